Context: an optimization exercise on an open-source flow, tuned for small area. The choices shown serve that exercise and are no tape-out recipe.
Where RTL was checked, it was by simulation tests only, not by an equivalence proof against the original.
Order is by start time. A run may have started before the one above it ended, and the first run may already hold edits.
Not every run is shown, and edits may drop behaviour that the tests do not exercise.
For run 3, only the layout was checked, not whether the RTL still works.
Power and IR drop assume default switching activity.

--- flow/config.mk ---
export PLATFORM = sky130hd
export DESIGN_NAME = game_engine
export DESIGN_NICKNAME = game_engine
export VERILOG_FILES = /design/flow/design.v
export SDC_FILE = /design/flow/constraint.sdc
export NUM_CORES = 4
export LEC_CHECK = 0
export CAP_MARGIN = 20
export CORE_MARGIN = 2
export CORE_UTILIZATION = 40
export PLACE_DENSITY = 0.6
export SLEW_MARGIN = 20
--- flow/constraint.sdc ---
create_clock -name core_clock -period 10.0 [get_ports {clk}]
set_input_delay 2.0000 -clock core_clock [delete_from_list [all_inputs] [get_ports {clk}]]
set_output_delay 2.0000 -clock core_clock [all_outputs]
set_load 0.01 [all_outputs]
--- flow/design.v ---
`timescale 1ns / 1ps
module timer_parameter
    #(parameter FINAL_VALUE = 255)(
    input clk,
    input rst,
    input enable,
    output done
    );
    localparam BITS = $clog2(FINAL_VALUE);
    reg [BITS - 1:0] Q_reg, Q_next;
    always @(posedge clk)
    begin
        if (rst)
            Q_reg <= 0;
        else if(enable)
            Q_reg <= Q_next;
        else
            Q_reg <= Q_reg;
    end
    assign done = Q_reg == FINAL_VALUE;
    always @(*)
        Q_next = done? 'b0: Q_reg + 1;
endmodule
`timescale 1ns / 1ps
module debouncer_delayed_fsm(
    input clk,
    input rst,
    input noisy, timer_done,
    output timer_reset, debounced
    );
    reg [1:0] state_reg, state_next;
    parameter s0 = 0, s1 = 1, s2 = 2, s3 = 3;
    always @(posedge clk)
    begin
		if (rst)
			state_reg <= s0;
		else
			state_reg <= state_next;
    end
    always @(*)
    begin
        state_next = state_reg;
        case(state_reg)
            s0: if (noisy)
                    state_next = s0;
                else if (~noisy)
                    state_next = s1;
            s1: if (noisy)
                    state_next = s0;
                else if (~noisy & ~timer_done)
                    state_next = s1;
                else if (~noisy & timer_done)
                    state_next = s2;
            s2: if (noisy)
                    state_next = s3;
                else if (~noisy)
                    state_next = s2;
            s3: if (~noisy)
                    state_next = s2;
                else if (noisy & ~timer_done)
                    state_next = s3;
                else if (noisy & timer_done)
                    state_next = s0;
            default: state_next = s0;                                             
        endcase
    end
    assign timer_reset = (state_reg == s0) | (state_reg == s2);
    assign debounced = (state_reg == s2) | (state_reg == s3);
endmodule
`timescale 1ns / 1ps
module debouncer_delayed(
    input clk,
    input rst,
    input noisy,
    output debounced
    );
    wire timer_done, timer_reset;
    debouncer_delayed_fsm FSM0(
        .clk(clk),
        .rst(rst),
        .noisy(noisy),
        .timer_done(timer_done),
        .timer_reset(timer_reset),
        .debounced(debounced)
    );
    timer_parameter #(.FINAL_VALUE(19)) T0(
        .clk(clk),
        .rst(rst),
        .enable(~timer_reset),
        .done(timer_done)
    );
endmodule
`timescale 1ns / 1ps
module edge_detector(
    input clk,
    input rst,
    input level,
    output p_edge, n_edge, _edge
    );
    reg state_reg, state_next;
    parameter s0 = 0, s1 = 1;
    always @(posedge clk)
    begin
		if (rst)
			state_reg <= s0;
		else
			state_reg <= state_next;
    end
    always @(*)
    begin
        case(state_reg)
            s0: if (level)
                    state_next = s1;
                else
                    state_next = s0;
            s1: if (level)
                    state_next = s1;
                else
                    state_next = s0;
            default: state_next = s0;                
        endcase
    end
    assign p_edge = (state_reg == s0) & level;
    assign n_edge = (state_reg == s1) & ~level;
    assign _edge = p_edge | n_edge;
endmodule
`timescale 1ns / 1ps
module button(
    input clk,
    input rst,
    input button,
    output debounced,
    output p_edge, n_edge, _edge
    );
    debouncer_delayed DD0(
        .clk(clk),
        .rst(rst),
        .noisy(button),
        .debounced(debounced)
    );
    edge_detector ED0(
        .clk(clk),
        .rst(rst),
        .level(debounced),
        .p_edge(p_edge),
        .n_edge(n_edge),
        ._edge(_edge)
    );
endmodule
module button_top( 
	input clk,
	input rst,
	input logic0_button, logic1_button, activity_button,
	output logic0, logic1, activity,
	output reg activity_reset
); 
	parameter PUSH_TIME = 511;
	integer button_timer;
	integer count_enable;
	wire act_n;
	button logic0_btn (
		.clk(clk),
		.rst(rst),
		.button(logic0_button),
		.p_edge(logic0)
	);
	button logic1_btn (
		.clk(clk),
		.rst(rst),
		.button(logic1_button),
		.p_edge(logic1)
	);
	button activity_btn (
		.clk(clk),
		.rst(rst),
		.button(activity_button),
		.n_edge(activity),
		.p_edge(act_n)
	);
	always @(posedge clk) begin 
		if (rst) begin
			count_enable <= 0;
			button_timer <= 0;
			activity_reset <= 0;
		end else begin
		if (act_n == 1) begin 
			count_enable <= 1; 
		end 
		if (activity == 1) begin 
			count_enable <= 0;
			button_timer <= 0;	
		end 
		if (count_enable == 1 && activity == 0) begin 
			button_timer <= button_timer + 1; 
		end 
		if (button_timer == PUSH_TIME) begin
			activity_reset <= 1;
			button_timer <= 0;	
		end else begin
			activity_reset <= 0;
		end
		end
	end
endmodule 
module controller(
						input clk,
						input rst,
						input logic_0_button,
						input logic_1_button,
						input activity_button,
						input activity_reset,
						input [6:0] addr,
						output reg [1:0] q_a,
						output [4:0] xout,  
						output [4:0] yout,  
						output [4:0] scoreCircOut,  
						output [4:0] scoreTrigOut,  
						output [1:0] currentTurn,  
						output [3:0] pressCounterxOut,
						output [3:0] pressCounteryOut,
						output [2:0] st_out,
						output debugOut,
						output reg winCondition,
						output reg [3:0] movTrig,
						output reg [3:0] movCirc,
						output reg [1:0] slope,
						output reg [6:0] lastMovx,
						output reg [6:0] lastMovy,
						output reg recentMovflag,
						output reg bonus1,
						output reg [3:0] rptx,
						output reg [3:0] rpty,
						output reg [3:0] rpcx,
						output reg [3:0] rpcy,
						output reg [3:0] xpre,
						output reg [3:0] ypre,
						output reg drawCon,
						output reg error
 						);
reg [1:0] board [0:127];
reg [8:0] bookKeeper[25:0];
reg [2:0] game_st;
parameter parse_inp_st = 3'b000;  
parameter invld_mv_st = 3'b001; 
parameter win_chck_st = 3'b010; 
parameter modulo_st = 3'b011;
parameter rst_st = 3'b111; 
parameter rstParam = 255;  
parameter movParam = 25;				 
parameter buttonactivehighlow = 1;  
integer movCounter;  
reg [31:0] rstCounter;  
reg [3:0] pressCounterx;  
reg [3:0] pressCountery;
integer bookKeeperrst;
integer i3;
integer j3;
reg [1:0] prevTurn;  
reg [4:0] y;  
reg [4:0] x;  
reg firstMove;  
integer scoreTrig;
integer scoreCirc;
integer dxmin, dymin, dxmax, dymax, negdiagoffset_min, negdiagoffset_max, posdiagoffset_min, posdiagoffset_max;
integer dx, dy, negdiagoffset, posdiagoffset;
integer xcounter;
integer ycounter;
integer posdiagcounter;
integer negdiagcounter;
integer checker_st;  
wire [31:0] row_idx = y*10 + x + dx;
wire [31:0] col_idx = (y + dy)*10 + x;
wire [31:0] pos_idx = (y + posdiagoffset)*10+ x + posdiagoffset;
wire [31:0] neg_idx = (y - negdiagoffset)*10 + x + negdiagoffset;
wire [31:0] mov_idx = y*10+x;
always @(posedge clk) begin
	if (rst)
		q_a <= 2'b00;
	else
		q_a <= board[addr];
end
always @(posedge clk)
begin
	if (rst) begin
		game_st <= parse_inp_st;
		movCounter <= 0;
		rstCounter <= 0;
		pressCounterx <= 0;
		pressCountery <= 0;
		prevTurn <= 0;
		x <= 0;
		y <= 0;
		firstMove <= 1;
		scoreTrig <= 0;
		scoreCirc <= 0;
		xcounter <= 0;
		ycounter <= 0;
		posdiagcounter <= 0;
		negdiagcounter <= 0;
		checker_st <= 0;
		winCondition <= 0;
		movTrig <= 0;
		movCirc <= 0;
		slope <= 0;
		lastMovx <= 0;
		lastMovy <= 0;
		recentMovflag <= 0;
		bonus1 <= 0;
		rptx <= 0;
		rpty <= 0;
		rpcx <= 0;
		rpcy <= 0;
		xpre <= 0;
		ypre <= 0;
		drawCon <= 0;
		error <= 0;
		for(i3 = 0; i3 <= 127; i3 = i3 + 1)
			board[i3] <= 2'b00;
	end else
	case (game_st)
	parse_inp_st: begin
	xcounter <= 0;
	ycounter <= 0;
	negdiagcounter <= 0;
	posdiagcounter <= 0;
	checker_st <= 0;
	if(movCounter == movParam) begin
		movCounter <= movCounter + 1;
		game_st <= modulo_st;
		pressCounterx <= 0;
		pressCountery <= 0;
	end else if(activity_reset == 1) begin 
		pressCounterx <= 0;
		pressCountery <= 0;
		x <= 0;
		y <= 0;
		game_st <= parse_inp_st;	
	end else if (firstMove == 1) begin
		prevTurn <= 'b01;
		firstMove <= 0;
	end else if(logic_0_button == buttonactivehighlow && pressCountery <= 3) begin
		y[pressCountery] <= 1'b0; 
		pressCountery <= pressCountery + 'd1;
	end else if (logic_1_button == buttonactivehighlow && pressCountery <= 3) begin
		y[pressCountery] <= 1'b1; 
		pressCountery <= pressCountery + 'd1;
	end else if ((logic_0_button == buttonactivehighlow)  && ((pressCountery == 'd4) && pressCounterx <= 3)) begin 
		x[pressCounterx] <= 1'b0; 
		pressCounterx <= pressCounterx + 'd1;
	end else if ( (logic_1_button == buttonactivehighlow) && ((pressCountery == 'd4) && (pressCounterx <= 3)) ) begin 
		x[pressCounterx] <= 1'b1; 
		pressCounterx <= pressCounterx + 'd1;
	end else if (pressCounterx == 4 && pressCountery == 4 && activity_button == buttonactivehighlow) begin
		game_st <= invld_mv_st;
		xpre <= x;
		ypre <= y;
		bonus1 <= 1;
	end else if ((pressCounterx < 4 || pressCountery < 4) && activity_button == buttonactivehighlow) begin
		pressCounterx <= 0;
		pressCountery <= 0;
		x <= 0;
		y <= 0;
		game_st <= parse_inp_st;
	end
	end  
	invld_mv_st:begin
		bonus1 <= 0;
		pressCounterx <= 0;
		pressCountery <= 0;
		if (y >= 10 || x >= 10) begin
			game_st <= parse_inp_st;
			error <= 1;
		end else if (board[mov_idx[6:0]][0] | board[mov_idx[6:0]][1]) begin
			game_st <= parse_inp_st;
			error <= 1;
		end else begin
			error <= 0;
			game_st <= modulo_st;
			board[mov_idx[6:0]] <= prevTurn;  
			bookKeeper[movCounter] <= mov_idx;
			movCounter <= movCounter + 1;
			recentMovflag <= 1;
			if (prevTurn == 'b01) begin
				movTrig <= movTrig + 1;
				rptx <= x;
				rpty <= y;
			end
			else if (prevTurn == 'b10) begin
				movCirc <= movCirc + 1;
				rpcx <= x;
				rpcy <= y;
			end
		end
	end  
	modulo_st: begin
		recentMovflag <= 0;
		case (movCounter)
			movParam + 1:  begin
								game_st <= rst_st;
								end
			11: begin
			    board[bookKeeper[0][6:0]] <= 2'b11;
				 game_st <= win_chck_st;
				 end
			12: begin
				 board[bookKeeper[1][6:0]] <= 2'b11;
				 game_st <= win_chck_st;
				 end
			23: begin
				 board[bookKeeper[2][6:0]] <= 2'b11;
				 game_st <= win_chck_st;
				 end
			24: begin
				 board[bookKeeper[3][6:0]] <= 2'b11;
				 game_st <= win_chck_st;
				 end
			default: game_st <= win_chck_st;
		endcase
		end  
	win_chck_st: begin
		case (checker_st)
			0: begin
				dxmin <= ( ( (x - (5'b00011)) > 5'b10000)) ? (-x) : -3; 
				dymin <= ( ( (y - (5'b00011)) > 5'b10000)) ? (-y) : -3;
				dxmax <= ( ( (x + (5'b00011)) >= 5'b01010)) ? (10 - x) : 3;
				dymax <= ( ( (y + (5'b00011)) >= 5'b01010)) ? (10 - y) : 3;
				checker_st <= 1;
				end
			1: begin
				dx <= dxmin;
				dy <= dymin;
				if ((-dxmin) >= (-dymin)) begin
					posdiagoffset_min <= dymin;
				end else if ((-dymin) > (-dxmin)) begin
					posdiagoffset_min <= dxmin;
				end
				if (dxmax <= dymax) begin
					posdiagoffset_max <= dxmax;
				end else if (dxmax > dymax) begin
					posdiagoffset_max <= dymax;
				end
				if ((-dymin) >= (dxmax)) begin
					negdiagoffset_max <= dxmax;
				end else if ((dxmax) > (-dymin)) begin
					negdiagoffset_max <= dymin;
				end
				if ((-dxmin) <= dymax) begin
					negdiagoffset_min <= dxmin;
				end else if ((-dxmin) > dymax) begin
					negdiagoffset_min <= dymax;
				end	
				checker_st <= 2;
				end  
			2: begin
				posdiagoffset <= posdiagoffset_min;
				negdiagoffset <= negdiagoffset_min;
				if (xcounter == 4 && prevTurn == 2'b01) begin
					scoreTrig <= scoreTrig + 1;
					game_st <= rst_st;
					winCondition <= 1;
					slope <= 'b00;
					lastMovx <= x + dx - 1;
					lastMovy <= y;
				end else if (xcounter == 4 && prevTurn == 2'b10) begin
					scoreCirc <= scoreCirc + 1;
					game_st <= rst_st;
					winCondition <= 1;
					slope <= 'b00;
					lastMovx <= x + dx - 1;
					lastMovy <= y;
				end else if(dx > dxmax) begin
					xcounter <= 0;
					checker_st <= 3;
				end else if(board[row_idx[6:0]] == prevTurn) begin
					dx <= dx + 1;
					xcounter <= xcounter + 1;	 
				end else if (board[row_idx[6:0]] != prevTurn)  begin
					dx <= dx + 1;
					xcounter <= 0;
				end			
				end 
			3: begin
				if (ycounter == 4 && prevTurn == 2'b01) begin
					scoreTrig <= scoreTrig + 1;
					game_st <= rst_st;
					winCondition <= 1;
					slope <= 'b11;
					lastMovy <= y + dy - 1;
					lastMovx <= x;
				end else if (ycounter == 4 && prevTurn == 2'b10) begin
					scoreCirc <= scoreCirc + 1;
					game_st <= rst_st;
					winCondition <= 1;
					slope <= 'b11;
					lastMovy <= y + dy - 1;
					lastMovx <= x;
				end else if(dy > dymax) begin
					ycounter <= 0;
					checker_st <= 4;
				end else if(board[col_idx[6:0]] == prevTurn) begin
					dy <= dy + 1;
					ycounter <= ycounter + 1;	
				end else begin
					dy <= dy + 1;
					ycounter <= 0;
				end
				end
			4: begin
				if (posdiagcounter == 4 && prevTurn == 2'b01) begin
					scoreTrig <= scoreTrig + 1;
					game_st <= rst_st;
					winCondition <= 1;
					slope <= 'b01;
					lastMovy <= (y + posdiagoffset - 1);
					lastMovx <= x + posdiagoffset - 1;
				end else if (posdiagcounter == 4 && prevTurn == 2'b10) begin
					scoreCirc <= scoreCirc + 1;
					game_st <= rst_st;
					winCondition <= 1;
					slope <= 'b01;
					lastMovy <= (y + posdiagoffset - 1);
					lastMovx <= x + posdiagoffset - 1;
				end else if(posdiagoffset > posdiagoffset_max) begin 
					posdiagcounter <= 0; 
					checker_st <= 5;
				end else if(board[pos_idx[6:0]] == prevTurn) begin
					posdiagoffset <= posdiagoffset + 1;
					posdiagcounter <= posdiagcounter + 1;	
				end else begin
					posdiagoffset <= posdiagoffset + 1;
					posdiagcounter <= 0;
				end
				end
			5: begin
				if (negdiagcounter == 4 && prevTurn == 2'b01) begin
					scoreTrig <= scoreTrig + 1;
					game_st <= rst_st;
					winCondition <= 1;
					slope <= 'b10;	
					lastMovy <= (y - negdiagoffset + 1);
					lastMovx <= x + negdiagoffset - 1;
				end else if (negdiagcounter == 4 && prevTurn == 2'b10) begin
					scoreCirc <= scoreCirc + 1;
					game_st <= rst_st;
					winCondition <= 1;
					slope <= 'b10;
					lastMovy <= (y - negdiagoffset + 1);
					lastMovx <= x + negdiagoffset - 1;
				end else if(negdiagoffset > negdiagoffset_max) begin 
					negdiagcounter <= 0;
					checker_st <= 0;
					game_st <= parse_inp_st;
					pressCounterx <= 0;
					pressCountery <= 0;
					x <= 0;
					y <= 0;
					prevTurn[0] <= ~prevTurn[0]; 
					prevTurn[1] <= ~prevTurn[1];
				end else if(board[neg_idx[6:0]] == prevTurn) begin
					negdiagoffset <= negdiagoffset + 1;
					negdiagcounter <= negdiagcounter + 1;	
				end else begin
					negdiagoffset <= negdiagoffset + 1;
					negdiagcounter <= 0;
				end
			end  
		endcase
	end  
	rst_st: begin
				if(rstCounter == rstParam) begin
					drawCon <= 0;
					winCondition <= 0;
					rstCounter <= 0;
					movCounter <= 0;
					movTrig <= 0;
					movCirc <= 0;
					game_st <= parse_inp_st;
					for(bookKeeperrst = 0; bookKeeperrst <= 25; bookKeeperrst = bookKeeperrst + 1) begin
						bookKeeper[bookKeeperrst] <= 0;
					end
					for(i3 = 0; i3 <= 9; i3 = i3 + 1)
					begin
						for(j3 = 0; j3 <= 9; j3 = j3 + 1)
						begin
							board[i3*10+j3] <= 2'b00;
						end
					end
					end else begin
						rstCounter <= rstCounter + 1;
						drawCon <= 1;
					end
				end 
		default: game_st <= parse_inp_st;
	endcase
	end  
	assign xout = x[4:0];
	assign yout = y[4:0];
	assign scoreCircOut = scoreCirc[4:0];
	assign scoreTrigOut = scoreTrig[4:0];
	assign currentTurn = prevTurn;
	assign pressCounterxOut = pressCounterx;
	assign pressCounteryOut = pressCountery;
	assign st_out = game_st;
	assign debugOut = logic_0_button;
endmodule
module game_engine (
    input        clk,
    input        rst,
    input        btn_logic0,
    input        btn_logic1,
    input        btn_activity,
    input  [6:0] rd_addr,
    output [1:0] rd_data,
    output [4:0] cur_x,
    output [4:0] cur_y,
    output [4:0] score_circ,
    output [4:0] score_tri,
    output [1:0] turn,
    output [3:0] press_cnt_x,
    output [3:0] press_cnt_y,
    output [2:0] state,
    output       win,
    output [3:0] mov_tri,
    output [3:0] mov_circ,
    output [1:0] slope,
    output [6:0] win_end_x,
    output [6:0] win_end_y,
    output       recent_mov,
    output       move_entered,
    output [3:0] rp_tri_x,
    output [3:0] rp_tri_y,
    output [3:0] rp_circ_x,
    output [3:0] rp_circ_y,
    output [3:0] entered_x,
    output [3:0] entered_y,
    output       game_over,
    output       error
);
    wire logic0;
    wire logic1;
    wire activity;
    wire activity_reset;
    button_top bt(
        .clk(clk),
        .rst(rst),
        .logic0_button(btn_logic0),
        .logic1_button(btn_logic1),
        .activity_button(btn_activity),
        .logic0(logic0),
        .logic1(logic1),
        .activity(activity),
        .activity_reset(activity_reset)
    );
    controller c(
        .clk(clk),
        .rst(rst),
        .logic_0_button(logic0),
        .logic_1_button(logic1),
        .activity_button(activity),
        .activity_reset(activity_reset),
        .addr(rd_addr),
        .q_a(rd_data),
        .xout(cur_x),
        .yout(cur_y),
        .scoreCircOut(score_circ),
        .scoreTrigOut(score_tri),
        .currentTurn(turn),
        .pressCounterxOut(press_cnt_x),
        .pressCounteryOut(press_cnt_y),
        .st_out(state),
        .debugOut(),
        .winCondition(win),
        .movTrig(mov_tri),
        .movCirc(mov_circ),
        .slope(slope),
        .lastMovx(win_end_x),
        .lastMovy(win_end_y),
        .recentMovflag(recent_mov),
        .bonus1(move_entered),
        .rptx(rp_tri_x),
        .rpty(rp_tri_y),
        .rpcx(rp_circ_x),
        .rpcy(rp_circ_y),
        .xpre(entered_x),
        .ypre(entered_y),
        .drawCon(game_over),
        .error(error)
    );
endmodule
--- flow/run.sh ---
#!/bin/bash
# synth_recipe.tcl (not shown) runs the flow's synth.tcl, then flattens the netlist and writes it again
# the make line also repeats each setting of config.mk as NAME=value (left out here)
make -C /OpenROAD-flow-scripts/flow DESIGN_CONFIG=/design/flow/config.mk WORK_HOME=/design/flow/orfs CLKGATE_MAP_FILE= SYNTH_SCRIPT=/design/flow/synth_recipe.tcl finish
==> results of run 1 <==
[metal layers]
layer	GRT usage, %	up-vias
li1	-	22000
met1	33.1	23900
met2	38.3	2517
met3	6.53	482
met4	11.4	6
met5	0	-
[cells in the final DEF (no fill, tap or decap), types with 21 or more instances in the layout]
cell type	instances
a211oi_1	59
o21ai_0	191
a21o_1	82
buf_4	88
o21a_1	30
nor2b_1	58
dfxtp_1	341
nand4_1	123
and2_1	39
edfxtp_1	475
mux2i_1	83
a211o_1	22
nand3_1	248
or3_1	51
and3_1	76
ha_1	335
nor4_1	64
fa_1	21
nand2b_1	39
nor3_1	374
nor2_1	523
a21oi_1	338
mux2_2	31
nand2_1	397
clkbuf_16	101
inv_1	256
mux4_2	401
xnor2_1	156
o31ai_1	120
clkdlybuf4s50_1	96
xor2_1	203
[power groups by stage]
| stage | registers, µW | logic (µW) | clock network (µW) |
|---|---|---|---|
| after floorplan | 3690 | 217 | 0 |
| after global placement | 3720 | 289 | 0 |
| after detailed placement | 3720 | 293 | 0 |
| after CTS | 3650 | 294 | 3790 |
| after global routing | 3660 | 315 | 3920 |
| final | 3660 | 301 | 3730 |
[final timing paths]
kind / start / endpoint / slack (ns) / depth (start not counted)
worst max register to register: c.y[0]$_SDFFE_PP0P_ / c.negdiagcounter[27]$_SDFFE_PP0P_ / 3.01 / 22
worst min register to register: c.rpcx[3]$_SDFFE_PP0P_ / c.rpcx[3]$_SDFFE_PP0P_ / 0.46 / 2
worst max-delay path: c.y[0]$_SDFFE_PP0P_ / c.negdiagcounter[27]$_SDFFE_PP0P_ / 3.01 / 22
worst min-delay path: c.rpcx[3]$_SDFFE_PP0P_ / c.rpcx[3]$_SDFFE_PP0P_ / 0.46 / 2
[logic make-up (layout without fill, tap and decap cells)]
kind of cell               Yosys count  count (layout)  share of synthesized area [%]
and+or+nand+nor                   2123            2123                           17.6
AOI/OAI and AO/OA                 1043            1043                           11.4
DFF                                817             817                           35.8
buffers and inverters              647             638                           4.32
muxes                              515             515                           17.3
xor gates and xnor gates           370             370                           5.60
adders and majority gates          364             364                           8.01
other                                0               1                              0
[through the flow]
stage / utilization [%] / cells / setup WS, ns / hold WS (ns) / instance area, µm²
final: 44.6 / 7788 / 3.01 / 0.456 / 65200
after global routing: 44.6 / 7787 / 2.66 / 0.485 / 65200
after CTS: 44.6 / 7786 / 3.23 / 0.458 / 65200
after detailed placement: 42.3 / 7602 / 3.27 / 0.450 / 61800
after global placement: 42.3 / 7602 / 3.35 / 0.442 / 61800
after floorplan: - / 5879 / 4.14 / 0.449 / 59000
[worst max-delay path, cell delays in order, from the launching register on]
cell	delay, ns
dfxtp_1	0.76
clkinv_1	0.60
ha_1	0.39
inv_1	0.08
a21o_1	0.11
a21o_1	0.15
xor2_1	0.40
ha_1	0.31
ha_1	0.28
inv_1	0.04
fa_1	0.47
inv_1	0.04
ha_1	0.34
xnor2_2	0.17
buf_4	0.37
mux4_2	0.35
mux2i_1	0.52
mux2i_1	0.31
mux2i_1	0.35
xnor2_1	0.15
a21oi_2	0.16
buf_4	0.32
nor3_1	0.10
[layout make-up]
cell class                 instances  area [µm²]  share of cell area (%)
clock inverter                    52         594                   0.911
antenna                            1        2.50                 0.00384
timing repair buffer             192        1750                    2.68
multi-input combinational       4415       35600                    54.6
inverter                         262         983                    1.51
clock buffer                     132        2770                    4.25
sequential                       817       21100                    32.4
tap                             1917        2400                    3.68
==> results.py, run 1 <==
metrics = {
    "logic_synthesis": {
        "synth_commonest_cells": "nor2_1, edfxtp_1, mux4_2, nand2_1, nor3_1",
        "synth_seq_area_share_pct": 35.8,
        "synthCells": 5879,
        "async_flop_share_pct": 0,
        "yosysMostFrequentCell": "nor2_1",
        "netlist_top_cells_area": "edfxtp_1, mux4_2, dfxtp_1, ha_1, nor2_1",
        "yosys_warnings": 6,
        "synth.distinct_cells": 93,
        "avgSynthCellArea_um2": 10.0,
        "synth_flop_cell": "edfxtp_1",
        "synth_edf_count": 475,
        "synth_top_area_share_pct": 24.2,
        "synth_area_um2": 59000,
        "ys_seq_elements": 817,
        "synth_top_cell_by_area": "edfxtp_1",
    },
    "finish": {
        "top_register": "c.board",
        "fillCellCount": 13700,
        "largest_reg_flops": 256,
        "area_delta_synth_final_pct": 10.5,
        "nets": 6162,
        "drive_gt1_share_pct": 13.1,
    },
    "route": {
        "drt_iter0_drc": 5449,
        "vias": 48900,
        "wl_met2_mm": 85.0,
        "totalWireLength_mm": 192,
        "wl_met3_mm": 20.1,
        "wl_per_cell_um": 24.6,
        "viasPerCell": 6.28,
        "dr.pass1.iters": 10,
        "top_layer_used": "met5",
        "wl_met1_mm": 77.1,
        "ant_nets": 0,
        "drc_errors": 0,
    },
    "global_route": {
        "grt_antenna_before_repair": 3,
        "grtUsageTotal_pct": 25.0,
        "grt_pass1_wl_mm": 292,
        "grt-ovfl-total": 0,
        "grt_max_degree": 156,
        "grt_pass1_vias": 46600,
    },
    "power_and_ir_drop": {
        "swShare_pct": 23.2,
        "peakVddDrop_uv": 129,
        "total_power_uw": 7690,
        "p_int_uw": 5900,
        "power_frac_seq_pct": 47.6,
        "power_frac_comb_pct": 3.9,
        "pwr-share-clk_pct": 48.5,
        "power_switching_uw": 1790,
        "p_per_area_nw_per_um2": 118,
        "p_leak_uw": 0.0232,
    },
    "placement": {
        "port_buffers": 99,
        "hpwl_mm": 133,
        "place_congestion": 0.984,
    },
    "timing": {
        "setup_tns_ns": 0,
        "finalCriticalPeriod_ns": 6.99,
        "rsz0062_at_grt": "false",
        "relSlewSlack_pct": 25.1,
        "tightest_slew_ns": 1.12,
        "max_freq_mhz": 143,
        "clock_skew_ns": 0.0710,
        "hold_violations": 0,
        "finalSetupViolCount": 0,
        "finalCritPeriodShare_pct": 69.9,
        "drv_slew": 0,
    },
    "worst_setup_path": {
        "worst_setup_path_end_kind": "register",
        "path_max_fanout": 30,
        "start_kind": "register",
        "setup.worst_path.class": "reg2reg",
        "arrival_ns": 7.58,
        "cp.required_ns": 10.59,
    },
    "clock_tree": {
        "clkTransAtPathRegs_ns": 0.06,
        "postCtsResizedCells": 0,
        "cts_tree": "built",
        "cts_setup_buffers": 0,
        "clk_latency_ns": 0.76,
        "htree_levels": 3,
        "cts.sinks": 817,
        "cts_made_buffers": 98,
        "hold_buffers": 0,
        "max-clock-path-buffers": 3,
        "root_buffer": "clkbuf_16",
    },
    "floorplan": {
        "die_x_um": 388,
        "coreArea_um2": 146000,
        "dieHeight_um": 388,
        "die_area_um2": 151000,
        "num_rows": 140,
        "initial_utilization_pct": 40.4,
        "ios": 100,
    },
    "run": {
        "cap_viol_max_count": 0,
    },
    "hold_path": {
        "hold_path.class": "reg2reg",
    },
    "outcome": {
        "status": "finished clean",
    },
}
==> run 2, diff against run 1 <==
==> flow/design.v (replaced) <==
module ge_button (
    input  clk,
    input  rst,
    input  noisy,
    output p_edge,
    output n_edge
);
    reg [1:0] st;
    reg [4:0] q;
    reg       ed;
    wire done = q[4] & q[1] & q[0];
    reg [1:0] st_n;
    always @(*) begin
        case (st)
            2'd0: st_n = noisy ? 2'd0 : 2'd1;
            2'd1: st_n = noisy ? 2'd0 : (done ? 2'd2 : 2'd1);
            2'd2: st_n = noisy ? 2'd3 : 2'd2;
            default: st_n = noisy ? (done ? 2'd0 : 2'd3) : 2'd2;
        endcase
    end
    always @(posedge clk) begin
        if (rst) begin
            st <= 2'd0;
            q  <= 5'd0;
            ed <= 1'b0;
        end else begin
            st <= st_n;
            ed <= st[1];
            if (st[0])
                q <= done ? 5'd0 : q + 5'd1;
        end
    end
    assign p_edge = st[1] & ~ed;
    assign n_edge = ~st[1] & ed;
endmodule
module game_engine (
    input        clk,
    input        rst,
    input        btn_logic0,
    input        btn_logic1,
    input        btn_activity,
    input  [6:0] rd_addr,
    output [1:0] rd_data,
    output [4:0] cur_x,
    output [4:0] cur_y,
    output [4:0] score_circ,
    output [4:0] score_tri,
    output [1:0] turn,
    output [3:0] press_cnt_x,
    output [3:0] press_cnt_y,
    output [2:0] state,
    output       win,
    output [3:0] mov_tri,
    output [3:0] mov_circ,
    output [1:0] slope,
    output [6:0] win_end_x,
    output [6:0] win_end_y,
    output       recent_mov,
    output       move_entered,
    output [3:0] rp_tri_x,
    output [3:0] rp_tri_y,
    output [3:0] rp_circ_x,
    output [3:0] rp_circ_y,
    output [3:0] entered_x,
    output [3:0] entered_y,
    output       game_over,
    output       error
);
    wire l0, l1, act, act_n;
    ge_button b0 (.clk(clk), .rst(rst), .noisy(btn_logic0),   .p_edge(l0),    .n_edge());
    ge_button b1 (.clk(clk), .rst(rst), .noisy(btn_logic1),   .p_edge(l1),    .n_edge());
    ge_button b2 (.clk(clk), .rst(rst), .noisy(btn_activity), .p_edge(act_n), .n_edge(act));
    reg       cen;
    reg [8:0] btim;
    reg       ar;
    always @(posedge clk) begin
        if (rst) begin
            cen  <= 1'b0;
            btim <= 9'd0;
            ar   <= 1'b0;
        end else begin
            if (act)
                cen <= 1'b0;
            else if (act_n)
                cen <= 1'b1;
            if (act)
                btim <= 9'd0;
            else if (cen)
                btim <= btim + 9'd1;
            ar <= &btim;
        end
    end
    localparam S_IN = 3'd0, S_MV = 3'd1, S_WIN = 3'd2, S_MOD = 3'd3, S_OVER = 3'd7;
    reg [2:0]  gs;
    reg [4:0]  mc;        
    reg [7:0]  rc;
    reg [2:0]  pcx, pcy;
    reg [1:0]  tn;
    reg [3:0]  x, y;
    reg [4:0]  sct, scc;
    reg [2:0]  cnt;       
    reg [2:0]  cs;        
    reg [3:0]  d;         
    reg [3:0]  mvt, mvc;
    reg [1:0]  slp;
    reg [3:0]  lmx, lmy;
    reg [3:0]  rtx, rty, rcx, rcy;
    reg [3:0]  xp, yp;
    reg        err;
    reg [1:0]  qa;
    reg [199:0] bd;       
    reg [6:0]  bk0, bk1, bk2, bk3;
    wire [6:0] mov_idx = {y, 3'b000} + {2'b00, y, 1'b0} + {3'b000, x};
    wire [1:0] mnx = {x[1] | x[2] | x[3], x[0] | x[2] | x[3]};    
    wire [1:0] mny = {y[1] | y[2] | y[3], y[0] | y[2] | y[3]};
    wire [1:0] mxx = {~(x[3] & x[0]), ~(x[3] & ~x[0])};            
    wire [1:0] mxy = {~(y[3] & y[0]), ~(y[3] & ~y[0])};
    wire [1:0] pmn = (mnx < mny) ? mnx : mny;
    wire [1:0] pmx = (mxx < mxy) ? mxx : mxy;
    wire [3:0] nmax = (mny >= mxx) ? {2'b00, mxx} : -{2'b00, mny};
    wire [3:0] nmin = (mnx <= mxy) ? -{2'b00, mnx} : {2'b00, mxy};
    reg [3:0] dmax;
    always @(*) begin
        case (cs)
            3'd2: dmax = {2'b00, mxx};
            3'd3: dmax = {2'b00, mxy};
            3'd4: dmax = {2'b00, pmx};
            default: dmax = nmax;
        endcase
    end
    wire dexit = {~d[3], d[2:0]} > {~dmax[3], dmax[2:0]};    
    wire [6:0] dx7 = {{3{d[3]}}, d};
    reg  [6:0] off;
    always @(*) begin
        case (cs)
            3'd2: off = dx7;
            3'd3: off = {dx7[3:0], 3'b000} + {dx7[5:0], 1'b0};
            3'd4: off = {dx7[3:0], 3'b000} + {dx7[5:0], 1'b0} + dx7;
            3'd5: off = dx7 - {dx7[3:0], 3'b000} - {dx7[5:0], 1'b0};
            default: off = 7'd0;
        endcase
    end
    wire [6:0] ridx = mov_idx + off;
    wire [1:0] rcell = (ridx < 7'd100) ? bd[{ridx, 1'b0} +: 2] : 2'b00;
    wire       match = (rcell == tn);
    wire [3:0] dm1 = d - 4'd1;
    wire [3:0] wlx = x + ((cs == 3'd3) ? 4'd0 : dm1);
    wire [3:0] wly = y + ((cs == 3'd2) ? 4'd0 : (cs == 3'd5) ? -dm1 : dm1);
    wire valid    = (x < 4'd10) && (y < 4'd10);
    wire place    = (gs == S_MV) && valid && (rcell == 2'b00);
    wire blk      = (gs == S_MOD) && (mc == 5'd11 || mc == 5'd12 || mc == 5'd23 || mc == 5'd24);
    wire [1:0] bsel = {mc[4], ~mc[0]};
    wire [6:0] bkv  = (bsel == 2'd0) ? bk0 : (bsel == 2'd1) ? bk1 : (bsel == 2'd2) ? bk2 : bk3;
    wire [6:0] waddr = (gs == S_MV) ? mov_idx : bkv;
    wire [1:0] wd    = (gs == S_MV) ? tn : 2'b11;
    wire       wen   = place | blk;
    wire       clr   = rst | ((gs == S_OVER) && (rc == 8'd255));
    genvar gi;
    generate
        for (gi = 0; gi < 100; gi = gi + 1) begin : g_cell
            wire we = wen && (waddr == gi);
            always @(posedge clk) begin
                if (clr)
                    bd[2*gi +: 2] <= 2'b00;
                else if (we)
                    bd[2*gi +: 2] <= bd[2*gi +: 2] | wd;
            end
        end
    endgenerate
    always @(posedge clk) begin
        if (rst)
            qa <= 2'b00;
        else
            qa <= (rd_addr < 7'd100) ? bd[{rd_addr, 1'b0} +: 2] : 2'b00;
    end
    always @(posedge clk) begin
        if (place && mc[4:2] == 3'd0) begin
            case (mc[1:0])
                2'd0: bk0 <= mov_idx;
                2'd1: bk1 <= mov_idx;
                2'd2: bk2 <= mov_idx;
                default: bk3 <= mov_idx;
            endcase
        end
    end
    always @(posedge clk) begin
        if (rst) begin
            gs  <= S_IN;
            mc  <= 5'd0;
            rc  <= 8'd0;
            pcx <= 3'd0;
            pcy <= 3'd0;
            tn  <= 2'd0;
            x   <= 4'd0;
            y   <= 4'd0;
            sct <= 5'd0;
            scc <= 5'd0;
            cnt <= 3'd0;
            cs  <= 3'd0;
            mvt <= 4'd0;
            mvc <= 4'd0;
            slp <= 2'd0;
            lmx <= 4'd0;
            lmy <= 4'd0;
            rtx <= 4'd0;
            rty <= 4'd0;
            rcx <= 4'd0;
            rcy <= 4'd0;
            xp  <= 4'd0;
            yp  <= 4'd0;
            err <= 1'b0;
        end else begin
            case (gs)
                S_IN: begin
                    cnt <= 3'd0;
                    cs  <= 3'd0;
                    if (mc == 5'd25) begin
                        mc  <= 5'd26;
                        gs  <= S_MOD;
                        pcx <= 3'd0;
                        pcy <= 3'd0;
                    end else if (ar) begin
                        pcx <= 3'd0;
                        pcy <= 3'd0;
                        x   <= 4'd0;
                        y   <= 4'd0;
                    end else if (tn == 2'd0) begin
                        tn <= 2'd1;
                    end else if ((l0 | l1) && !pcy[2]) begin
                        y[pcy[1:0]] <= ~l0;
                        pcy <= pcy + 3'd1;
                    end else if ((l0 | l1) && !pcx[2]) begin
                        x[pcx[1:0]] <= ~l0;
                        pcx <= pcx + 3'd1;
                    end else if (act) begin
                        if (pcx[2] && pcy[2]) begin
                            gs <= S_MV;
                            xp <= x;
                            yp <= y;
                        end else begin
                            pcx <= 3'd0;
                            pcy <= 3'd0;
                            x   <= 4'd0;
                            y   <= 4'd0;
                        end
                    end
                end
                S_MV: begin
                    pcx <= 3'd0;
                    pcy <= 3'd0;
                    if (!place) begin
                        gs  <= S_IN;
                        err <= 1'b1;
                    end else begin
                        err <= 1'b0;
                        gs  <= S_MOD;
                        mc  <= mc + 5'd1;
                        if (tn == 2'd1) begin
                            mvt <= mvt + 4'd1;
                            rtx <= x;
                            rty <= y;
                        end else if (tn == 2'd2) begin
                            mvc <= mvc + 4'd1;
                            rcx <= x;
                            rcy <= y;
                        end
                    end
                end
                S_MOD: begin
                    gs <= (mc == 5'd26) ? S_OVER : S_WIN;
                end
                S_WIN: begin
                    if (cs == 3'd0) begin
                        cs <= 3'd1;
                    end else if (cs == 3'd1) begin
                        cs <= 3'd2;
                        d  <= -{2'b00, mnx};
                    end else if (cnt == 3'd4) begin
                        if (tn == 2'd1)
                            sct <= sct + 5'd1;
                        else if (tn == 2'd2)
                            scc <= scc + 5'd1;
                        gs  <= S_OVER;
                        slp <= (cs == 3'd2) ? 2'd0 : (cs == 3'd3) ? 2'd3 : (cs == 3'd4) ? 2'd1 : 2'd2;
                        lmx <= wlx;
                        lmy <= wly;
                    end else if (dexit) begin
                        cnt <= 3'd0;
                        if (cs == 3'd5) begin
                            cs  <= 3'd0;
                            gs  <= S_IN;
                            pcx <= 3'd0;
                            pcy <= 3'd0;
                            x   <= 4'd0;
                            y   <= 4'd0;
                            tn  <= ~tn;
                        end else begin
                            cs <= cs + 3'd1;
                            d  <= (cs == 3'd2) ? -{2'b00, mny} :
                                  (cs == 3'd3) ? -{2'b00, pmn} : nmin;
                        end
                    end else begin
                        d   <= d + 4'd1;
                        cnt <= match ? cnt + 3'd1 : 3'd0;
                    end
                end
                S_OVER: begin
                    if (rc == 8'd255) begin
                        rc  <= 8'd0;
                        mc  <= 5'd0;
                        mvt <= 4'd0;
                        mvc <= 4'd0;
                        gs  <= S_IN;
                    end else begin
                        rc <= rc + 8'd1;
                    end
                end
                default: gs <= S_IN;
            endcase
        end
    end
    assign rd_data      = qa;
    assign cur_x        = {1'b0, x};
    assign cur_y        = {1'b0, y};
    assign score_circ   = scc;
    assign score_tri    = sct;
    assign turn         = tn;
    assign press_cnt_x  = {1'b0, pcx};
    assign press_cnt_y  = {1'b0, pcy};
    assign state        = gs;
    assign win          = (gs == S_OVER) && (mc != 5'd26);
    assign mov_tri      = mvt;
    assign mov_circ     = mvc;
    assign slope        = slp;
    assign win_end_x    = {3'b000, lmx};
    assign win_end_y    = {3'b000, lmy};
    assign recent_mov   = (gs == S_MOD) && (mc != 5'd26);
    assign move_entered = (gs == S_MV);
    assign rp_tri_x     = rtx;
    assign rp_tri_y     = rty;
    assign rp_circ_x    = rcx;
    assign rp_circ_y    = rcy;
    assign entered_x    = xp;
    assign entered_y    = yp;
    assign game_over    = (gs == S_OVER) && (rc != 8'd0);
    assign error        = err;
endmodule
==> run 2 against run 1 <==
Net effect: non-clock buffer count decreased by 76; global-route usage decreased by 2.2 points; wire length decreased by 67%.
==> results.py, run 2 <==
metrics = {
    "outcome": {
        "status": "finished clean",
    },
    "timing": {
        "holdWs_ns": 0.457,
        "max_freq_mhz": 137,
        "finalSetupViolCount": 0,
        "finalWorstSetupSlack_ns": 2.72,
        "relSlewSlack_pct": 25.9,
        "clock_skew_ns": 0.0360,
        "finalCriticalPeriod_ns": 7.28,
        "hold_violations": 0,
        "rsz0062_at_grt": "false",
        "finalCritPeriodShare_pct": 72.8,
        "drv_slew": 0,
        "setup_tns_ns": 0,
        "tightest_slew_ns": 1.11,
    },
    "worst_setup_path": {
        "path_max_fanout": 168,
        "crit_slowest_cell": "o211a_4",
        "critPathMostFrequentCell": "o21ai_0",
        "crit_family": "compound AO/OA/AOI/OAI gates",
        "path_buf_inv": 3,
        "start_kind": "register",
        "setup.worst_path.class": "reg2reg",
        "rrSetupSlack_ns": 2.72,
        "path_cells": "inv_1 > ha_1 > nor2b_1 > o21ai_0 > o21ai_0 > a222oi_1 > inv_1 > ha_1 > a21oi_2 > nand3_1 > nand2_1 > mux4_2 > a211oi_2 > a22o_1 > o211a_4 > buf_12 > o21ai_0 > a21oi_1",
        "arrival_ns": 7.78,
        "cpPeakStageDelay_ns": 0.78,
        "cp.required_ns": 10.50,
        "worst_setup_path_end_kind": "register",
    },
    "floorplan": {
        "die_area_um2": 54800,
        "die_x_um": 234,
        "dieHeight_um": 234,
        "coreArea_um2": 52400,
        "initial_utilization_pct": 40.4,
        "num_rows": 84,
        "ios": 100,
    },
    "clock_tree": {
        "cts_made_buffers": 43,
        "cts.sinks": 360,
        "postCtsResizedCells": 0,
        "cts_tree": "built",
        "htree_levels": 2,
        "clk_latency_ns": 0.59,
        "hold_buffers": 0,
        "root_buffer": "clkbuf_16",
        "cts_setup_buffers": 0,
        "max-clock-path-buffers": 3,
        "clkTransAtPathRegs_ns": 0.06,
    },
    "route": {
        "dr.pass1.iters": 7,
        "vias": 18200,
        "drc_errors": 0,
        "viasPerCell": 5.89,
        "totalWireLength_mm": 63.3,
        "wl_per_cell_um": 20.5,
        "ant_nets": 0,
        "drt_iter0_drc": 1835,
    },
    "finish": {
        "largest_reg_flops": 200,
        "final_cell_mix": "dfxtp_1, a21oi_1, inv_1, nor2_1, o21ai_0",
        "layout_commonest_cell": "dfxtp_1",
        "top_regs": "bd (200), btim (9), rc (8)",
        "final_util_pct": 45.5,
        "diodes": 0,
        "area_delta_synth_final_pct": 12.5,
        "fillCellCount": 5004,
        "nets": 2468,
        "drive_gt1_share_pct": 11.7,
        "top_register": "bd",
    },
    "logic_synthesis": {
        "synth_top_area_share_pct": 31.0,
        "ys_seq_elements": 360,
        "synth_seq_area_share_pct": 35.5,
        "synth_edf_count": 32,
        "synth_commonest_cells": "dfxtp_1, a21oi_1, inv_1",
        "synth_top_cell_by_area": "dfxtp_1",
        "synth-compound-area-share_pct": 18.8,
        "synthCells": 2387,
        "yosysMostFrequentCell": "dfxtp_1",
        "netlist_top_cells_area": "dfxtp_1, mux4_2, a21oi_1, ha_1, inv_1",
        "synth.distinct_cells": 78,
        "synth-simple-area-share_pct": 13.2,
        "yosys_warnings": 2,
        "synth_flop_cell": "dfxtp_1",
        "avgSynthCellArea_um2": 8.88,
        "muxShareOfSynthArea_pct": 15.6,
        "synth_xor_xnor_area_share_pct": 2.68,
        "synth_area_um2": 21200,
        "async_flop_share_pct": 0,
        "synth_top_family_by_area": "compound AO/OA/AOI/OAI gates",
        "synth-adder-area-share_pct": 5.53,
    },
    "global_route": {
        "grtUsageTotal_pct": 22.7,
        "grt_max_degree": 209,
        "grt_pass1_wl_mm": 98.3,
        "grt_antenna_before_repair": 2,
        "grt_pass1_vias": 17400,
        "grt-ovfl-total": 0,
    },
    "run": {
        "cap_viol_max_count": 0,
    },
    "placement": {
        "port_buffers": 89,
        "pre_cts_ws_ns": 2.90,
        "hpwl_mm": 40.6,
        "place_congestion": 0.891,
    },
    "power_and_ir_drop": {
        "p_per_area_nw_per_um2": 130,
        "p_leak_uw": 0.00827,
        "peakVddDrop_uv": 122,
    },
    "hold_path": {
        "hold_path.class": "reg2reg",
    },
}
[run 2: cell families (layout without fill, tap and decap cells)]
| kind of cell | Yosys count | after routing |
|---|---|---|
| AOI/OAI and AO/OA | 649 | 649 |
| xor gates and xnor gates | 64 | 64 |
| adders and majority gates | 89 | 89 |
| buffers and inverters | 450 | 452 |
| DFF | 360 | 360 |
| muxes | 174 | 174 |
| other | 1 | 10 |
| and+or+nand+nor | 600 | 600 |
[run 2: layout make-up]
cell class                      instances  area, µm²  area share [%]
Tap cell                              688        861            3.61
Inverter                              261        980            4.11
Clock buffer                           59       1260            5.28
Timing Repair Buffer                  116       1140            4.76
Clock inverter                         16        160           0.672
Multi-Input combinational cell       1586      11900            50.0
Sequential cell                       360       7530            31.6
[run 2: worst min-delay path: stages, from the launching register on]
cell and delay (ns):
dfxtp_1 0.31, inv_1 0.05, a21oi_1 0.05
[run 2: worst paths after layout]
| path | start | to | cells after the start |
|---|---|---|---|
| max | d[1]$_DFFE_PP_ | bd[141]$_SDFFE_PP0P_ | 18 |
| min | bd[0]$_SDFFE_PP0P_ | bd[0]$_SDFFE_PP0P_ | 2 |
| max reg2reg | d[1]$_DFFE_PP_ | bd[141]$_SDFFE_PP0P_ | 18 |
| min reg2reg | bd[0]$_SDFFE_PP0P_ | bd[0]$_SDFFE_PP0P_ | 2 |
[run 2: metrics by stage]
step	cell area, µm²	std cells	power, µW
after floorplan	21200	2396	1540
after CTS	23800	3086	3140
after detailed placement	22400	3011	1560
after global placement	22400	3011	1560
final	23800	3086	3110
after global routing	23800	3086	3200
[run 2: power by group]
| group | switching [µW] | leakage, µW | internal (µW) |
|---|---|---|---|
| registers | 4.43 | 0.00294 | 1450 |
| clock network | 647 | 0.000695 | 934 |
| logic | 48.2 | 0.00464 | 21.8 |
| total | 700 | 0.00827 | 2410 |
[run 2: metal layers]
layer  GRT usage (%)  up-vias  share of wire [%]
met2            36.2      731                 46
met5               0        -              0.036
met4            8.58        4                3.4
li1                -     8420                  -
met1            30.6     8876                 43
met3            4.37      155                7.8
==> run 3, diff against run 2 <==
--- a/flow/design.v
+++ b/flow/design.v
@@ -102,5 +102,4 @@
     reg [2:0]  cs;        
     reg [3:0]  d;         
-    reg [3:0]  mvt, mvc;
     reg [1:0]  slp;
     reg [3:0]  lmx, lmy;
@@ -156,13 +155,19 @@
     wire       wen   = place | blk;
     wire       clr   = rst | ((gs == S_OVER) && (rc == 8'd255));
+    wire [6:0]  hs0, hs1;
+    wire [15:0] ls;
     genvar gi;
     generate
+        for (gi = 0; gi < 7; gi = gi + 1) begin : g_hs
+            assign hs0[gi] = wen && wd[0] && (waddr[6:4] == gi);
+            assign hs1[gi] = wen && wd[1] && (waddr[6:4] == gi);
+        end
+        for (gi = 0; gi < 16; gi = gi + 1) begin : g_ls
+            assign ls[gi] = (waddr[3:0] == gi);
+        end
         for (gi = 0; gi < 100; gi = gi + 1) begin : g_cell
-            wire we = wen && (waddr == gi);
             always @(posedge clk) begin
-                if (clr)
-                    bd[2*gi +: 2] <= 2'b00;
-                else if (we)
-                    bd[2*gi +: 2] <= bd[2*gi +: 2] | wd;
+                bd[2*gi]   <= ~clr & (bd[2*gi]   | (hs0[gi / 16] & ls[gi % 16]));
+                bd[2*gi+1] <= ~clr & (bd[2*gi+1] | (hs1[gi / 16] & ls[gi % 16]));
             end
         end
@@ -198,6 +203,4 @@
             cnt <= 3'd0;
             cs  <= 3'd0;
-            mvt <= 4'd0;
-            mvc <= 4'd0;
             slp <= 2'd0;
             lmx <= 4'd0;
@@ -257,9 +260,7 @@
                         mc  <= mc + 5'd1;
                         if (tn == 2'd1) begin
-                            mvt <= mvt + 4'd1;
                             rtx <= x;
                             rty <= y;
                         end else if (tn == 2'd2) begin
-                            mvc <= mvc + 4'd1;
                             rcx <= x;
                             rcy <= y;
@@ -309,6 +310,4 @@
                         rc  <= 8'd0;
                         mc  <= 5'd0;
-                        mvt <= 4'd0;
-                        mvc <= 4'd0;
                         gs  <= S_IN;
                     end else begin
@@ -330,6 +329,8 @@
     assign state        = gs;
     assign win          = (gs == S_OVER) && (mc != 5'd26);
-    assign mov_tri      = mvt;
-    assign mov_circ     = mvc;
+    wire [4:0] mcl  = (mc == 5'd26) ? 5'd25 : mc;
+    wire       stri = tn[0] ^ mc[0] ^ gs[1];
+    assign mov_tri      = mcl[4:1] + {3'b000, stri & mcl[0]};
+    assign mov_circ     = mcl[4:1] + {3'b000, ~stri & mcl[0]};
     assign slope        = slp;
     assign win_end_x    = {3'b000, lmx};
--- a/flow/config.mk
+++ b/flow/config.mk
@@ -8,5 +8,6 @@
 export CAP_MARGIN = 20
 export CORE_MARGIN = 2
-export CORE_UTILIZATION = 40
-export PLACE_DENSITY = 0.6
+export CORE_UTILIZATION = 70
+export CTS_BUF_LIST = sky130_fd_sc_hd__clkbuf_4
+export PLACE_DENSITY = 0.8
 export SLEW_MARGIN = 20
==> run 3 against run 2 <==
Net effect: non-clock buffer count fell by 17; die area fell by 48%; cell count fell by 19%; sequential share of layout area rose by 3.3 points; clock skew rose by 0.0091 ns; critical path type unchanged; wire length fell by 20%; largest cell class unchanged.
==> results.py, run 3 <==
metrics = {
    "outcome": {
        "status": "finished clean",
    },
    "logic_synthesis": {
        "synth.distinct_cells": 79,
        "synth_seq_area_share_pct": 38.4,
        "ys_seq_elements": 352,
        "synthCells": 2020,
        "synth_edf_count": 32,
        "synth_area_um2": 19200,
        "yosys_warnings": 2,
        "yosysMostFrequentCell": "nand2_1",
        "synth_commonest_cells": "nand2_1, dfxtp_1, nor2_1",
        "netlist_top_cells_area": "dfxtp_1, mux4_2, nand2_1, ha_1, edfxtp_1",
        "synth_flop_cell": "dfxtp_1",
        "synth_top_area_share_pct": 33.4,
        "async_flop_share_pct": 0,
        "avgSynthCellArea_um2": 9.49,
        "synth_top_cell_by_area": "dfxtp_1",
    },
    "worst_setup_path": {
        "cp.required_ns": 10.62,
        "start_kind": "register",
        "cpPeakStageDelay_ns": 0.75,
        "path_max_fanout": 50,
        "critPathMostFrequentCell": "nand3_1",
        "setup.worst_path.class": "reg2reg",
        "arrival_ns": 7.44,
        "path_cells": "inv_1 > ha_1 > xnor2_1 > a21oi_1 > a22o_1 > ha_4 > fa_2 > buf_4 > mux4_2 > and2_1 > a2111oi_0 > a311o_1 > nand3_1 > o211ai_1 > o211a_1 > a21bo_4 > nand3_1 > o21ai_0",
        "crit_slowest_cell": "nand3_1",
        "worst_setup_path_end_kind": "register",
    },
    "finish": {
        "fillCellCount": 1865,
        "top_register": "bd",
        "final_util_pct": 78.5,
        "final_cell_mix": "nand2_1, dfxtp_1, nor2_1, o21ai_0, clkbuf_4",
        "layout_commonest_cell": "nand2_1",
        "area_delta_synth_final_pct": 10.3,
        "largest_reg_flops": 200,
        "multi_input_area_um2": 11000,
        "top_regs": "bd (200), btim (9), rc (8)",
        "nets": 2185,
        "drive_gt1_share_pct": 16.5,
        "regArea_um2": 7370,
    },
    "power_and_ir_drop": {
        "p_leak_uw": 0.00784,
        "peakVddDrop_uv": 148,
        "power_frac_comb_pct": 5.5,
        "p_int_uw": 2110,
        "swShare_pct": 25.5,
        "power_frac_seq_pct": 50.8,
        "pwr-share-clk_pct": 43.7,
        "power_switching_uw": 725,
        "total_power_uw": 2840,
        "p_per_area_nw_per_um2": 134,
    },
    "timing": {
        "holdWs_ns": 0.460,
        "rsz0062_at_grt": "false",
        "clock_skew_ns": 0.0451,
        "tightest_slew_ns": 1.21,
        "finalWorstSetupSlack_ns": 3.18,
        "finalCriticalPeriod_ns": 6.82,
        "finalSetupViolCount": 0,
        "relSlewSlack_pct": 19.3,
        "drv_slew": 0,
        "max_freq_mhz": 147,
        "hold_violations": 0,
        "finalCritPeriodShare_pct": 68.2,
        "setup_tns_ns": 0,
    },
    "clock_tree": {
        "postCtsResizedCells": 0,
        "cts.sinks": 352,
        "cts_setup_buffers": 0,
        "max-clock-path-buffers": 3,
        "clk_latency_ns": 0.75,
        "cts_tree": "built",
        "root_buffer": "clkbuf_4",
        "cts_made_buffers": 92,
        "hold_buffers": 0,
        "clkTransAtPathRegs_ns": 0.07,
        "htree_levels": 3,
    },
    "route": {
        "dr.pass1.iters": 7,
        "top_layer_used": "met5",
        "totalWireLength_mm": 50.7,
        "drc_errors": 0,
        "wl_met1_mm": 20.3,
        "wl_per_cell_um": 20.3,
        "vias": 16100,
        "drt_iter0_drc": 1695,
        "viasPerCell": 6.43,
        "wl_met2_mm": 23.8,
        "ant_nets": 0,
        "wl_met3_mm": 4.86,
    },
    "floorplan": {
        "dieHeight_um": 170,
        "num_rows": 60,
        "coreArea_um2": 27000,
        "initial_utilization_pct": 71.2,
        "die_x_um": 170,
        "die_area_um2": 28700,
        "ios": 100,
    },
    "global_route": {
        "grt_pass1_vias": 15600,
        "grtUsageTotal_pct": 35.8,
        "grt-ovfl-total": 0,
        "grt_pass1_wl_mm": 80.7,
        "grt_antenna_before_repair": 5,
        "grt_max_degree": 114,
    },
    "placement": {
        "pre_cts_ws_ns": 3.38,
        "place_congestion": 0.972,
        "port_buffers": 89,
        "hpwl_mm": 35.1,
    },
    "hold_path": {
        "hold_path.class": "reg2reg",
    },
    "run": {
        "cap_viol_max_count": 0,
    },
}
run 3: cell count changes after synthesis, moves of 17 or more:
cell / before / now
nand2_1: 104 / 325
inv_1: 259 / 51
a21oi_1: 278 / 77
nor2_1: 252 / 164
o211ai_1: 70 / 4
o21ai_1: 5 / 59
o2111ai_1: 45 / 1
clkbuf_1: 130 / 91
o21ai_2: 0 / 36
a21bo_2: 18 / 1
and3_1: 32 / 15
run 3: kinds of logic after synthesis:
group           Yosys count  synth area share [%]
xor+xnor                 65                  2.97
buf+inv                 193                  4.45
mux                     176                  17.5
compound gates          424                  13.5
fa+ha+maj                94                  6.42
simple gates            715                  16.7
other cells               1                0.0196
flops                   352                  38.4
run 3: power groups by stage:
stage | clock network [µW] | registers (µW) | logic (µW)
2_1_floorplan | 0 | 1460 | 123
3_3_place_gp | 0 | 1470 | 150
3_5_place_dp | 0 | 1470 | 152
4_1_cts | 1260 | 1440 | 152
5_1_grt | 1330 | 1440 | 167
6_report | 1240 | 1440 | 155
run 3: path summary, 6_finish.rpt:
| path | start | to | slack (ns) | cells after the start |
|---|---|---|---|---|
| setup / recovery | d[1]$_DFFE_PP_ | bd[54]$_DFF_P_ | 3.18 | 18 |
| hold / removal | lmy[0]$_SDFFE_PP0P_ | lmy[0]$_SDFFE_PP0P_ | 0.46 | 2 |
| setup reg to reg | d[1]$_DFFE_PP_ | bd[54]$_DFF_P_ | 3.18 | 18 |
| hold reg to reg | lmy[0]$_SDFFE_PP0P_ | lmy[0]$_SDFFE_PP0P_ | 0.46 | 2 |
run 3: metal layers:
| layer | vias up | GRT usage [%] |
|---|---|---|
| li1 | 7439 | - |
| met1 | 7701 | 46.7 |
| met2 | 753 | 56.7 |
| met3 | 153 | 10.2 |
| met4 | 4 | 13.7 |
| met5 | - | 2.43 |
run 3: final cells by class:
| type | count | area share (%) |
|---|---|---|
| multi-input cells | 1484 | 52.1 |
| flip-flops and latches | 352 | 34.8 |
| clock buffers | 139 | 4.93 |
| repair buffers | 99 | 4.56 |
| well taps | 341 | 2.02 |
| inverters | 52 | 0.923 |
| clock inverters | 25 | 0.603 |
| diodes | 4 | 0.0473 |
run 3: through the flow:
step | instance area (µm²) | std cells
after floorplan | 19200 | 2029
after global placement | 19900 | 2327
after detailed placement | 19900 | 2327
after CTS | 21100 | 2491
after global routing | 21100 | 2495
final | 21100 | 2496
run 3: worst max-delay path: cells and delay by family, from the launching register on:
family | cells | cell delay (ns)
simple gates | 3 | 1.06
flops | 1 | 0.59
fa+ha+maj | 3 | 1.22
mux | 1 | 0.47
buf+inv | 2 | 0.95
compound gates | 8 | 2.21
xor+xnor | 1 | 0.15
==> run 4, diff against run 3 <==
--- a/flow/design.v
+++ b/flow/design.v
@@ -7,7 +7,8 @@
 );
     reg [1:0] st;
-    reg [4:0] q;
+    reg [1:0] qa;         
+    reg [2:0] qb;         
     reg       ed;
-    wire done = q[4] & q[1] & q[0];
+    wire done = qa[1] & ~qa[0] & qb[2] & ~qb[1];
     reg [1:0] st_n;
     always @(*) begin
@@ -22,11 +23,15 @@
         if (rst) begin
             st <= 2'd0;
-            q  <= 5'd0;
+            qa <= 2'd0;
+            qb <= 3'd0;
             ed <= 1'b0;
         end else begin
             st <= st_n;
             ed <= st[1];
-            if (st[0])
-                q <= done ? 5'd0 : q + 5'd1;
+            if (st[0]) begin
+                qa <= {qa[0], ~qa[1]};
+                if (qa[1] & ~qa[0])
+                    qb <= {qb[1:0], ~(qb[2] | qb[1])};
+            end
         end
     end
@@ -74,4 +79,5 @@
     reg [8:0] btim;
     reg       ar;
+    wire      bz = ~|btim[7:0];
     always @(posedge clk) begin
         if (rst) begin
@@ -84,9 +90,9 @@
             else if (act_n)
                 cen <= 1'b1;
-            if (act)
+            if (act | ~cen)
                 btim <= 9'd0;
-            else if (cen)
-                btim <= btim + 9'd1;
-            ar <= &btim;
+            else
+                btim <= {btim[7:0], btim[8] ^ btim[4] ^ bz};
+            ar <= btim[8] & bz;
         end
     end
@@ -94,5 +100,4 @@
     reg [2:0]  gs;
     reg [4:0]  mc;        
-    reg [7:0]  rc;
     reg [2:0]  pcx, pcy;
     reg [1:0]  tn;
@@ -110,5 +115,8 @@
     reg [199:0] bd;       
     reg [6:0]  bk0, bk1, bk2, bk3;
-    wire [6:0] mov_idx = {y, 3'b000} + {2'b00, y, 1'b0} + {3'b000, x};
+    wire [7:0] rc    = {d, cnt, cs[0]};
+    wire       rcz   = ~|rc[6:0];
+    wire       rcend = rc[7] & rcz;
+    wire       rcfb  = rc[7] ^ rc[3] ^ rc[2] ^ rc[1] ^ rcz;
     wire [1:0] mnx = {x[1] | x[2] | x[3], x[0] | x[2] | x[3]};    
     wire [1:0] mny = {y[1] | y[2] | y[3], y[0] | y[2] | y[3]};
@@ -129,30 +137,20 @@
     end
     wire dexit = {~d[3], d[2:0]} > {~dmax[3], dmax[2:0]};    
-    wire [6:0] dx7 = {{3{d[3]}}, d};
-    reg  [6:0] off;
-    always @(*) begin
-        case (cs)
-            3'd2: off = dx7;
-            3'd3: off = {dx7[3:0], 3'b000} + {dx7[5:0], 1'b0};
-            3'd4: off = {dx7[3:0], 3'b000} + {dx7[5:0], 1'b0} + dx7;
-            3'd5: off = dx7 - {dx7[3:0], 3'b000} - {dx7[5:0], 1'b0};
-            default: off = 7'd0;
-        endcase
-    end
-    wire [6:0] ridx = mov_idx + off;
+    wire [3:0] er = (cs == 3'd3 || cs == 3'd4) ? d : (cs == 3'd5) ? -d : 4'd0;
+    wire [3:0] ec = (cs == 3'd2 || cs == 3'd4 || cs == 3'd5) ? d : 4'd0;
+    wire [3:0] rr = y + er;
+    wire [3:0] cc = x + ec;
+    wire [6:0] ridx = {rr, 3'b000} + {2'b00, rr, 1'b0} + {3'b000, cc};
     wire [1:0] rcell = (ridx < 7'd100) ? bd[{ridx, 1'b0} +: 2] : 2'b00;
     wire       match = (rcell == tn);
-    wire [3:0] dm1 = d - 4'd1;
-    wire [3:0] wlx = x + ((cs == 3'd3) ? 4'd0 : dm1);
-    wire [3:0] wly = y + ((cs == 3'd2) ? 4'd0 : (cs == 3'd5) ? -dm1 : dm1);
+    wire [3:0] wlx = cc - {3'b000, cs != 3'd3};
+    wire [3:0] wly = rr + ((cs == 3'd2) ? 4'd0 : (cs == 3'd5) ? 4'd1 : 4'd15);
     wire valid    = (x < 4'd10) && (y < 4'd10);
     wire place    = (gs == S_MV) && valid && (rcell == 2'b00);
     wire blk      = (gs == S_MOD) && (mc == 5'd11 || mc == 5'd12 || mc == 5'd23 || mc == 5'd24);
-    wire [1:0] bsel = {mc[4], ~mc[0]};
-    wire [6:0] bkv  = (bsel == 2'd0) ? bk0 : (bsel == 2'd1) ? bk1 : (bsel == 2'd2) ? bk2 : bk3;
-    wire [6:0] waddr = (gs == S_MV) ? mov_idx : bkv;
+    wire [6:0] waddr = (gs == S_MV) ? ridx : bk3;
     wire [1:0] wd    = (gs == S_MV) ? tn : 2'b11;
     wire       wen   = place | blk;
-    wire       clr   = rst | ((gs == S_OVER) && (rc == 8'd255));
+    wire       clr   = rst | ((gs == S_OVER) && rcend);
     wire [6:0]  hs0, hs1;
     wire [15:0] ls;
@@ -180,11 +178,9 @@
     end
     always @(posedge clk) begin
-        if (place && mc[4:2] == 3'd0) begin
-            case (mc[1:0])
-                2'd0: bk0 <= mov_idx;
-                2'd1: bk1 <= mov_idx;
-                2'd2: bk2 <= mov_idx;
-                default: bk3 <= mov_idx;
-            endcase
+        if ((place && mc[4:2] == 3'd0) || blk) begin
+            bk3 <= bk2;
+            bk2 <= bk1;
+            bk1 <= bk0;
+            bk0 <= ridx;
         end
     end
@@ -193,5 +189,4 @@
             gs  <= S_IN;
             mc  <= 5'd0;
-            rc  <= 8'd0;
             pcx <= 3'd0;
             pcy <= 3'd0;
@@ -269,4 +264,5 @@
                 end
                 S_MOD: begin
+                    d  <= 4'd0;
                     gs <= (mc == 5'd26) ? S_OVER : S_WIN;
                 end
@@ -283,4 +279,7 @@
                             scc <= scc + 5'd1;
                         gs  <= S_OVER;
+                        d   <= 4'd0;
+                        cnt <= 3'd0;
+                        cs  <= 3'd0;
                         slp <= (cs == 3'd2) ? 2'd0 : (cs == 3'd3) ? 2'd3 : (cs == 3'd4) ? 2'd1 : 2'd2;
                         lmx <= wlx;
@@ -307,10 +306,9 @@
                 end
                 S_OVER: begin
-                    if (rc == 8'd255) begin
-                        rc  <= 8'd0;
+                    if (rcend) begin
                         mc  <= 5'd0;
                         gs  <= S_IN;
                     end else begin
-                        rc <= rc + 8'd1;
+                        {d, cnt, cs[0]} <= {rc[6:0], rcfb};
                     end
                 end
==> run 4 against run 3 <==
Net effect: cell area is 8.1% lower; flip-flop and latch count down 8; die area decreased by 9.0%; hold slack got worse by 0.060 ns; critical path type unchanged; critical endpoint is now bd[128]$_DFF_P_; clock skew up 0.032 ns; first-iteration DRC count is 15% lower; sequential power decreased by 3%; wire length shrank 9.5%; still clean; via count decreased by 9.3%; power shrank 7.3%; register-to-register slack got worse by 1.2 ns.
==> results.py, run 4 <==
metrics = {
    "clock_tree": {
        "max-clock-path-buffers": 3,
        "hold_buffers": 0,
        "root_buffer": "clkbuf_4",
        "postCtsResizedCells": 0,
        "cts_tree": "built",
        "htree_levels": 3,
        "clk_latency_ns": 0.74,
        "cts.sinks": 344,
        "cts_made_buffers": 88,
        "cts_setup_buffers": 0,
        "clkTransAtPathRegs_ns": 0.07,
    },
    "placement": {
        "port_buffers": 89,
        "hpwl_mm": 31.6,
        "pre_cts_ws_ns": 2.09,
        "place_congestion": 0.976,
        "dp_cells": 2144,
    },
    "timing": {
        "relSlewSlack_pct": 34.6,
        "finalWorstSetupSlack_ns": 1.97,
        "finalSetupViolCount": 0,
        "hold_violations": 0,
        "max_freq_mhz": 125,
        "clock_skew_ns": 0.0770,
        "setup_tns_ns": 0,
        "drv_slew": 0,
        "finalCriticalPeriod_ns": 8.03,
        "rsz0062_at_grt": "false",
        "finalCritPeriodShare_pct": 80.3,
        "tightest_slew_ns": 0.979,
    },
    "hold_path": {
        "worstHoldStart": "bk2[2]$_DFFE_PP_",
        "holdPathStages": 0,
        "min_to": "bk3[2]$_DFFE_PP_",
        "hold_path.class": "reg2reg",
    },
    "logic_synthesis": {
        "synth_flop_cell": "dfxtp_1",
        "synthCells": 1826,
        "synth.distinct_cells": 70,
        "synth_edf_count": 32,
        "synth_top_cell_by_area": "dfxtp_1",
        "synth_top_area_share_pct": 35.9,
        "synth_commonest_cells": "dfxtp_1, nand2_1, nor2_1",
        "avgSynthCellArea_um2": 9.53,
        "netlist_top_cells_area": "dfxtp_1, mux4_2, nand2_1, edfxtp_1, ha_1",
        "yosys_warnings": 2,
        "yosysMostFrequentCell": "dfxtp_1",
        "synth_area_um2": 17400,
        "async_flop_share_pct": 0,
        "synth_seq_area_share_pct": 41.4,
        "ys_seq_elements": 344,
    },
    "power_and_ir_drop": {
        "swShare_pct": 23.4,
        "power_switching_uw": 614,
        "pwr-share-clk_pct": 44.7,
        "p_leak_uw": 0.00698,
        "peakVddDrop_uv": 161,
        "total_power_uw": 2630,
        "power_frac_seq_pct": 52.9,
        "power_frac_comb_pct": 2.3,
        "p_per_area_nw_per_um2": 135,
        "p_int_uw": 2020,
    },
    "finish": {
        "layout_commonest_cell": "dfxtp_1",
        "area_delta_synth_final_pct": 11.7,
        "instances_no_fill": 2295,
        "top_register": "bd",
        "top_regs": "bd (200), btim (9)",
        "nets": 1987,
        "final_util_pct": 79.7,
        "final_cell_mix": "dfxtp_1, nand2_1, nor2_1, o21ai_0, clkbuf_4",
        "drive_gt1_share_pct": 14.6,
        "largest_reg_flops": 200,
    },
    "worst_setup_path": {
        "reg2reg_to": "bd[128]$_DFF_P_",
        "worst_setup_path_end_kind": "register",
        "setup.worst_path.class": "reg2reg",
        "worstReg2RegStart": "cs[0]$_SDFFE_PP0P_",
        "start_kind": "register",
        "arrival_ns": 8.62,
        "path_max_fanout": 28,
        "cp.required_ns": 10.60,
        "rrSetupSlack_ns": 1.97,
        "reg2regPathDepth": 22,
    },
    "floorplan": {
        "num_rows": 57,
        "ios": 100,
        "dieHeight_um": 162,
        "die_area_um2": 26100,
        "initial_utilization_pct": 71.4,
        "die_x_um": 162,
        "coreArea_um2": 24400,
    },
    "route": {
        "drc_errors": 0,
        "drt_iter0_drc": 1449,
        "wl_per_cell_um": 20.0,
        "vias": 14600,
        "dr.pass1.iters": 7,
        "viasPerCell": 6.34,
        "totalWireLength_mm": 45.9,
        "ant_nets": 0,
    },
    "global_route": {
        "grtUsageTotal_pct": 35.3,
        "met1_usage_pct": 46.2,
        "grt_pass1_wl_mm": 73.0,
        "met3_usage_pct": 7.18,
        "grt_max_degree": 187,
        "top_usage_layer": "met2",
        "grt_pass1_vias": 13800,
        "grt-ovfl-total": 0,
        "grt_antenna_before_repair": 1,
        "grt_use_met2_pct": 57.1,
    },
    "outcome": {
        "status": "finished clean",
    },
    "run": {
        "cap_viol_max_count": 0,
    },
}
## run 4: cell count changes after synthesis, moves of 14 or more
cell	previous run	this run
o21ai_2	36	1
ha_1	84	59
a31oi_1	5	27
nand2_1	325	305
nand4_1	37	18
clkbuf_1	91	74
a21oi_1	77	61
mux2i_1	43	58
mux4_2	126	112
xor2_1	38	24
## run 4: kinds of logic (layout without fill, tap and decap cells)
| logic type | Yosys count | in the layout | synth area share, % |
|---|---|---|---|
| and+or+nand+nor | 643 | 643 | 16.2 |
| AOI/OAI and AO/OA | 388 | 388 | 13.0 |
| DFF | 344 | 344 | 41.4 |
| muxes | 173 | 173 | 18.0 |
| buffers and inverters | 172 | 307 | 4.36 |
| adders and majority gates | 64 | 64 | 4.82 |
| xor gates and xnor gates | 41 | 41 | 2.21 |
| other | 1 | 11 | 0.0215 |
## run 4: power groups by stage
stage / logic (µW) / clock network (µW) / registers [µW]
2_1_floorplan: 48.4 / 0 / 1420
3_3_place_gp: 59.6 / 0 / 1420
3_5_place_dp: 60.1 / 0 / 1420
4_1_cts: 60.1 / 1190 / 1390
5_1_grt: 66.1 / 1270 / 1390
6_report: 61.7 / 1180 / 1390
## run 4: metrics by stage
step | hold WS, ns | instance area, µm²
after floorplan | 0.400 | 17400
after global placement | 0.403 | 18300
after detailed placement | 0.405 | 18300
after CTS | 0.397 | 19400
after global routing | 0.402 | 19400
final | 0.399 | 19400
## run 4: how the worst max path moves through the flow
stage / from / endpoint / depth (start not counted)
floorplan: cs[0]$_SDFFE_PP0P_ / bk0[0]$_DFFE_PP_ / 25
global placement: cs[0]$_SDFFE_PP0P_ / bd[188]$_DFF_P_ / 22
detailed placement: cs[0]$_SDFFE_PP0P_ / bd[128]$_DFF_P_ / 22
CTS: cs[0]$_SDFFE_PP0P_ / bd[182]$_DFF_P_ / 22
global route: cs[0]$_SDFFE_PP0P_ / bd[168]$_DFF_P_ / 22
finish: cs[0]$_SDFFE_PP0P_ / bd[128]$_DFF_P_ / 22
## run 4: area by class of cell
class,instances,area (µm²)
Fill cell,1635,4960
Multi-Input combinational cell,1319,9500
Clock inverter,23,138
Inverter,52,195
Sequential cell,344,7210
Clock buffer,126,946
Tap cell,324,405
Antenna cell,1,2.50
Timing Repair Buffer,106,1040
## run 4: critical path, stage by stage, from the launching register on
cell and delay, ns:
dfxtp_1 0.67, and2_1 0.21, ha_1 0.36, inv_1 0.17, a21oi_1 0.16, ha_1 0.19, inv_1 0.06, fa_1 0.37
xnor2_1 0.30, inv_1 0.11, fa_1 0.52, inv_1 0.07, ha_1 0.28, a21o_1 0.17, a21oi_1 0.16, xor2_1 0.71
clkinv_1 0.47, nor4_1 0.38, a31oi_1 0.10, or4_1 0.72, nand3_2 0.45, nand3_1 0.79, o21ai_0 0.50
## run 4: metal layers
layer | wire [µm] | vias to the layer above
li1 | - | 6754
met1 | 18000 | 6889
met2 | 21600 | 758
met3 | 4110 | 153
met4 | 2150 | 0
met5 | 0 | -

[afterwards: timing with drivers on the ports]
No port has a modelled driver above. Below, the same layouts with a new extraction and two added sets of constraints. Step 1 sets driving cells, clkbuf_16 on the clock port and buf_2 on the other inputs (assumed; they add their load-dependent delay and slew). Step 2 adds t to the input delays and takes it off the output delays; t is the mean of the earliest and latest rising clock arrival at the registers after step 1. Input paths then give back, and output paths get back, about the clock's delay inside the block. a / b / c = ideal / step 1 / step 2; a / b = the first two.
run	shift t [ns]	slack for setup (ns)	clock arrival spread, ns	worst register clock-pin slew, ns
run 1	0.806	3.011 / 3.011 / 3.011	0.071 / 0.071	0.07 / 0.07
run 2	0.635	2.717 / 2.717 / 2.717	0.037 / 0.037	0.06 / 0.06
run 3	0.774	3.180 / 3.180 / 3.180	0.045 / 0.045	0.08 / 0.08
run 4	0.742	1.974 / 1.974 / 1.974	0.077 / 0.077	0.07 / 0.07
After both steps setup and hold are still met in every run listed.
